Source: an optimization exercise on an open RTL-to-GDS flow (aim: small area). Production flows keep margins and buffers that such runs may drop.
Where RTL was checked, it was by simulation tests only, not by an equivalence proof against the original.
Runs are listed by start time; runs that overlapped did not see each other's results, and the first one shown may already differ from the original design.
Some runs may be left out. An edit can pass the tests and still lose a function that they never use.
No functional check of the RTL was part of runs 1 and 2.
No driver is modelled on the clock port, so clocking that relies on it looks cheaper here than on a real chip.
Power figures rest on the tool's default switching activity, not on a simulated workload.

## config.mk

```make
export PLATFORM = sky130hd
export DESIGN_NAME = router_fifo
export DESIGN_NICKNAME = router_fifo
export VERILOG_FILES = /design/flow/design.v
export SDC_FILE = /design/flow/constraint.sdc
export NUM_CORES = 4
export LEC_CHECK = 0
export CAP_MARGIN = 20
export CORE_MARGIN = 2
export CORE_UTILIZATION = 40
export SLEW_MARGIN = 20
```

## constraint.sdc

```tcl
create_clock -name core_clock -period 5.0 [get_ports {clk}]
set_input_delay 1.0000 -clock core_clock [delete_from_list [all_inputs] [get_ports {clk}]]
set_output_delay 1.0000 -clock core_clock [all_outputs]
set_load 0.01 [all_outputs]
```

## design.v

```verilog
module router_fifo(clk,rstn,din,rd_enb,wr_enb,d_out,lfd_state,sft_rst,full,empty);
parameter width=9,depth=16; 
input [width-2:0]din;
input lfd_state;
input clk,rstn,rd_enb,sft_rst,wr_enb;
output reg [width-2:0]d_out;
output full,empty;
reg [4:0]wr_pntr,rd_pntr;
reg [6:0]count;
reg [width-1:0]mem[depth-1:0];
integer i;
reg temp;
assign full=((wr_pntr[4]!=rd_pntr[4])&&(wr_pntr[3:0]==rd_pntr[3:0]));
assign empty=(wr_pntr==rd_pntr);
always@(posedge clk)
begin
if(!rstn)
begin
temp<=0;
end
else
temp<=lfd_state;
end
always@(posedge clk)
begin
if(!rstn)
begin
for(i=0;i<16;i=i+1)
mem[i]<=0;
wr_pntr<=0;
end
else if(sft_rst)
begin
for(i=0;i<16;i=i+1)
mem[i]<=0;
wr_pntr<=0;
end
else if(wr_enb&&!full)
begin
{mem[wr_pntr[3:0]][8],mem[wr_pntr[3:0]][7:0]}<={temp,din};
wr_pntr<=wr_pntr+1'b1;
end
end
always@(posedge clk)
begin
if(!rstn)
begin
d_out<=0;
rd_pntr<=0;
end
else if(sft_rst)
begin
d_out<=8'b0;
end
else if(count==0)
begin
d_out<=8'b0;
end
else if(rd_enb&&!empty)
begin
d_out<=mem[rd_pntr[3:0]][7:0];
rd_pntr<=rd_pntr+1'b1;
end
else
d_out<=8'b0;
end
always@(posedge clk)
begin
if(!rstn)
count<=0;
else if(sft_rst)
count<=0;
else if(mem[rd_pntr[3:0]][8]==1)
begin
count<=mem[rd_pntr[3:0]][7:2]+1'b1;
end
else if(rd_enb&&!empty)
count<=count-1'b1;
else
count<=count;
end
endmodule
```

## run.sh

```bash
#!/bin/bash
# synth_recipe.tcl (not shown) runs the flow's synth.tcl, then flattens the netlist and writes it again
# the make line also repeats each setting of config.mk as NAME=value (left out here)
make -C /OpenROAD-flow-scripts/flow DESIGN_CONFIG=/design/flow/config.mk WORK_HOME=/design/flow/orfs CLKGATE_MAP_FILE= SYNTH_SCRIPT=/design/flow/synth_recipe.tcl finish
```

==> results of run 1 <==
[cell type report]
class | instances | area, um2 | share of cell area, %
Clock inverter | 13 | 166.4 | 1.811
Multi-Input combinational cell | 348 | 2939 | 31.99
Timing Repair Buffer | 38 | 342.8 | 3.732
Sequential cell | 174 | 4926 | 53.62
Tap cell | 270 | 337.8 | 3.677
Inverter | 12 | 45.04 | 0.4903
Clock buffer | 18 | 429.2 | 4.672
[cell usage in the layout (no fill, tap or decap), types with 3 or more instances in the layout]
cell,Yosys,layout
o21ai_0,12,12
mux4_2,22,22
clkbuf_16,0,17
mux4_1,14,14
mux2i_1,17,17
edfxtp_1,144,144
and2_1,150,150
nor2b_1,3,3
xor2_1,6,6
o211ai_1,4,4
bufinv_16,0,3
nand2_1,6,6
inv_1,10,10
dfxtp_1,30,29
nand4_1,6,6
nand2b_1,7,7
clkinv_4,0,4
clkdlybuf4s50_1,0,23
nor2_1,35,35
ha_1,7,7
nand3_1,4,4
buf_4,2,15
and3_1,3,3
clkinv_1,2,3
xnor2_1,15,15
a221oi_1,3,3
o21ai_1,3,3
nor3_2,5,5
[registers in the layout, indices dropped and copies added, names as in the netlist, named ones only]
signal / count
count: 7
rd_pntr: 5
temp: 1
mem: 144
d_out: 8
wr_pntr: 5
[worst paths after layout]
check / cells after the start / slack [ns] / endpoint / start
worst max-delay path: 5 / 1.45 / mem[2][7] / rstn
worst min-delay path: 2 / 0.54 / wr_pntr[4] / wr_pntr[4]
worst max register to register: 8 / 1.94 / count[2] / register
worst min register to register: 2 / 0.54 / wr_pntr[4] / wr_pntr[4]
[power groups by stage]
stage	logic, mW	registers, mW	clock network, mW
2_1_floorplan	0.101	1.66	0
3_3_place_gp	0.163	1.67	0
3_5_place_dp	0.166	1.67	0
4_1_cts	0.167	1.64	1.36
6_report	0.164	1.64	1.34
5_1_grt	0.178	1.64	1.42
[metrics by stage]
step / utilization, % / hold WS [ns] / instance area (um2) / setup slack (ns) / power [mW]
2_1_floorplan: - / 0.4984 / 8093 / 2.396 / 1.759
3_3_place_gp: 42.87 / 0.5114 / 8591 / 1.193 / 1.830
3_5_place_dp: 42.87 / 0.5319 / 8591 / 1.044 / 1.837
4_1_cts: 45.84 / 0.5485 / 9186 / 1.484 / 3.165
5_1_grt: 45.84 / 0.5855 / 9186 / 1.217 / 3.240
6_report: 45.84 / 0.5430 / 9186 / 1.448 / 3.141
[worst max-delay path, stage by stage]
cell             delay [ns]
clkdlybuf4s50_1        0.68
nor2b_1                0.64
nand3_1                0.41
nor3_2                 0.46
nand2b_1               0.43
[layer usage]
metal	GRT usage (%)	share of wire [%]	up-vias
met4	6.602	2.5	0
met1	24.41	43	2305
li1	-	-	2116
met5	0	0	-
met2	30.45	50	114
met3	4.281	5.2	24
[cells by family after synthesis]
group | after synthesis | synth area share, %
adders and majority gates | 7 | 1.082
buffers and inverters | 39 | 2.829
xor gates and xnor gates | 21 | 2.273
muxes | 56 | 13.27
AOI/OAI and AO/OA | 39 | 3.370
and+or+nand+nor | 225 | 16.33
DFF | 174 | 60.85
[synthesized netlist by cell type, drive strengths merged]
cell | n | share of area (%)
and2 | 150 | 12
edfxtp | 144 | 53
mux4 | 36 | 11
nor2 | 35 | 1.6
dfxtp | 30 | 7.4
mux2i | 18 | 2.3
o21ai | 15 | 0.93
xnor2 | 15 | 1.6
clkbuf | 14 | 0.70
buf | 13 | 1.6
inv | 10 | 0.46
ha | 7 | 1.1
nand2b | 7 | 0.54
nand2 | 6 | 0.28
nand4 | 6 | 0.46
nor3 | 6 | 0.68
xor2 | 6 | 0.65
a221oi | 4 | 0.51
nand3 | 4 | 0.25
o211ai | 4 | 0.37
and3 | 3 | 0.23
nor2b | 3 | 0.23
o21a | 3 | 0.29
a211oi | 2 | 0.19
a21oi | 2 | 0.12
a22oi | 2 | 0.19
clkinv | 2 | 0.093
mux2 | 2 | 0.32
a31o | 1 | 0.11
a31oi | 1 | 0.077
nand3b | 1 | 0.093
nor4 | 1 | 0.077
o2111ai | 1 | 0.11
o21ba | 1 | 0.12
o311a | 1 | 0.12
o311ai | 1 | 0.11
o32a | 1 | 0.12
or2 | 1 | 0.077
or3 | 1 | 0.077
or3b | 1 | 0.11
==> impl_metrics.tcl, run 1 <==
set metrics [dict create \
    hold_viol_final 0 \
    fp-row-count 52 \
    antenna_found_initial 0 \
    cts_hold_buf 0 \
    clock_latency_ns 0.43 \
    via_per_inst 5.222 \
    dp_hpwl_um 12810 \
    grt_max_degree 26 \
    htree_num_levels 4 \
    cp_max_fo 13 \
    place.gp.congestion 0.8675 \
    place_inst 842 \
    clock_power_share_pct 42.6 \
    dr.pass1.iters 4 \
    p_seq_share_pct 52.2 \
    status "finished clean" \
    netlist_area_um2 8093 \
    swShare_pct 21.45 \
    max_freq_mhz 281.6 \
    switching_power_uw 673.7 \
    cts_setup_buffers 0 \
    clkSlewWorstSetupHoldPaths_ns 0.06 \
    timing.setup.tns_ns 0 \
    post-route-period-util_pct 71.03 \
    cts_buffers 17 \
    end_kind "register" \
    finalMaxSlewViolations 0 \
    cp-start-kind "input port" \
    wirelength_um 18770 \
    clockBufferDepth 2 \
    cts_tree "done" \
    grt_pass1_vias 4805 \
    die_area_um2 21390 \
    die_x_um 146.2 \
    yosys_register_bits 174 \
    num_vias 4559 \
    period_needed_ns 3.552 \
    postSynthAreaPerCell_um2 14.43 \
    dr.first_iter.drc_count 459 \
    worst_slew_pin_slew_ns 0.8951 \
    crit_type "in -> reg" \
    port_buffers 23 \
    die_y_um 146.2 \
    powerDensity_nw_per_um2 342.0 \
    pwr-share-comb_pct 5.2 \
    nets 612 \
    grt_pass1_wl_um 28810 \
    initial_utilization_pct 40.38 \
    relSlewSlack_pct 40.25 \
    ys_warn_count 1 \
    yosysSeqAreaShare_pct 60.85 \
    syn_to_final_growth_pct 13.51 \
    synth_cell_types 53 \
    grt-ovfl-total 0 \
    layout-drive-gt1-share_pct 13.10 \
    track_usage_pct 18.57 \
    syn_inst 561 \
    insertedDiodeCount 0 \
    final_cells 873 \
    ios 24 \
    drcViolationCount 0 \
    drtAntennaViolNets 0 \
    setup_violations 0 \
    p_leak_nw 3.427 \
    rsz0062_at_grt "no" \
    internal_power_mw 2.468 \
    hold_path_class "reg -> reg" \
    clock-root-buffer "clkbuf_16" \
    clkSinkCount 174 \
    crit_required_ns 5.08 \
    cts_resized 0 \
    clock_skew_ns 0.009856 \
    max_cap_viol_count 0 \
    fillers 1798 \
    vdd_drop_max_mv 0.2219 \
    coreArea_um2 20040 \
    synth_nets 582 \
    routedWlPerCell_um 21.49 \
    arrival_ns 3.63 \
]
==> run 2: changes to the inputs <==
==> design.v (replaced) <==
module router_fifo(clk,rstn,din,rd_enb,wr_enb,d_out,lfd_state,sft_rst,full,empty);
input [7:0] din;
input lfd_state;
input clk,rstn,rd_enb,sft_rst,wr_enb;
output reg [7:0] d_out;
output full,empty;
reg [4:0] wr_pntr, rd_pntr;
reg [6:0] cnt_m1;       
reg temp;
reg wrapped;            
reg [8:0] mem [0:15];   
wire clr = !rstn || sft_rst;
assign full  = (wr_pntr[4] != rd_pntr[4]) && (wr_pntr[3:0] == rd_pntr[3:0]);
assign empty = (wr_pntr == rd_pntr);
wire wr = wr_enb && !full;
wire rd = rd_enb && !empty;
wire valid = wrapped || (rd_pntr[3:0] < wr_pntr[3:0]);
wire [8:0] q = valid ? mem[rd_pntr[3:0]] : 9'd0;
wire cnt_zero = &cnt_m1;
always @(posedge clk)
  temp <= rstn && lfd_state;
always @(posedge clk)
  if (!clr && wr) mem[wr_pntr[3:0]] <= {temp, din};
always @(posedge clk)
  if (clr) begin
    wr_pntr <= 5'd0;
    wrapped <= 1'b0;
  end else if (wr) begin
    wr_pntr <= wr_pntr + 1'b1;
    if (&wr_pntr[3:0]) wrapped <= 1'b1;
  end
always @(posedge clk)
  if (!rstn) rd_pntr <= 5'd0;
  else if (!sft_rst && !cnt_zero && rd) rd_pntr <= rd_pntr + 1'b1;
always @(posedge clk)
  d_out <= (!clr && !cnt_zero && rd) ? q[7:0] : 8'd0;
always @(posedge clk)
  if (clr) cnt_m1 <= 7'h7f;
  else if (q[8]) cnt_m1 <= {1'b0, q[7:2]};
  else if (rd) cnt_m1 <= cnt_m1 - 1'b1;
endmodule
--- a/config.mk
+++ b/config.mk
@@ -7,5 +7,6 @@
 export LEC_CHECK = 0
 export CAP_MARGIN = 20
 export CORE_MARGIN = 2
-export CORE_UTILIZATION = 40
+export CORE_UTILIZATION = 60
+export CTS_BUF_LIST = sky130_fd_sc_hd__clkbuf_8
 export SLEW_MARGIN = 20
==> run 2 against run 1 <==
- setup slack got worse by 0.062 ns
- via count decreased by 19%
- critical endpoint is now full
- clock skew increased by 0.0050 ns
- clock power decreased by 36%
- worst hold slack got worse by 0.060 ns
- still clean
- fmax decreased by 1.7%
==> impl_metrics.tcl, run 2 <==
set metrics [dict create \
    hold_viol_final 0 \
    yosys_register_bits 175 \
    rsz0062_at_grt "no" \
    dp_hpwl_um 9369 \
    ys.flop_type "edfxtp_1" \
    clock-root-buffer "clkbuf_8" \
    antenna_found_initial 0 \
    synth_compound_area_share_pct 2.304 \
    synth_top_cells_by_area "edfxtp_1, mux4_2, dfxtp_1" \
    crit_type "reg -> out" \
    drtAntennaViolNets 0 \
    syn_inst 414 \
    synth_xor_area_share_pct 1.983 \
    place_inst 569 \
    grt_max_degree 40 \
    place.gp.congestion 0.8430 \
    crit_required_ns 4.00 \
    synthArstFlopShare_pct 0 \
    track_usage_pct 24.61 \
    vdd_drop_max_mv 0.2388 \
    die_area_um2 12550 \
    synth.top_cell.area_share_pct 61.74 \
    ff2ff_path_depth 8 \
    synth_top_area_cell "edfxtp_1" \
    holdPathEnd "wrapped" \
    powerDensity_nw_per_um2 326.2 \
    cp_max_fo 9 \
    port_buffers 23 \
    dr.first_iter.drc_count 312 \
    synth_top_family_by_area "multiplexers" \
    netlist_area_um2 7004 \
    arrival_ns 2.61 \
    clkSlewWorstSetupHoldPaths_ns 0.08 \
    synthSimpleGateAreaFrac_pct 9.039 \
    hold_path_class "reg -> reg" \
    clock_latency_ns 0.47 \
    layout_common_cells "edfxtp_1, mux4_2, dfxtp_1" \
    grt_pass1_vias 3657 \
    timing.setup.tns_ns 0 \
    cts_tree "done" \
    initial_utilization_pct 61.34 \
    regToRegStartpoint "wr_pntr[2]" \
    coreArea_um2 11420 \
    relSlewSlack_pct 37.75 \
    dr.pass1.iters 5 \
    grt-ovfl-total 0 \
    synth_fa_ha_area_share_pct 1.965 \
    worst_slew_pin_slew_ns 0.9303 \
    cp-start-kind "register" \
    synth_mux_area_share_pct 11.99 \
    timing.reg2reg.setup_slack_ns 1.76 \
    whs_path_depth 2 \
    post-route-period-util_pct 72.26 \
    postSynthAreaPerCell_um2 16.92 \
    cts_hold_buf 0 \
    finalMaxSlewViolations 0 \
    wirelength_um 14210 \
    htree_num_levels 4 \
    worstReg2RegEnd "mem[8][5]" \
    layout-drive-gt1-share_pct 17.03 \
    synth-edff-count 144 \
    final_core_util_pct 67.41 \
    cts_setup_buffers 0 \
    num_vias 3676 \
    final_cells 601 \
    clockBufferDepth 2 \
    ios 24 \
    largest_register_ffs 144 \
    yosys-top-cells-count "edfxtp_1, mux4_2, dfxtp_1, nand3_1, nand2_1" \
    grt_pass1_wl_um 21980 \
    routedWlPerCell_um 23.64 \
    cts_resized 0 \
    end_kind "output port" \
    min_from "wrapped" \
    insertedDiodeCount 0 \
    final_common_cell "edfxtp_1" \
    syn_to_final_growth_pct 9.896 \
    max_cap_viol_count 0 \
    die_x_um 112.0 \
    synth_cell_types 40 \
    die_y_um 112.0 \
    synth_nets 439 \
    period_needed_ns 3.613 \
    ys_warn_count 1 \
    fp-row-count 39 \
    clkSinkCount 175 \
    yosysSeqAreaShare_pct 70.60 \
    p_leak_nw 2.451 \
    drcViolationCount 0 \
    via_per_inst 6.116 \
    setup_violations 0 \
    clock_skew_ns 0.01488 \
    max_freq_mhz 276.8 \
    nets 470 \
    power_mw 2.511 \
    cts_buffers 17 \
    yosysMostFrequentCell "edfxtp_1" \
    status "finished clean" \
]
==> run 2: changes by cell type after synthesis, sizes merged, moves of 5 or more <==
cell,delta
clkbuf,-7
and2,-144
nand3,+21
nor2b,+16
a22oi,+5
nor2,-13
nand2b,-5
o21ai,-7
mux2i,-11
nand2,+18
xnor2,-5
==> run 2: worst max-delay path by stage <==
| stage | depth (start not counted) | start | end |
|---|---|---|---|
| floorplan | 9 | wr_pntr[3] | mem[3][0] |
| global placement | 5 | rstn | mem[8][3] |
| global route | 5 | wr_pntr[2] | full |
| detailed placement | 5 | rstn | mem[8][3] |
| finish | 5 | wr_pntr[2] | full |
| CTS | 5 | wr_pntr[2] | full |
==> run 2: cell type report <==
| type | count | area, um2 |
|---|---|---|
| Tap cell | 143 | 178.9 |
| Clock inverter | 15 | 111.4 |
| Inverter | 9 | 33.78 |
| Fill cell | 793 | 3721 |
| Clock buffer | 17 | 234.0 |
| Timing Repair Buffer | 30 | 282.8 |
| Multi-Input combinational cell | 212 | 1911 |
| Sequential cell | 175 | 4946 |
==> run 2: metrics by stage <==
step | hold WS [ns] | setup WS [ns] | instance area (um2)
2_1_floorplan | 0.4457 | 2.259 | 7004
3_3_place_gp | 0.4779 | 1.520 | 7352
3_5_place_dp | 0.4719 | 1.410 | 7352
4_1_cts | 0.4851 | 1.390 | 7697
5_1_grt | 0.5235 | 1.200 | 7697
6_report | 0.4832 | 1.387 | 7697
==> run 2: cells by family after synthesis <==
kind of cell | after synthesis
DFF | 175
muxes | 41
buffers and inverters | 27
adders and majority gates | 11
and+or+nand+nor | 120
AOI/OAI and AO/OA | 25
xor gates and xnor gates | 15
==> run 2: power by group <==
group	switching [mW]	internal [mW]	leakage [nW]
combinational	0.0437	0.0276	0.720
clock	0.506	0.348	0.182
sequential	0.00661	1.58	1.55
==> run 2: routing by layer <==
metal,up-vias,part of all wire [%],wire length [um],GRT usage (%)
li1,1656,-,-,-
met1,1845,46,6587,38.61
met2,154,45,6422,34.71
met3,21,6.1,873,4.644
met4,0,2.3,326,10.16
met5,-,0,0,0
==> run 2: critical path, cell delays in order, from the launching register on <==
cell and delay (ns):
dfxtp_1 0.58, inv_1 0.17, ha_1 0.33, nand4_1 0.22, nor2b_1 0.28, clkdlybuf4s50_1 0.58
==> run 3: changes to the inputs <==
--- a/design.v
+++ b/design.v
@@ -15,7 +15,15 @@
 wire wr = wr_enb && !full;
 wire rd = rd_enb && !empty;
 wire valid = wrapped || (rd_pntr[3:0] < wr_pntr[3:0]);
-wire [8:0] q = valid ? mem[rd_pntr[3:0]] : 9'd0;
+wire [3:0] sel_lo = 4'b1 << rd_pntr[1:0];
+wire [3:0] sel_hi = {4{valid}} & (4'b1 << rd_pntr[3:2]);
+reg  [8:0] q;
+integer k;
+always @* begin
+  q = 9'd0;
+  for (k = 0; k < 16; k = k + 1)
+    q = q | ({9{sel_hi[k/4] & sel_lo[k%4]}} & mem[k]);
+end
 wire cnt_zero = &cnt_m1;
 always @(posedge clk)
   temp <= rstn && lfd_state;
==> flow/run.sh (new file) <==
#!/bin/bash
# Standard ORFS layout with smaller port buffers, no CTS dummy loads and
# power/area recovery on non-critical gates. Full make output in flow.log.
set -euo pipefail
export BUFFER_PORTS_ARGS="-buffer_cell sky130_fd_sc_hd__buf_1"
export CTS_ARGS="-sink_clustering_enable -repair_clock_nets -buf_list sky130_fd_sc_hd__clkbuf_8 -dont_use_dummy_load -sink_clustering_size 30 -sink_clustering_max_diameter 80"
export RECOVER_POWER=100
bash standard.sh finish > flow.log 2>&1
==> standard.sh (new file) <==
#!/bin/bash
# synth_recipe.tcl (not shown) runs the flow's synth.tcl, then flattens the netlist and writes it again
# the make line also repeats each setting of config.mk as NAME=value (left out here)
make -C /OpenROAD-flow-scripts/flow DESIGN_CONFIG=/design/flow/config.mk WORK_HOME=/design/flow/orfs CLKGATE_MAP_FILE= SYNTH_SCRIPT=/design/flow/synth_recipe.tcl "${@:-finish}"
--- a/config.mk
+++ b/config.mk
@@ -8,5 +8,4 @@
 export CAP_MARGIN = 20
 export CORE_MARGIN = 2
 export CORE_UTILIZATION = 60
-export CTS_BUF_LIST = sky130_fd_sc_hd__clkbuf_8
 export SLEW_MARGIN = 20
removed: run.sh
==> run 3 against run 2 <==
- the layout now fails its checks (max-capacitance violations, max-slew violations)
- via count up 12%
- setup slack better by 0.029 ns
- sequential share of layout area up 2.9 points
- critical path type is now reg -> reg
- largest power group unchanged
==> impl_metrics.tcl, run 3 <==
set metrics [dict create \
    postSynthAreaPerCell_um2 14.63 \
    final_common_cell "edfxtp_1" \
    die_x_um 110.7 \
    hold_viol_final 0 \
    synthArstFlopShare_pct 0 \
    clockBufferDepth 2 \
    yosysSeqAreaShare_pct 71.18 \
    grt_pass1_wl_um 24070 \
    grt_max_degree 51 \
    worst_slew_pin_slew_ns 1.520 \
    ff2ff_path_depth 8 \
    synth_top_area_cell "edfxtp_1" \
    cp_max_fo 43 \
    nets 519 \
    netlist_area_um2 6834 \
    synth_nets 495 \
    port_buffers 23 \
    whs_path_depth 2 \
    hold_path_class "reg -> reg" \
    clock-root-buffer "clkbuf_8" \
    max_cap_viol_count 1 \
    layout_common_cells "edfxtp_1, nor2_1, a22oi_1" \
    dr.pass1.iters 6 \
    htree_num_levels 4 \
    layout-drive-gt1-share_pct 6.339 \
    cts_hold_buf 0 \
    drcViolationCount 0 \
    track_usage_pct 27.19 \
    initial_utilization_pct 62.22 \
    synth_cell_types 50 \
    ys_warn_count 1 \
    insertedDiodeCount 0 \
    synth-edff-count 144 \
    post-route-period-util_pct 71.69 \
    clock_latency_ns 0.45 \
    die_area_um2 12260 \
    arrival_ns 3.62 \
    syn_to_final_growth_pct 6.042 \
    grt_pass1_vias 3959 \
    rsz0062_at_grt "no" \
    die_y_um 110.7 \
    num_vias 4124 \
    timing.reg2reg.setup_slack_ns 1.42 \
    fp-row-count 38 \
    setup_violations 0 \
    so_faults "max-capacitance violations, max-slew violations" \
    coreArea_um2 10980 \
    clock_skew_ns 0.02716 \
    cts_setup_buffers 0 \
    vdd_drop_max_mv 0.2283 \
    synth_top_cells_by_area "edfxtp_1, dfxtp_1, a22oi_1" \
    drtAntennaViolNets 0 \
    routedWlPerCell_um 25.30 \
    crit_type "reg -> reg" \
    power_mw 2.322 \
    ios 24 \
    whs_ns 0.4770 \
    relSlewSlack_pct -1.330 \
    grt-ovfl-total 0 \
    powerDensity_nw_per_um2 320.4 \
    finalMaxSlewViolations 36 \
    end_kind "register" \
    cts_resized 0 \
    syn_inst 467 \
    yosys_register_bits 171 \
    yosysMostFrequentCell "edfxtp_1" \
    max_freq_mhz 279.0 \
    worstReg2RegEnd "mem[0][2]" \
    critPathCapture "mem[0][2]" \
    largest_register_ffs 144 \
    p_leak_nw 2.251 \
    dp_hpwl_um 10270 \
    crit_required_ns 5.04 \
    period_needed_ns 3.584 \
    cts_tree "done" \
    antenna_found_initial 0 \
    cp-start-kind "register" \
    place.gp.congestion 0.8990 \
    ys.flop_type "edfxtp_1" \
    crit_path_start "rd_pntr[2]" \
    wirelength_um 15910 \
    timing.setup.tns_ns 0 \
    yosys-top-cells-count "edfxtp_1, a22oi_1, nor2_1, a21oi_1, dfxtp_1" \
    cts_buffers 17 \
    clkSlewWorstSetupHoldPaths_ns 0.07 \
    regToRegStartpoint "rd_pntr[2]" \
    synth.top_cell.area_share_pct 63.27 \
    dr.first_iter.drc_count 528 \
    via_per_inst 6.556 \
    status "complete, but fails checks" \
    final_core_util_pct 65.98 \
    clkSinkCount 171 \
]
## run 3: changes by cell type after synthesis, moves of 4 or more
cell,before,now
buf_2,6,18
nor2b_1,17,9
a21oi_1,4,28
dfxtp_1,31,27
a221oi_1,0,12
o21ai_0,7,2
nand3_1,25,8
mux4_2,33,2
nor2_1,22,31
a222oi_1,0,8
a22o_1,1,7
a22oi_1,7,31
## run 3: where the power goes
| part | internal [mW] | switching (mW) |
|---|---|---|
| Combinational | 0.0167 | 0.0470 |
| Sequential | 1.55 | 0.00562 |
| Clock | 0.300 | 0.405 |
## run 3: worst min-delay path by stage
stage,start,to,slack (ns)
final,wrapped,wrapped,0.48
after global routing,wrapped,wrapped,0.52
after CTS,wrapped,wrapped,0.48
after detailed placement,wrapped,wrapped,0.47
after global placement,wrapped,wrapped,0.46
after floorplan,wrapped,wrapped,0.45
## run 3: cell type report
type | instances | area, um2
sequential | 171 | 4866
fill | 791 | 3736
multi-input combinational | 258 | 1792
clock buffer | 17 | 234.0
tap | 140 | 175.2
timing repair buffer | 31 | 135.1
inverter | 12 | 45.04
## run 3: metal layers
layer	part of all wire, %	up-vias	GRT usage [%]
met3	9.4	21	8.748
met1	44	2028	40.09
met2	45	229	38.85
met4	2.0	0	9.000
li1	-	1846	-
met5	0	-	0
## run 3: through the flow
stage / setup slack [ns] / instances / area (um2)
finish: 1.416 / 629 / 7247
detailed placement: 1.723 / 612 / 7044
global route: 1.180 / 629 / 7247
global placement: 1.829 / 612 / 7044
floorplan: 2.122 / 467 / 6834
CTS: 1.690 / 629 / 7278
## run 3: kinds of logic (layout without fill, tap and decap cells)
kind of cell | after synthesis | after routing | share of synthesized area, %
flip-flops | 171 | 171 | 71.18
AO/OA/AOI/OAI | 113 | 113 | 12.16
AND/OR/NAND/NOR | 103 | 103 | 7.323
buffers and inverters | 38 | 60 | 2.417
XOR/XNOR | 15 | 15 | 2.032
adder cells (fa/ha/maj) | 14 | 14 | 2.563
multiplexers | 13 | 13 | 2.325
## run 3: critical path: stages, from the launching register on
cell and delay (ns):
dfxtp_1 0.31, buf_4 0.39, ha_1 0.33, nand4_1 0.14, nor2b_1 0.08, nor2b_1 0.39, nor2b_1 0.33, nand2_1 0.19
nor3_1 1.01
==> run 4: changes to the inputs <==
==> flow/run.sh (replaced) <==
#!/bin/bash
# Standard ORFS layout with smaller port buffers, no CTS dummy loads and
# power/area recovery on non-critical gates. Full make output in flow.log.
set -euo pipefail
export BUFFER_PORTS_ARGS="-buffer_cell sky130_fd_sc_hd__buf_1"
export CTS_ARGS="-sink_clustering_enable -repair_clock_nets -buf_list sky130_fd_sc_hd__clkbuf_8 -dont_use_dummy_load"
export RECOVER_POWER=100
bash standard.sh finish > flow.log 2>&1
==> run 4 against run 3 <==
- the layout still fails its checks (max-capacitance violations, max-slew violations)
- sequential share of layout area unchanged
- non-clock buffer count unchanged
- combinational power about the same
- fmax unchanged
- synthesized cell count unchanged
- flip-flop and latch count unchanged
- worst hold slack unchanged
- first-iteration DRC count unchanged
- routed wire length unchanged
- final area unchanged
- critical path depth unchanged
- sequential power about the same
- highest routed layer unchanged
==> impl_metrics.tcl, run 4 <==
set metrics [dict create \
    status "complete, but fails checks" \
    so_faults "max-capacitance violations, max-slew violations" \
    wirelength_um 15910 \
    arrival_ns 3.62 \
    rsz0062_at_grt "no" \
    die_x_um 110.7 \
    max_freq_mhz 279.0 \
    yosys-top-cells-count "edfxtp_1, a22oi_1, nor2_1, a21oi_1, dfxtp_1" \
    grt_pass1_wl_um 24070 \
    syn_inst 467 \
    synth.top_cell.area_share_pct 63.27 \
    drcViolationCount 0 \
    cp_slowest_cell "nor3_1" \
    end_kind "register" \
    powerDensity_nw_per_um2 320.4 \
    cpMostUsedCell "nor2b_1" \
    holdPathEnd "wrapped" \
    crit_type "reg -> reg" \
    grt_max_degree 51 \
    synth_top_cells_by_area "edfxtp_1, dfxtp_1, a22oi_1" \
    dr.pass1.iters 6 \
    netlist_area_um2 6834 \
    dp_hpwl_um 10270 \
    p_leak_nw 2.251 \
    synth_mux_area_share_pct 2.325 \
    largest_register_ffs 144 \
    timing.reg2reg.setup_slack_ns 1.42 \
    finalMaxSlewViolations 36 \
    clock_latency_ns 0.45 \
    yosysMostFrequentCell "edfxtp_1" \
    htree_num_levels 4 \
    place.gp.congestion 0.8990 \
    hold_path_class "reg -> reg" \
    fp-row-count 38 \
    period_needed_ns 3.584 \
    antenna_found_initial 0 \
    critPathTopFamily "simple AND/OR/NAND/NOR gates" \
    clkSinkCount 171 \
    synth-edff-count 144 \
    layout_common_cells "edfxtp_1, nor2_1, a22oi_1" \
    max_stage_delay_ns 1.01 \
    clkSlewWorstSetupHoldPaths_ns 0.07 \
    min_from "wrapped" \
    ios 24 \
    initial_utilization_pct 62.22 \
    regToRegStartpoint "rd_pntr[2]" \
    insertedDiodeCount 0 \
    ys.flop_type "edfxtp_1" \
    setup_violations 0 \
    ff2ff_path_depth 8 \
    synth_top_area_cell "edfxtp_1" \
    synth_xor_area_share_pct 2.032 \
    crit_required_ns 5.04 \
    postSynthAreaPerCell_um2 14.63 \
    layout-drive-gt1-share_pct 6.339 \
    track_usage_pct 27.19 \
    port_buffers 23 \
    fillers 791 \
    routedWlPerCell_um 25.30 \
    grt_pass1_vias 3959 \
    final_common_cell "edfxtp_1" \
    yosys_register_bits 171 \
    vdd_drop_max_mv 0.2283 \
    worstReg2RegEnd "mem[0][2]" \
    path_buf_inv 1 \
    coreArea_um2 10980 \
    clock-root-buffer "clkbuf_8" \
    synth_top_family_by_area "compound AO/OA/AOI/OAI gates" \
    cp_max_fo 43 \
    cts_resized 0 \
    clock_skew_ns 0.02716 \
    nets 519 \
    relSlewSlack_pct -1.330 \
    yosysSeqAreaShare_pct 71.18 \
    design_area_um2 7247 \
    synth_fa_ha_area_share_pct 2.563 \
    cp-start-kind "register" \
    synth_cell_types 50 \
    dr.first_iter.drc_count 528 \
    grt-ovfl-total 0 \
    drtAntennaViolNets 0 \
    syn_to_final_growth_pct 6.042 \
    worst_slew_pin_slew_ns 1.520 \
    post-route-period-util_pct 71.69 \
    max_cap_viol_count 1 \
    whs_path_depth 2 \
    synthSimpleGateAreaFrac_pct 7.323 \
    place_area_um2 7044 \
    path_cells "buf_4 > ha_1 > nand4_1 > nor2b_1 > nor2b_1 > nor2b_1 > nand2_1 > nor3_1" \
    synth_compound_area_share_pct 12.16 \
    clockBufferDepth 2 \
    cts_hold_buf 0 \
    ys_warn_count 1 \
    num_vias 4124 \
    cts_setup_buffers 0 \
    die_y_um 110.7 \
    synthArstFlopShare_pct 0 \
    synth_nets 495 \
    cts_tree "done" \
    hold_viol_final 0 \
    cts_buffers 17 \
    die_area_um2 12260 \
    timing.setup.tns_ns 0 \
    via_per_inst 6.556 \
]
run 4: worst max path at each step:
stage                          start          to  slack, ns  cells after the start
after floorplan           wr_pntr[2]   mem[2][0]       2.12                     10
after global routing      rd_pntr[2]   mem[0][2]       1.18                      8
final                     rd_pntr[2]   mem[0][2]       1.42                      8
after CTS                 rd_pntr[2]  mem[12][5]       1.69                      8
after global placement    rd_pntr[2]  mem[12][6]       1.83                      8
after detailed placement  rd_pntr[2]  mem[13][4]       1.72                      8
run 4: layout make-up:
type | count | area [um2] | area share, %
clock buffer | 17 | 234.0 | 3.229
inverter | 12 | 45.04 | 0.6215
multi-input combinational | 258 | 1792 | 24.72
tap | 140 | 175.2 | 2.417
sequential | 171 | 4866 | 67.14
timing repair buffer | 31 | 135.1 | 1.865
run 4: logic make-up (layout without fill, tap and decap cells):
| logic type | Yosys count | after routing |
|---|---|---|
| AO/OA/AOI/OAI | 113 | 113 |
| XOR/XNOR | 15 | 15 |
| adder cells (fa/ha/maj) | 14 | 14 |
| buffers and inverters | 38 | 60 |
| flip-flops | 171 | 171 |
| multiplexers | 13 | 13 |
| AND/OR/NAND/NOR | 103 | 103 |
run 4: routing by layer:
metal | global-route usage (%) | vias up | wire length [um]
met5 | 0 | - | 0
met4 | 9.000 | 0 | 318
met3 | 8.748 | 21 | 1498
met2 | 38.85 | 229 | 7095
met1 | 40.09 | 2028 | 7000
li1 | - | 1846 | -
run 4: metrics by stage:
stage / worst slack [ns] / util, % / total power, mW / hold slack (ns) / instances
after floorplan: 2.122 / - / 1.613 / 0.4495 / 467
after global placement: 1.829 / 64.14 / 1.648 / 0.4585 / 612
after detailed placement: 1.723 / 64.14 / 1.649 / 0.4715 / 612
after CTS: 1.690 / 66.27 / 2.337 / 0.4813 / 629
after global routing: 1.180 / 65.98 / 2.395 / 0.5180 / 629
final: 1.416 / 65.98 / 2.322 / 0.4770 / 629
run 4: report_power, final:
group / switching, mW / total (mW) / internal [mW]
combinational: 0.0470 / 0.0636 / 0.0167
clock: 0.405 / 0.705 / 0.300
sequential: 0.00562 / 1.55 / 1.55
total: 0.457 / 2.32 / 1.86
run 4: worst reg2reg max path: stages, from the launching register on:
cell and delay [ns]:
dfxtp_1 0.31, buf_4 0.39, ha_1 0.34, nand4_1 0.14
nor2b_1 0.08, nor2b_1 0.39, nor2b_1 0.33, nand2_1 0.19
nor3_1 1.01
==> run 5: changes to the inputs <==
==> flow/run.sh (replaced) <==
#!/bin/bash
# Own layout flow:
#  1. the standard synthesis (standard.sh synth), unchanged;
#  2. its combinational logic re-mapped for area with ABC (remap.sh), every
#     flip-flop kept as the standard synthesis made it, and the result proven
#     equivalent to the standard netlist (if any step fails, the standard
#     netlist is kept);
#  3. the standard ORFS layout (standard.sh finish), with buf_1 port buffers
#     and no CTS dummy loads.
# Each tool's output goes to its own log file in this folder.
set -uo pipefail
W=$(pwd)
F=$W/flow
if [[ -x $FLOW_HOME/../tools/install/yosys/bin/yosys ]]; then
  export YOSYS=$FLOW_HOME/../tools/install/yosys/bin/yosys
fi
export BUFFER_PORTS_ARGS="-buffer_cell sky130_fd_sc_hd__buf_1"
export CTS_ARGS="-sink_clustering_enable -repair_clock_nets -buf_list sky130_fd_sc_hd__clkbuf_8 -dont_use_dummy_load"
bash standard.sh synth > synth.log 2>&1 || exit 1
RES=$W/orfs/results/sky130hd/router_fifo/base
cp $RES/1_2_yosys.v $W/standard_netlist.v
if bash $F/remap.sh $W/standard_netlist.v $W/remapped.v $F/area.abc $W/remap > remap.log 2>&1; then
  echo "remapped netlist used" >> remap.log
  cp $W/remapped.v $RES/1_2_yosys.v
  rm -f $RES/1_synth.odb $RES/1_synth.sdc
  bash standard.sh synth > synth_remapped.log 2>&1 || exit 1
else
  echo "remap failed: standard netlist kept" >> remap.log
fi
bash standard.sh finish > layout.log 2>&1
==> flow/area.abc (new file) <==
strash
&get -n
&st
&deepsyn -T 20
&dch -f
&nf -R 1000 -a
&put
topo
==> flow/dontuse.txt (new file) <==
sky130_fd_sc_hd__lpflow_bleeder_1
sky130_fd_sc_hd__lpflow_clkbufkapwr_1
sky130_fd_sc_hd__lpflow_clkbufkapwr_16
sky130_fd_sc_hd__lpflow_clkbufkapwr_2
sky130_fd_sc_hd__lpflow_clkbufkapwr_4
sky130_fd_sc_hd__lpflow_clkbufkapwr_8
sky130_fd_sc_hd__lpflow_clkinvkapwr_1
sky130_fd_sc_hd__lpflow_clkinvkapwr_16
sky130_fd_sc_hd__lpflow_clkinvkapwr_2
sky130_fd_sc_hd__lpflow_clkinvkapwr_4
sky130_fd_sc_hd__lpflow_clkinvkapwr_8
sky130_fd_sc_hd__lpflow_decapkapwr_12
sky130_fd_sc_hd__lpflow_decapkapwr_3
sky130_fd_sc_hd__lpflow_decapkapwr_4
sky130_fd_sc_hd__lpflow_decapkapwr_6
sky130_fd_sc_hd__lpflow_decapkapwr_8
sky130_fd_sc_hd__lpflow_inputiso0n_1
sky130_fd_sc_hd__lpflow_inputiso0p_1
sky130_fd_sc_hd__lpflow_inputiso1n_1
sky130_fd_sc_hd__lpflow_inputiso1p_1
sky130_fd_sc_hd__lpflow_inputisolatch_1
sky130_fd_sc_hd__lpflow_isobufsrc_1
sky130_fd_sc_hd__lpflow_isobufsrc_16
sky130_fd_sc_hd__lpflow_isobufsrc_2
sky130_fd_sc_hd__lpflow_isobufsrc_4
sky130_fd_sc_hd__lpflow_isobufsrc_8
sky130_fd_sc_hd__lpflow_isobufsrckapwr_16
sky130_fd_sc_hd__lpflow_lsbuf_lh_hl_isowell_tap_1
sky130_fd_sc_hd__lpflow_lsbuf_lh_hl_isowell_tap_2
sky130_fd_sc_hd__lpflow_lsbuf_lh_hl_isowell_tap_4
sky130_fd_sc_hd__lpflow_lsbuf_lh_isowell_4
sky130_fd_sc_hd__lpflow_lsbuf_lh_isowell_tap_1
sky130_fd_sc_hd__lpflow_lsbuf_lh_isowell_tap_2
sky130_fd_sc_hd__lpflow_lsbuf_lh_isowell_tap_4
sky130_fd_sc_hd__probe_p_8
sky130_fd_sc_hd__probec_p_8
==> flow/genmodels.py (new file) <==
# Writes comb.v (Verilog models of the combinational cells, from the liberty
# functions) and seq.v (blackboxes of the sequential cells).
import re, sys
lib = open(sys.argv[1]).read()
comb, seq = [], []
def expr(f):
    f = f.strip().strip('"')
    f = f.replace('!', '~')
    f = re.sub(r'(?<=[\w)])\s+(?=[\w(~])', ' & ', f)  # implicit AND
    f = f.replace('*', '&').replace('+', '|')
    return f
for c in re.split(r'\n\s*cell\s*\(', lib)[1:]:
    name = re.match(r'\s*"?(\w+)"?', c).group(1)
    pins = re.findall(r'pin\s*\(\s*"?(\w+)"?\s*\)\s*\{(.*?)\n\s{8}\}', c, re.S)
    pins = []
    for m in re.finditer(r'\bpin\s*\(\s*"?(\w+)"?\s*\)', c):
        body = c[m.end():m.end()+20000]
        d = re.search(r'direction\s*:\s*"?(\w+)"?', body).group(1)
        fn = re.search(r'\bfunction\s*:\s*"([^"]*)"', body[:body.find('timing') if 'timing' in body else 3000])
        pins.append((m.group(1), d, fn.group(1) if fn else None))
    seen=set(); pins=[p for p in pins if not (p[0] in seen or seen.add(p[0]))]
    if not pins: continue
    is_seq = re.search(r'\b(ff|latch|statetable)\s*\(', c) is not None
    ports = ', '.join(p for p, _, _ in pins)
    decl = ''.join(f'  {"input" if d=="input" else "output" if d=="output" else "inout"} {p};\n' for p, d, _ in pins)
    if is_seq or any(d == 'output' and fn is None for p, d, fn in pins):
        seq.append(f'(* blackbox *)\nmodule {name}({ports});\n{decl}endmodule\n')
    else:
        body = ''.join(f'  assign {p} = {expr(fn)};\n' for p, d, fn in pins if d == 'output')
        comb.append(f'module {name}({ports});\n{decl}{body}endmodule\n')
open('comb.v', 'w').write('\n'.join(comb))
open('seq.v', 'w').write('\n'.join(seq))
print(len(comb), 'comb', len(seq), 'seq')

# Functional models of the plain and enable flip-flops, for the equivalence check.
ff = []
for n in re.findall(r'\n\s*cell\s*\(\s*"?(sky130_fd_sc_hd__e?dfxtp_\d)"?', lib):
    if n.split('__')[1].startswith('e'):
        ff.append(f'module {n}(CLK, D, DE, Q);\n  input CLK, D, DE;\n  output reg Q;\n  always @(posedge CLK) if (DE) Q <= D;\nendmodule\n')
    else:
        ff.append(f'module {n}(CLK, D, Q);\n  input CLK, D;\n  output reg Q;\n  always @(posedge CLK) Q <= D;\nendmodule\n')
open('ff.v', 'w').write('\n'.join(ff))
==> flow/remap.sh (new file) <==
#!/bin/bash
# remap.sh IN.v OUT.v ABC_SCRIPT WORKDIR
# Re-maps the combinational logic of the standard synthesis netlist IN.v with
# ABC_SCRIPT, keeping every flip-flop instance (name, cell type, connections),
# then proves OUT.v equivalent to IN.v. Exits non-zero if anything fails.
set -euo pipefail
H=$(dirname $(realpath $0))
IN=$(realpath $1); OUT=$2; S=$(realpath $3); W=$4
mkdir -p $W; W=$(realpath $W)
LIB=${LIB:-$FLOW_HOME/platforms/sky130hd/lib/sky130_fd_sc_hd__tt_025C_1v80.lib}
YOSYS=${YOSYS:-yosys}
(cd $W && python3 $H/genmodels.py $LIB)
DU=""
for c in $(cat $H/dontuse.txt); do DU="$DU -dont_use $c"; done
for p in 'sky130_fd_sc_hd__lpflow_*' 'sky130_fd_sc_hd__clkdlybuf*' 'sky130_fd_sc_hd__dlygate*' \
         'sky130_fd_sc_hd__dlymetal*' 'sky130_fd_sc_hd__clkbuf_*' 'sky130_fd_sc_hd__clkinv*' \
         'sky130_fd_sc_hd__probe*' 'sky130_fd_sc_hd__buf_*'; do DU="$DU -dont_use $p"; done
cat > $W/flat.ys <<EOF
read_verilog -lib $W/seq.v
read_verilog $W/comb.v
read_verilog $IN
hierarchy -top router_fifo
flatten
rename -hide w:*.*
proc
techmap
opt -fast
opt_clean
write_verilog -noattr $W/gates.v
EOF
cat > $W/map.ys <<EOF
read_liberty -lib $LIB
read_verilog $W/gates.v
hierarchy -top router_fifo
techmap
opt -fast
abc -liberty $LIB $DU -script $S
opt_clean
hilomap -singleton -hicell sky130_fd_sc_hd__conb_1 HI -locell sky130_fd_sc_hd__conb_1 LO
insbuf -buf sky130_fd_sc_hd__buf_1 A X
splitnets
opt_clean
check -assert -mapped
tee -o $W/remap_stat.txt stat -liberty $LIB
write_verilog -noattr -nohex -nodec $W/remap.v
EOF
cat > $W/equiv.ys <<EOF
read_verilog $W/ff.v
read_verilog $W/comb.v
read_verilog $IN
rename router_fifo gold
read_verilog $W/remap.v
rename router_fifo gate
hierarchy -check
flatten gold gate
proc
opt_clean
rename -hide gold/w:_* gold/w:*.* gate/w:_* gate/w:*.*
equiv_make gold gate eq
hierarchy -top eq
equiv_simple -undef
equiv_induct -undef
equiv_status -assert
EOF
$YOSYS -q -l $W/flat.log $W/flat.ys
$YOSYS -q -l $W/map.log $W/map.ys
$YOSYS -q -l $W/equiv.log $W/equiv.ys
# same flip-flops, by instance name and cell type
ffs() { grep -oE '^\s*sky130_fd_sc_hd__e?dfxtp_[0-9]+\s+\S+' $1 | awk '{print $1, $2}' | sort; }
cmp <(ffs $IN) <(ffs $W/remap.v)
[ "$(ffs $IN | wc -l)" -gt 0 ]
cp $W/remap.v $OUT
==> run 5 against run 4 <==
- now clean on timing, DRC and antenna
- total power is 0.85% lower
- routed wire length decreased by 4.3%
- sequential share of layout area increased by 4.1 points
- core utilization up 0.73 points
- sequential power barely moved
- synthesized area decreased by 8.4%
- clock skew shrank 0.010 ns
- non-clock buffer count grew 2
- clock power hardly changed
- flip-flop and latch count stayed put
- setup slack better by 0.51 ns
- largest cell class unchanged
==> impl_metrics.tcl, run 5 <==
set metrics [dict create \
    status "finished clean" \
    final_core_util_pct 66.71 \
    dr.first_iter.drc_count 503 \
    syn_inst 429 \
    clock-root-buffer "clkbuf_8" \
    cts_buffers 17 \
    largest_register_ffs 144 \
    clockBufferDepth 2 \
    antenna_found_initial 0 \
    die_area_um2 11260 \
    cts_resized 0 \
    wirelength_um 15220 \
    end_kind "register" \
    arrival_ns 3.14 \
    layout-drive-gt1-share_pct 5.846 \
    post-route-period-util_pct 61.53 \
    clkSlewWorstSetupHoldPaths_ns 0.07 \
    cpMostUsedCell "nor2_1" \
    powerDensity_nw_per_um2 337.3 \
    initial_utilization_pct 61.16 \
    clock_skew_ns 0.01712 \
    rsz0062_at_grt "no" \
    nets 495 \
    drcViolationCount 0 \
    via_per_inst 6.537 \
    worst_slew_pin_slew_ns 0.9567 \
    layout_common_cells "edfxtp_1, nor2_1, a21oi_1" \
    finalMaxSlewViolations 0 \
    critPathTopFamily "simple AND/OR/NAND/NOR gates" \
    max_freq_mhz 325.1 \
    postSynthAreaPerCell_um2 14.59 \
    die_x_um 106.1 \
    cts_setup_buffers 0 \
    max_cap_viol_count 0 \
    grt_pass1_vias 3722 \
    place_inst 598 \
    setup_violations 0 \
    final_cells 615 \
    insertedDiodeCount 0 \
    path_cells "inv_1 > o22ai_1 > a21oi_1 > o2111ai_1 > o21ai_0 > nor2_1 > nand3_1 > nor2_1" \
    dp_hpwl_um 9831 \
    fp-row-count 37 \
    die_y_um 106.1 \
    grt-ovfl-total 0 \
    dp_slack_ns 2.016 \
    num_vias 4020 \
    vdd_drop_max_mv 0.2332 \
    final_common_cell "edfxtp_1" \
    grt_pass1_wl_um 22660 \
    syn_to_final_growth_pct 9.078 \
    hold_viol_final 0 \
    cp-start-kind "register" \
    dr.pass1.iters 5 \
    drtAntennaViolNets 0 \
    cp_slowest_cell "nor2_1" \
    hold_path_class "reg -> reg" \
    crit_required_ns 5.06 \
    place.gp.congestion 0.9566 \
    relSlewSlack_pct 35.99 \
    synth_nets 443 \
    p_leak_nw 2.100 \
    clock_latency_ns 0.45 \
    ios 24 \
    cts_tree "done" \
    whs_ns 0.4575 \
    max_stage_delay_ns 0.81 \
    track_usage_pct 28.95 \
    htree_num_levels 4 \
    port_buffers 23 \
    cp_max_fo 12 \
    crit_type "reg -> reg" \
    ys_warn_count 1 \
    routedWlPerCell_um 24.75 \
    path_buf_inv 1 \
    clkSinkCount 171 \
    timing.setup.tns_ns 0 \
    cts_hold_buf 0 \
    netlist_area_um2 6257 \
    grt_max_degree 20 \
    period_needed_ns 3.076 \
    worst_slack_ns 1.924 \
    coreArea_um2 10230 \
]
## run 5: cell types whose count changed in the layout (fill, tap and decap cells not counted), sizes merged, moves of 10 or more
cell	previous run	this run
o21ai	5	33
o22ai	0	25
a22oi	31	16
buf	19	33
ha	14	0
clkbuf	29	17
nor2	31	43
a221oi	12	2
## run 5: cell type report
cell class                      instances  area, um2
Timing Repair Buffer                   33      161.4
Clock buffer                           17      234.0
Sequential cell                       171       4865
Inverter                                8      30.03
Tap cell                              136      170.2
Fill cell                             768       3406
Multi-Input combinational cell        250       1365
## run 5: per-layer routing
layer  share of wire [%]  global-route usage [%]  up-vias  routed length (um)
met3                  11                   7.541       29                1725
met5                   0                       0        -                   0
met1                  41                   41.66     1981                6215
met4                 2.4                   11.09        0                 364
met2                  45                   42.99      225                6916
li1                    -                       -     1785                   -
## run 5: path summary, 6_finish.rpt
path | start | end | slack (ns) | cells after the start
max | rd_pntr[3] | mem[15][7] | 1.92 | 8
min | wrapped | wrapped | 0.46 | 1
max reg2reg | rd_pntr[3] | mem[15][7] | 1.92 | 8
min reg2reg | wrapped | wrapped | 0.46 | 1
## run 5: metrics by stage
step / total power, mW / cell area [um2]
detailed placement: 1.630 / 6591
global placement: 1.629 / 6591
finish: 2.302 / 6825
CTS: 2.317 / 6825
floorplan: 1.598 / 6257
global route: 2.366 / 6825
## run 5: worst register-to-register path: cells and delay by family, from the launching register on
kind	cells	cell delay (ns)
simple gates	3	1.36
buf+inv	1	0.19
compound gates	4	0.64
flops	1	0.52
## run 5: power by group
| group | internal [mW] | leakage (nW) | switching (mW) |
|---|---|---|---|
| Clock | 0.300 | 0.122 | 0.402 |
| Sequential | 1.55 | 1.52 | 0.00458 |
| Combinational | 0.0110 | 0.462 | 0.0369 |
| Total | 1.86 | 2.10 | 0.444 |
==> run 6: changes to the inputs <==
--- a/flow/run.sh
+++ b/flow/run.sh
@@ -5,8 +5,9 @@
 #     flip-flop kept as the standard synthesis made it, and the result proven
 #     equivalent to the standard netlist (if any step fails, the standard
 #     netlist is kept);
-#  3. the standard ORFS layout (standard.sh finish), with buf_1 port buffers
-#     and no CTS dummy loads.
+#  3. the standard ORFS layout (standard.sh finish), with buf_1 port buffers,
+#     no CTS dummy loads, and clock buffers downsized after CTS where the
+#     flip-flop clock pins keep a slew under 110 ps (post_cts.tcl).
 # Each tool's output goes to its own log file in this folder.
 set -uo pipefail
 W=$(pwd)
@@ -15,6 +16,7 @@
   export YOSYS=$FLOW_HOME/../tools/install/yosys/bin/yosys
 fi
 export BUFFER_PORTS_ARGS="-buffer_cell sky130_fd_sc_hd__buf_1"
+export POST_CTS_TCL=$F/post_cts.tcl
 export CTS_ARGS="-sink_clustering_enable -repair_clock_nets -buf_list sky130_fd_sc_hd__clkbuf_8 -dont_use_dummy_load"
 bash standard.sh synth > synth.log 2>&1 || exit 1
 RES=$W/orfs/results/sky130hd/router_fifo/base
==> flow/area.abc (replaced) <==
strash
&get -n
&st
&deepsyn -T 60
&dch -f
&nf -R 1000 -a
&put
topo
==> flow/clkdown.tcl (new file) <==
# Downsize clock-tree buffers while every flip-flop clock pin keeps a slew
# under clk_slew_target (placement parasitics). Run after CTS.
proc clk_worst_slew {} {
  set worst 0
  foreach pin [all_registers -clock_pins] {
    foreach e {rise fall} {
      foreach a {min max} {
        set s [sta::time_ui_sta [get_property $pin slew_${a}_$e]]
        if {$s > $worst} { set worst $s }
      }
    }
  }
  return $worst
}
proc clk_downsize {target sizes} {
  set block [ord::get_db_block]
  estimate_parasitics -placement
  puts "clkdown: start worst clock pin slew [format %.1f [expr [clk_worst_slew]*1e12]] ps"
  # leaves first (they drive the flip-flops), the root last
  set insts {}
  foreach inst [$block getInsts] {
    if {[string match "sky130_fd_sc_hd__clkbuf_*" [[$inst getMaster] getName]] && [string match "clkbuf_*" [$inst getName]]} {
      lappend insts $inst
    }
  }
  set insts [lsort -command {apply {{a b} {expr {[string length [$b getName]] - [string length [$a getName]]}}}} $insts]
  foreach inst $insts {
    set name [$inst getName]
    set orig [[$inst getMaster] getName]
    foreach cand $sizes {
      if {$cand eq $orig} { break }
      replace_cell $name $cand
      estimate_parasitics -placement
      set w [clk_worst_slew]
      if {$w <= $target} {
        puts "clkdown: $name $orig -> $cand (worst [format %.1f [expr $w*1e12]] ps)"
        set orig $cand
        break
      }
      replace_cell $name $orig
    }
  }
  estimate_parasitics -placement
  puts "clkdown: end worst clock pin slew [format %.1f [expr [clk_worst_slew]*1e12]] ps"
}
==> flow/post_cts.tcl (new file) <==
# ORFS POST_CTS_TCL hook: downsize clock buffers while every flip-flop clock
# pin stays under 110 ps of slew.
source [file join [file dirname [info script]] clkdown.tcl]
set_propagated_clock [all_clocks]
clk_downsize 110e-12 {sky130_fd_sc_hd__clkbuf_1 sky130_fd_sc_hd__clkbuf_2 sky130_fd_sc_hd__clkbuf_4 sky130_fd_sc_hd__clkbuf_8}
--- a/config.mk
+++ b/config.mk
@@ -8,4 +8,5 @@
 export CAP_MARGIN = 20
 export CORE_MARGIN = 2
 export CORE_UTILIZATION = 60
+export GPL_TIMING_DRIVEN = 0
 export SLEW_MARGIN = 20
==> run 6 against run 5 <==
- die area is the same
- still clean
- combinational power shrank 14%
- clock skew grew 0.021 ns
- cell count shrank 0.81%
- routed wire length shrank 9.3%
- critical path type is now reg -> out
- fmax shrank 9.6%
- non-clock buffer count shrank 3
- worst hold slack gained 0.023 ns
- final area shrank 0.35%
- synthesized cell count shrank 0.70%
- total power shrank 4.6%
==> impl_metrics.tcl, run 6 <==
set metrics [dict create \
    multiInputGateArea_um2 1398 \
    drcViolationCount 0 \
    final_cells 610 \
    max_freq_mhz 293.9 \
    nets 489 \
    postSynthAreaPerCell_um2 14.69 \
    fillers 771 \
    syn_to_final_growth_pct 8.698 \
    worst_slack_ns 1.598 \
    status "finished clean" \
    timing.reg2reg.setup_slack_ns 1.77 \
    timing.setup.tns_ns 0 \
    grt_pass1_wl_um 21070 \
    antenna_found_initial 1 \
    netlist_area_um2 6257 \
    final_core_util_pct 66.48 \
    p_leak_nw 2.146 \
    place.gp.congestion 0.8384 \
    rsz0062_at_grt "no" \
    place_inst 592 \
    period_needed_ns 3.402 \
    coreArea_um2 10230 \
    via_per_inst 6.316 \
    drtAntennaViolNets 0 \
    vdd_drop_max_mv 0.2311 \
    setup_violations 0 \
    dp_slack_ns 1.461 \
    port_buffers 23 \
    max_cap_viol_count 0 \
    wirelength_um 13810 \
    power_mw 2.197 \
    routedWlPerCell_um 22.64 \
    num_vias 3853 \
    layout_common_cells "edfxtp_1, nor2_1, nand2_1" \
    ys_warn_count 1 \
    relSlewSlack_pct 20.75 \
    synth_nets 440 \
    clock_latency_ns 0.55 \
    end_kind "output port" \
    die_x_um 106.1 \
    fp-row-count 37 \
    crit_required_ns 4.00 \
    whs_ns 0.4805 \
    worst_slew_pin_slew_ns 1.184 \
    arrival_ns 2.40 \
    worstReg2RegEnd "mem[5][5]" \
    clkSlewWorstSetupHoldPaths_ns 0.11 \
    hold_path_class "reg -> reg" \
    initial_utilization_pct 61.16 \
    crit_type "reg -> out" \
    die_y_um 106.1 \
    dr.first_iter.drc_count 366 \
    post-route-period-util_pct 68.05 \
    hold_viol_final 0 \
    dp_hpwl_um 8766 \
    ff2ff_path_depth 9 \
    clkSinkCount 171 \
    grt_max_degree 21 \
    final_common_cell "edfxtp_1" \
    clock_skew_ns 0.03781 \
    ios 24 \
    grt_pass1_vias 3734 \
    design_area_um2 6802 \
    cp-start-kind "register" \
    dr.pass1.iters 5 \
    finalMaxSlewViolations 0 \
    layout-drive-gt1-share_pct 7.188 \
    powerDensity_nw_per_um2 323.0 \
    cts_tree "done" \
    grt-ovfl-total 0 \
    regToRegStartpoint "rd_pntr[3]" \
    cp_max_fo 9 \
    largest_register_ffs 144 \
    syn_inst 426 \
    die_area_um2 11260 \
    critPathCapture "empty" \
    crit_path_start "rd_pntr[1]" \
    place_area_um2 6623 \
    track_usage_pct 26.16 \
    regArea_um2 4865 \
]
==> run 6: changes by cell type in the layout (fill, tap and decap cells not counted), moves of 8 or more <==
cell / delta
a21oi_1: -11
a22oi_1: -11
o22ai_1: -8
clkbuf_8: -10
a222oi_1: +10
o21ai_0: -11
buf_4: -8
clkbuf_4: +10
==> run 6: power breakdown <==
part	internal (mW)	switching, mW
Clock	0.214	0.392
Combinational	0.0104	0.0309
Sequential	1.55	0.00387
Total	1.77	0.426
==> run 6: worst min-delay path by stage <==
stage | slack [ns] | end | cells after the start | startpoint
detailed placement | 0.45 | wrapped | 1 | wrapped
global placement | 0.44 | wrapped | 1 | wrapped
global route | 0.49 | rd_pntr[4] | 1 | rd_pntr[4]
finish | 0.48 | wrapped | 1 | wrapped
floorplan | 0.43 | wrapped | 1 | wrapped
==> run 6: layout make-up <==
type                    instances  share of cell area (%)
flip-flops and latches        171                   71.52
multi-input cells             247                   20.55
clock buffers                  17                   2.520
well taps                     136                   2.502
repair buffers                 30                   2.428
inverters                       8                  0.4415
diodes                          1                 0.03679
==> run 6: routing by layer <==
layer / wire (um) / GRT usage [%]
met1: 5753 / 35.15
met2: 6966 / 42.03
met3: 823 / 5.702
met4: 267 / 10.53
met5: 0 / 0
==> run 6: critical path, cell delays in order (launching register included) <==
cell and delay (ns):
dfxtp_1 0.52, inv_1 0.13, a222oi_1 0.32, o21ai_0 0.21
or3_1 0.46, inv_1 0.07, buf_1 0.14
==> run 7: changes to the inputs <==
--- a/config.mk
+++ b/config.mk
@@ -5,8 +5,8 @@
 export SDC_FILE = /design/flow/constraint.sdc
 export NUM_CORES = 4
 export LEC_CHECK = 0
-export CAP_MARGIN = 20
+export CAP_MARGIN = 0
 export CORE_MARGIN = 2
 export CORE_UTILIZATION = 60
 export GPL_TIMING_DRIVEN = 0
-export SLEW_MARGIN = 20
+export SLEW_MARGIN = 0
==> run 7 against run 6 <==
- still clean
- core utilization is 0.62 points lower
- register-to-register slack worse by 0.02 ns
- clock-buffer cell count stayed put
- first-iteration DRC count is 12% higher
- die area is 0.42% lower
- sequential share of layout area is 1.0 points higher
- via count is 0.18% higher
- critical path depth is 3 higher
- largest power group unchanged
==> impl_metrics.tcl, run 7 <==
set metrics [dict create \
    status "finished clean" \
    die_area_um2 11210 \
    post-route-period-util_pct 65.00 \
    die_x_um 105.9 \
    timing.setup.tns_ns 0 \
    ff2ff_path_depth 9 \
    clkSlewWorstSetupHoldPaths_ns 0.09 \
    regArea_um2 4865 \
    drcViolationCount 0 \
    path_cells "inv_1 > o22ai_1 > a31oi_1 > nand3_1 > nor3_1 > nand2b_1 > nor2_1 > nand3_1 > nor2_1" \
    worstReg2RegEnd "mem[15][6]" \
    setup_violations 0 \
    coreArea_um2 10180 \
    path_buf_inv 1 \
    regToRegStartpoint "wr_pntr[2]" \
    min_from "wrapped" \
    fp-row-count 37 \
    track_usage_pct 25.92 \
    synth_nets 441 \
    drtAntennaViolNets 0 \
    end_kind "register" \
    nets 484 \
    dr.first_iter.drc_count 409 \
    ios 24 \
    hold_path_class "reg -> reg" \
    final_common_cell "edfxtp_1" \
    ys_warn_count 1 \
    syn_to_final_growth_pct 7.672 \
    cp-start-kind "register" \
    max_cap_viol_count 0 \
    cts_tree "done" \
    fillers 787 \
    timing.reg2reg.setup_slack_ns 1.75 \
    multiInputGateArea_um2 1359 \
    worst_slew_pin_slew_ns 1.410 \
    holdPathEnd "wrapped" \
    layout-drive-gt1-share_pct 4.701 \
    place.gp.congestion 0.8391 \
    rsz0062_at_grt "no" \
    wirelength_um 13620 \
    arrival_ns 3.29 \
    routedWlPerCell_um 22.55 \
    netlist_area_um2 6230 \
    syn_inst 427 \
    die_y_um 105.9 \
    postSynthAreaPerCell_um2 14.59 \
    grt_pass1_wl_um 20470 \
    cp_max_fo 12 \
    crit_required_ns 5.04 \
    initial_utilization_pct 61.17 \
    critPathTopFamily "simple AND/OR/NAND/NOR gates" \
    p_leak_nw 2.065 \
    num_vias 3860 \
    grt_pass1_vias 3618 \
    crit_type "reg -> reg" \
    clock_latency_ns 0.44 \
    finalMaxSlewViolations 0 \
    antenna_found_initial 0 \
    max_freq_mhz 307.7 \
    grt_max_degree 22 \
    insertedDiodeCount 0 \
    via_per_inst 6.391 \
    dr.pass1.iters 7 \
    port_buffers 23 \
    max_stage_delay_ns 0.97 \
    grt-ovfl-total 0 \
    hold_viol_final 0 \
    cp_slowest_cell "nor2_1" \
    relSlewSlack_pct 5.836 \
    layout_common_cells "edfxtp_1, nor2_1, o21ai_0" \
    powerDensity_nw_per_um2 333.7 \
    period_needed_ns 3.250 \
    vdd_drop_max_mv 0.2447 \
    largest_register_ffs 144 \
    clkSinkCount 171 \
    final_core_util_pct 65.86 \
    whs_path_depth 1 \
    dp_hpwl_um 8320 \
    clock_skew_ns 0.02822 \
]
==> run 7: worst reg2reg max path, cell delays in order, from the launching register on <==
cell and delay (ns):
dfxtp_1 0.57, inv_1 0.14, o22ai_1 0.15, a31oi_1 0.08
nand3_1 0.14, nor3_1 0.08, nand2b_1 0.21, nor2_1 0.28
nand3_1 0.23, nor2_1 0.97
==> run 7: area by class of cell <==
type / count / share of cell area, %
flip-flops and latches: 171 / 72.52
multi-input cells: 249 / 20.26
clock buffers: 17 / 2.835
well taps: 136 / 2.537
repair buffers: 24 / 1.455
inverters: 7 / 0.3917
==> run 7: worst max-delay path by stage <==
stage | from | end | slack (ns) | depth (start not counted)
global route | wr_pntr[2] | mem[15][6] | 1.50 | 9
finish | wr_pntr[2] | mem[15][6] | 1.75 | 9
global placement | rstn | mem[2][6] | 1.04 | 4
floorplan | rstn | mem[1][0] | 2.23 | 3
detailed placement | rstn | mem[15][5] | 1.31 | 4
==> run 7: per-layer routing <==
| layer | GRT usage, % | vias to the layer above | wire length, um |
|---|---|---|---|
| li1 | - | 1770 | - |
| met1 | 36.96 | 1893 | 6014 |
| met2 | 38.94 | 177 | 6270 |
| met3 | 6.315 | 20 | 1071 |
| met4 | 10.71 | 0 | 263 |
| met5 | 0 | - | 0 |
==> run 7: where the power goes <==
group	total (mW)	internal, mW	switching (mW)
registers	1.55	1.55	0.00378
clock network	0.644	0.242	0.401
logic	0.0449	0.0101	0.0349
==> run 7: stage by stage <==
step	hold slack, ns	std cells	setup slack, ns	area, um2	power, mW
after detailed placement	0.4444	586	1.308	6506	1.627
after global placement	0.4402	586	1.035	6486	1.625
after floorplan	0.4280	427	2.232	6230	1.599
after global routing	0.4859	604	1.497	6708	2.300
final	0.4689	604	1.750	6708	2.238
==> run 8: changes to the inputs <==
--- a/design.v
+++ b/design.v
@@ -15,8 +15,9 @@
 wire wr = wr_enb && !full;
 wire rd = rd_enb && !empty;
 wire valid = wrapped || (rd_pntr[3:0] < wr_pntr[3:0]);
-wire [3:0] sel_lo = 4'b1 << rd_pntr[1:0];
-wire [3:0] sel_hi = {4{valid}} & (4'b1 << rd_pntr[3:2]);
+wire [3:0] ra = wr_pntr[3:0] + ~rd_pntr[3:0];   
+wire [3:0] sel_lo = 4'b1 << ra[1:0];
+wire [3:0] sel_hi = {4{valid}} & (4'b1 << ra[3:2]);
 reg  [8:0] q;
 integer k;
 always @* begin
@@ -27,8 +28,12 @@
 wire cnt_zero = &cnt_m1;
 always @(posedge clk)
   temp <= rstn && lfd_state;
+integer i;
 always @(posedge clk)
-  if (!clr && wr) mem[wr_pntr[3:0]] <= {temp, din};
+  if (!clr && wr) begin
+    for (i = 15; i > 0; i = i - 1) mem[i] <= mem[i-1];
+    mem[0] <= {temp, din};
+  end
 always @(posedge clk)
   if (clr) begin
     wr_pntr <= 5'd0;
--- a/flow/run.sh
+++ b/flow/run.sh
@@ -7,7 +7,9 @@
 #     netlist is kept);
 #  3. the standard ORFS layout (standard.sh finish), with buf_1 port buffers,
 #     no CTS dummy loads, and clock buffers downsized after CTS where the
-#     flip-flop clock pins keep a slew under 110 ps (post_cts.tcl).
+#     flip-flop clock pins keep a slew under 110 ps (post_cts.tcl), and,
+#     before repair_design, drivers of nets with a slew over 1.2 ns upsized
+#     where that fixes the slew (presize.tcl), so fewer buffers are added.
 # Each tool's output goes to its own log file in this folder.
 set -uo pipefail
 W=$(pwd)
@@ -16,6 +18,7 @@
   export YOSYS=$FLOW_HOME/../tools/install/yosys/bin/yosys
 fi
 export BUFFER_PORTS_ARGS="-buffer_cell sky130_fd_sc_hd__buf_1"
+export PRE_RESIZE_TCL=$F/presize.tcl
 export POST_CTS_TCL=$F/post_cts.tcl
 export CTS_ARGS="-sink_clustering_enable -repair_clock_nets -buf_list sky130_fd_sc_hd__clkbuf_8 -dont_use_dummy_load"
 bash standard.sh synth > synth.log 2>&1 || exit 1
==> flow/presize.tcl (new file) <==
proc ps_load_slew {drv_inst_name out_pin} {
  set worst 0
  set net [get_nets -of_objects [get_pins $drv_inst_name/$out_pin]]
  foreach p [get_pins -of_objects $net -filter "direction == input"] {
    foreach e {rise fall} {
      set s [sta::time_ui_sta [get_property $p slew_max_$e]]
      if {$s > $worst} { set worst $s }
    }
  }
  foreach e {rise fall} {
    set s [sta::time_ui_sta [get_property [get_pins $drv_inst_name/$out_pin] slew_max_$e]]
    if {$s > $worst} { set worst $s }
  }
  return $worst
}
proc presize {limit} {
  set block [ord::get_db_block]
  set db [ord::get_db]
  estimate_parasitics -placement
  set n 0
  foreach inst [$block getInsts] {
    set m [$inst getMaster]
    set mname [$m getName]
    if {![regexp {^(sky130_fd_sc_hd__[a-z0-9]+)_([0-9]+)$} $mname -> base size]} { continue }
    if {[string match "*df*" $base] || [string match "*clk*" $base] || [string match "*tap*" $base]} { continue }
    set outs {}
    foreach mt [$m getMTerms] {
      if {[$mt getIoType] eq "OUTPUT" && [$mt getSigType] eq "SIGNAL"} { lappend outs [$mt getName] }
    }
    if {[llength $outs] != 1} { continue }
    set out [lindex $outs 0]
    set iname [$inst getName]
    if {[ps_load_slew $iname $out] <= $limit} { continue }
    # bigger variants of the same cell, smallest first
    set cands {}
    foreach lib [$db getLibs] {
      foreach cm [$lib getMasters] {
        if {[regexp "^${base}_(\[0-9\]+)\$" [$cm getName] -> s] && $s > $size} {
          lappend cands [list [expr {[$cm getWidth]}] [$cm getName]]
        }
      }
    }
    set done 0
    foreach c [lsort -integer -index 0 $cands] {
      replace_cell $iname [lindex $c 1]
      estimate_parasitics -placement
      if {[ps_load_slew $iname $out] <= $limit} {
        puts "presize: $iname $mname -> [lindex $c 1]"
        incr n; set done 1; break
      }
    }
    if {!$done} { replace_cell $iname $mname; estimate_parasitics -placement }
  }
  puts "presize: $n drivers upsized"
}

presize 1.2e-9
==> run 8 against run 7 <==
- still clean
- synthesized area shrank 1.4%
- setup slack worse by 0.48 ns
- global-route usage decreased by 3.1 points
- routed wire length fell by 14%
- sequential share of layout area grew 0.23 points
- critical path depth grew 5
- flip-flop and latch count unchanged
- critical endpoint is now cnt_m1[1]
- largest cell class unchanged
- highest routed layer unchanged
==> impl_metrics.tcl, run 8 <==
set metrics [dict create \
    postSynthAreaPerCell_um2 17.11 \
    layout_common_cells "edfxtp_1, a222oi_1, dfxtp_1" \
    die_area_um2 11060 \
    status "finished clean" \
    worstReg2RegEnd "cnt_m1[1]" \
    netlist_area_um2 6141 \
    track_usage_pct 22.85 \
    grt_pass1_vias 3386 \
    final_cells 536 \
    final_common_cell "edfxtp_1" \
    post-route-period-util_pct 74.56 \
    worst_slew_pin_slew_ns 1.120 \
    setup_violations 0 \
    nets 419 \
    power_mw 2.290 \
    end_kind "register" \
    grt_pass1_wl_um 18390 \
    coreArea_um2 9864 \
    via_per_inst 6.470 \
    dr.first_iter.drc_count 472 \
    rsz0062_at_grt "no" \
    insertedDiodeCount 0 \
    cts_tree "done" \
    initial_utilization_pct 62.25 \
    clkSlewWorstSetupHoldPaths_ns 0.09 \
    ios 24 \
    hold_viol_final 0 \
    layout-drive-gt1-share_pct 7.444 \
    max_cap_viol_count 0 \
    ff2ff_path_depth 14 \
    port_buffers 23 \
    drtAntennaViolNets 0 \
    synth_nets 373 \
    crit_path_start "rd_pntr[1]" \
    place_inst 519 \
    regToRegStartpoint "rd_pntr[1]" \
    dp_slack_ns 1.296 \
    finalMaxSlewViolations 0 \
    period_needed_ns 3.728 \
    dr.pass1.iters 8 \
    relSlewSlack_pct 24.79 \
    timing.reg2reg.setup_slack_ns 1.27 \
    ys_warn_count 2 \
    wirelength_um 11660 \
    critPathCapture "cnt_m1[1]" \
    die_y_um 105.2 \
    max_freq_mhz 268.3 \
    place.gp.congestion 0.7505 \
    syn_to_final_growth_pct 8.883 \
    p_leak_nw 2.112 \
    clock_latency_ns 0.44 \
    cp-start-kind "register" \
    fp-row-count 36 \
    cp_max_fo 17 \
    routedWlPerCell_um 21.74 \
    largest_register_ffs 144 \
    dp_hpwl_um 6916 \
    num_vias 3468 \
    powerDensity_nw_per_um2 342.4 \
    vdd_drop_max_mv 0.2618 \
    grt_max_degree 36 \
    worst_slack_ns 1.272 \
    grt-ovfl-total 0 \
    clock_skew_ns 0.03279 \
    clkSinkCount 171 \
    crit_type "reg -> reg" \
    arrival_ns 4.10 \
    die_x_um 105.2 \
    crit_required_ns 5.38 \
    antenna_found_initial 0 \
    drcViolationCount 0 \
    timing.setup.tns_ns 0 \
    syn_inst 359 \
    hold_path_class "reg -> reg" \
]
-- run 8: per-stage QoR --
step | util [%] | hold slack (ns) | cell area (um2)
after floorplan | - | 0.3855 | 6148
after global placement | 64.89 | 0.3927 | 6401
after detailed placement | 65.98 | 0.3913 | 6509
after global routing | 67.78 | 0.4218 | 6686
final | 67.78 | 0.4163 | 6686
-- run 8: routing by layer --
metal / track usage, % / part of all wire, % / wire, um / vias to the layer above
met4: 11.33 / 1.6 / 191 / 0
met1: 32.27 / 42 / 4930 / 1703
met5: 0 / 0 / 0 / -
met3: 6.862 / 9.3 / 1080 / 18
li1: - / - / - / 1585
met2: 32.61 / 47 / 5452 / 162
-- run 8: critical path, cell delays in order, from the launching register on --
cell and delay (ns):
dfxtp_1 0.36, xor2_1 0.21, nor3b_1 0.27, a21oi_1 0.11, nor2_1 0.10, a21oi_1 0.08, o21ai_0 0.22, nand2_1 0.21
nor2_2 0.82, a22o_1 0.27, a221oi_1 0.05, and3_1 0.26, a21oi_1 0.18, or2_0 0.33, o32a_1 0.20
-- run 8: final cells by class --
class	count	area, um2
Clock buffer	17	177.7
Fill cell	689	3178
Inverter	6	22.52
Multi-Input combinational cell	182	1281
Sequential cell	171	4865
Tap cell	133	166.4
Timing Repair Buffer	27	173.9
-- run 8: power breakdown --
group	leakage, nW	switching, mW	internal [mW]
combinational	0.451	0.0583	0.0323
clock	0.0989	0.388	0.226
sequential	1.56	0.0168	1.57
-- run 8: worst min path at each step --
| stage | startpoint | end | slack [ns] | depth (start not counted) |
|---|---|---|---|---|
| floorplan | temp | mem[0][8] | 0.39 | 0 |
| global placement | temp | mem[0][8] | 0.39 | 0 |
| detailed placement | temp | mem[0][8] | 0.39 | 0 |
| global route | temp | mem[0][8] | 0.42 | 0 |
| finish | temp | mem[0][8] | 0.42 | 0 |
==> run 9: changes to the inputs <==
--- a/config.mk
+++ b/config.mk
@@ -5,8 +5,8 @@
 export SDC_FILE = /design/flow/constraint.sdc
 export NUM_CORES = 4
 export LEC_CHECK = 0
-export CAP_MARGIN = 0
+export CAP_MARGIN = 20
 export CORE_MARGIN = 2
 export CORE_UTILIZATION = 60
 export GPL_TIMING_DRIVEN = 0
-export SLEW_MARGIN = 0
+export SLEW_MARGIN = 20
==> run 9 against run 8 <==
- clock power down 2%
- combinational power up 4.3%
- synthesized cell count unchanged
- routed wire length up 1.3%
- worst hold slack worse by 0.0044 ns
- core utilization up 0.37 points
- flip-flop and latch count unchanged
- sequential share of layout area down 0.39 points
- largest power group unchanged
==> impl_metrics.tcl, run 9 <==
set metrics [dict create \
    period_needed_ns 3.820 \
    global_route.usage.met1_pct 33.32 \
    setup_violations 0 \
    die_x_um 105.2 \
    cp_max_fo 17 \
    timing.setup.tns_ns 0 \
    clock_skew_ns 0.04127 \
    dr.pass1.iters 6 \
    hold_path_class "reg -> reg" \
    die_y_um 105.2 \
    fillers 679 \
    num_vias 3520 \
    fp-row-count 36 \
    max_stage_delay_ns 0.85 \
    track_usage_pct 23.05 \
    vdd_drop_max_mv 0.2485 \
    grt_pass1_vias 3424 \
    cp_slowest_cell "nor2_2" \
    postSynthAreaPerCell_um2 17.11 \
    netlist_area_um2 6141 \
    end_kind "register" \
    layout_common_cells "edfxtp_1, a222oi_1, dfxtp_1" \
    synth_nets 373 \
    nets 420 \
    coreArea_um2 9864 \
    ios 24 \
    powerDensity_nw_per_um2 339.5 \
    cp-start-kind "register" \
    path_cells "xor2_1 > nor3b_1 > a21oi_1 > nor2_1 > a21oi_1 > o21ai_0 > nand2_1 > nor2_2 > a22o_1 > a221oi_1 > and3_1 > a21oi_1 > or2_0 > o32a_1" \
    rsz0062_at_grt "no" \
    initial_utilization_pct 62.25 \
    worst_slew_pin_slew_ns 1.143 \
    cts_tree "done" \
    insertedDiodeCount 0 \
    dr.first_iter.drc_count 542 \
    dp_hpwl_um 6960 \
    crit_required_ns 5.51 \
    p_leak_nw 2.126 \
    path_buf_inv 0 \
    grt-ovfl-total 0 \
    grt_max_degree 31 \
    status "finished clean" \
    post-route-period-util_pct 76.40 \
    cpMostUsedCell "a21oi_1" \
    critPathTopFamily "simple AND/OR/NAND/NOR gates" \
    final_common_cell "edfxtp_1" \
    use_met3_pct 7.923 \
    whs_ns 0.4119 \
    place.gp.congestion 0.7505 \
    clkSlewWorstSetupHoldPaths_ns 0.11 \
    finalMaxSlewViolations 0 \
    syn_to_final_growth_pct 9.474 \
    relSlewSlack_pct 23.22 \
    layout-drive-gt1-share_pct 7.921 \
    grt_pass1_wl_um 18670 \
    syn_inst 359 \
    via_per_inst 6.555 \
    clock_latency_ns 0.57 \
    routedWlPerCell_um 21.99 \
    power_mw 2.282 \
    hold_viol_final 0 \
    arrival_ns 4.33 \
    max_cap_viol_count 0 \
    ys_warn_count 2 \
    crit_type "reg -> reg" \
    drcViolationCount 0 \
    wirelength_um 11810 \
    clkSinkCount 171 \
    antenna_found_initial 0 \
    busiest_layer "met1" \
    max_freq_mhz 261.8 \
    port_buffers 23 \
    largest_register_ffs 144 \
    gr-usage-met2_pct 31.77 \
    drtAntennaViolNets 0 \
    die_area_um2 11060 \
]
run 9: final timing paths:
check / depth (start not counted) / startpoint / endpoint / slack (ns)
setup / recovery: 14 / rd_pntr[1] / cnt_m1[1] / 1.18
hold / removal: 0 / mem[2][4] / mem[3][4] / 0.41
setup reg to reg: 14 / rd_pntr[1] / cnt_m1[1] / 1.18
hold reg to reg: 0 / mem[2][4] / mem[3][4] / 0.41
run 9: cell type report:
class	instances	area, um2	share of cell area [%]
clock buffer	17	171.4	2.550
sequential	171	4865	72.36
timing repair buffer	28	209.0	3.108
tap	133	166.4	2.475
multi-input combinational	182	1289	19.17
inverter	6	22.52	0.3350
run 9: worst register-to-register path, delay by kind of cell (launching register included):
kind            cells  cell delay (ns)
compound gates      7             1.16
xor+xnor            1             0.22
simple gates        6             2.04
flops               1             0.37
run 9: report_power, final:
part           internal (mW)  switching [mW]
registers               1.57          0.0168
clock network          0.214           0.389
logic                 0.0344          0.0600
run 9: stage by stage:
| step | setup slack, ns | cell area (um2) | utilization (%) | cells |
|---|---|---|---|---|
| 2_1_floorplan | 1.098 | 6148 | - | 359 |
| 3_3_place_gp | 0.1107 | 6401 | 64.89 | 515 |
| 3_5_place_dp | 1.315 | 6544 | 66.34 | 520 |
| 5_1_grt | 0.8995 | 6723 | 68.15 | 537 |
| 6_report | 1.180 | 6723 | 68.15 | 537 |
run 9: metal layers:
layer	vias up	routed length (um)
met1	1728	5092
met3	18	1090
li1	1591	-
met4	0	231
met5	-	0
met2	183	5396
==> run 10: changes to the inputs <==
--- a/design.v
+++ b/design.v
@@ -15,9 +15,8 @@
 wire wr = wr_enb && !full;
 wire rd = rd_enb && !empty;
 wire valid = wrapped || (rd_pntr[3:0] < wr_pntr[3:0]);
-wire [3:0] ra = wr_pntr[3:0] + ~rd_pntr[3:0];   
-wire [3:0] sel_lo = 4'b1 << ra[1:0];
-wire [3:0] sel_hi = {4{valid}} & (4'b1 << ra[3:2]);
+wire [3:0] sel_lo = 4'b1 << rd_pntr[1:0];
+wire [3:0] sel_hi = {4{valid}} & (4'b1 << rd_pntr[3:2]);
 reg  [8:0] q;
 integer k;
 always @* begin
@@ -28,12 +27,8 @@
 wire cnt_zero = &cnt_m1;
 always @(posedge clk)
   temp <= rstn && lfd_state;
-integer i;
 always @(posedge clk)
-  if (!clr && wr) begin
-    for (i = 15; i > 0; i = i - 1) mem[i] <= mem[i-1];
-    mem[0] <= {temp, din};
-  end
+  if (!clr && wr) mem[wr_pntr[3:0]] <= {temp, din};
 always @(posedge clk)
   if (clr) begin
     wr_pntr <= 5'd0;
==> run 10 against run 9 <==
- still clean on timing, DRC and antenna
- routed wire length up 15%
- cell count up 13%
- worst hold slack better by 0.063 ns
- fmax up 22%
- critical path type unchanged
==> impl_metrics.tcl, run 10 <==
set metrics [dict create \
    rsz0062_at_grt "no" \
    layout-drive-gt1-share_pct 5.342 \
    worst_slew_pin_slew_ns 1.082 \
    die_y_um 105.9 \
    die_x_um 105.9 \
    path_cells "inv_1 > o22ai_1 > a31oi_1 > nand3_1 > nor3_1 > nand2b_1 > nor2_1 > nand3_1 > nor2_1" \
    clock_skew_ns 0.03262 \
    dp_hpwl_um 8386 \
    cp_max_fo 9 \
    antenna_found_initial 1 \
    postSynthAreaPerCell_um2 14.59 \
    dr.pass1.iters 7 \
    final_common_cell "edfxtp_1" \
    clkSlewWorstSetupHoldPaths_ns 0.11 \
    dr.first_iter.drc_count 456 \
    crit_type "reg -> reg" \
    drtAntennaViolNets 0 \
    coreArea_um2 10180 \
    drcViolationCount 0 \
    status "finished clean" \
    powerDensity_nw_per_um2 327.9 \
    layout_common_cells "edfxtp_1, nor2_1, o21ai_0" \
    fp-row-count 37 \
    initial_utilization_pct 61.17 \
    grt-ovfl-total 0 \
    wirelength_um 13580 \
    ios 24 \
    arrival_ns 3.29 \
    die_area_um2 11210 \
    max_freq_mhz 319.6 \
    via_per_inst 6.476 \
    clkSinkCount 171 \
    max_stage_delay_ns 0.83 \
    p_leak_nw 2.057 \
    finalMaxSlewViolations 0 \
    timing.setup.tns_ns 0 \
    end_kind "register" \
    setup_violations 0 \
    netlist_area_um2 6230 \
    routedWlPerCell_um 22.44 \
    port_buffers 23 \
    grt_pass1_wl_um 20360 \
    ys_warn_count 1 \
    hold_viol_final 0 \
    final_core_util_pct 65.71 \
    largest_register_ffs 144 \
    relSlewSlack_pct 27.81 \
    synth_nets 441 \
    cp_slowest_cell "nor2_1" \
    num_vias 3918 \
    place.gp.congestion 0.8391 \
    grt_pass1_vias 3601 \
    hold_path_class "reg -> reg" \
    track_usage_pct 25.67 \
    max_cap_viol_count 0 \
    crit_required_ns 5.16 \
    nets 484 \
    cts_tree "done" \
    syn_to_final_growth_pct 7.431 \
    clock_latency_ns 0.56 \
    vdd_drop_max_mv 0.2012 \
    cp-start-kind "register" \
    post-route-period-util_pct 62.58 \
    syn_inst 427 \
    grt_max_degree 22 \
    period_needed_ns 3.129 \
]
==> run 10: path summary, 6_finish.rpt <==
path	startpoint	end	slack, ns	depth (start not counted)
worst max register to register	wr_pntr[2]	mem[13][3]	1.87	9
worst min register to register	wrapped	wrapped	0.47	1
worst max-delay path	wr_pntr[2]	mem[13][3]	1.87	9
worst min-delay path	wrapped	wrapped	0.47	1
==> run 10: final cells by class <==
cell class,instances,area [um2]
diodes,1,2.502
clock buffers,17,165.2
fillers,777,3492
inverters,7,26.28
multi-input cells,249,1366
flip-flops and latches,171,4865
well taps,136,170.2
repair buffers,24,97.59
==> run 10: power breakdown <==
group	internal (mW)	total (mW)	switching, mW
registers	1.55	1.55	0.00397
clock network	0.206	0.600	0.394
logic	0.00998	0.0446	0.0346
==> run 10: worst max-delay path: cells and delay by family (launching register included) <==
family / cells / cell delay (ns)
simple gates: 6 / 1.80
flops: 1 / 0.57
buf+inv: 1 / 0.14
compound gates: 2 / 0.23
==> run 10: layer usage <==
| layer | GRT usage, % | vias to the layer above | share of wire, % |
|---|---|---|---|
| met4 | 7.049 | 0 | 0.82 |
| met2 | 38.57 | 177 | 47 |
| li1 | - | 1770 | - |
| met5 | 0 | - | 0 |
| met1 | 38.14 | 1962 | 42 |
| met3 | 6.438 | 9 | 9.6 |
==> run 10: metrics by stage <==
stage / setup WS (ns) / instances / power, mW / cell area, um2 / hold slack (ns)
floorplan: 2.232 / 427 / 1.599 / 6230 / 0.4280
global route: 1.593 / 605 / 2.249 / 6693 / 0.4901
finish: 1.871 / 605 / 2.194 / 6693 / 0.4749
global placement: 1.035 / 586 / 1.625 / 6486 / 0.4402
detailed placement: 1.395 / 587 / 1.626 / 6525 / 0.4454
==> run 11: changes to the inputs <==
--- a/design.v
+++ b/design.v
@@ -15,8 +15,9 @@
 wire wr = wr_enb && !full;
 wire rd = rd_enb && !empty;
 wire valid = wrapped || (rd_pntr[3:0] < wr_pntr[3:0]);
-wire [3:0] sel_lo = 4'b1 << rd_pntr[1:0];
-wire [3:0] sel_hi = {4{valid}} & (4'b1 << rd_pntr[3:2]);
+wire [3:0] ra = wr_pntr[3:0] + ~rd_pntr[3:0];   
+wire [3:0] sel_lo = 4'b1 << ra[1:0];
+wire [3:0] sel_hi = {4{valid}} & (4'b1 << ra[3:2]);
 reg  [8:0] q;
 integer k;
 always @* begin
@@ -27,8 +28,12 @@
 wire cnt_zero = &cnt_m1;
 always @(posedge clk)
   temp <= rstn && lfd_state;
+integer i;
 always @(posedge clk)
-  if (!clr && wr) mem[wr_pntr[3:0]] <= {temp, din};
+  if (!clr && wr) begin
+    for (i = 15; i > 0; i = i - 1) mem[i] <= mem[i-1];
+    mem[0] <= {temp, din};
+  end
 always @(posedge clk)
   if (clr) begin
     wr_pntr <= 5'd0;
--- a/flow/run.sh
+++ b/flow/run.sh
@@ -8,8 +8,10 @@
 #  3. the standard ORFS layout (standard.sh finish), with buf_1 port buffers,
 #     no CTS dummy loads, and clock buffers downsized after CTS where the
 #     flip-flop clock pins keep a slew under 110 ps (post_cts.tcl), and,
-#     before repair_design, drivers of nets with a slew over 1.2 ns upsized
-#     where that fixes the slew (presize.tcl), so fewer buffers are added.
+#     before repair_design (presize.tcl), nets with 30 or more loads split
+#     into clusters driven by buf_2 (prebuf.tcl) and drivers of nets with a
+#     slew over 1.2 ns upsized where that fixes it, so that repair_design
+#     adds fewer and smaller buffers.
 # Each tool's output goes to its own log file in this folder.
 set -uo pipefail
 W=$(pwd)
==> flow/prebuf.tcl (new file) <==
# Before repair_design: split every high-fanout signal net into clusters of
# at most $maxfo loads (k-means on location), each driven by one small buffer
# placed at its centroid. repair_design would otherwise drive such a net with
# a few very large buffers.
proc pb_kmeans {pts k iters} {
  set n [llength $pts]
  set sorted [lsort -real -index 0 $pts]
  set cents {}
  for {set i 0} {$i < $k} {incr i} { lappend cents [lindex $sorted [expr {int(($i + 0.5) * $n / $k)}]] }
  set asg {}
  for {set it 0} {$it < $iters} {incr it} {
    set asg {}
    foreach p $pts {
      set best 0; set bd 1e30
      for {set i 0} {$i < $k} {incr i} {
        set c [lindex $cents $i]
        set d [expr {abs([lindex $p 0]-[lindex $c 0]) + abs([lindex $p 1]-[lindex $c 1])}]
        if {$d < $bd} { set bd $d; set best $i }
      }
      lappend asg $best
    }
    set sx {}; set sy {}; set sn {}
    for {set i 0} {$i < $k} {incr i} { lappend sx 0.0; lappend sy 0.0; lappend sn 0 }
    foreach p $pts a $asg {
      lset sx $a [expr {[lindex $sx $a] + [lindex $p 0]}]
      lset sy $a [expr {[lindex $sy $a] + [lindex $p 1]}]
      lset sn $a [expr {[lindex $sn $a] + 1}]
    }
    for {set i 0} {$i < $k} {incr i} {
      if {[lindex $sn $i] > 0} {
        lset cents $i [list [expr {[lindex $sx $i] / [lindex $sn $i]}] [expr {[lindex $sy $i] / [lindex $sn $i]}]]
      }
    }
  }
  return [list $asg $cents]
}
proc prebuf {minfo maxfo bufcell} {
  set block [ord::get_db_block]
  set bm [[ord::get_db] findMaster $bufcell]
  set nb 0
  foreach net [$block getNets] {
    if {[$net getSigType] ne "SIGNAL"} { continue }
    if {[llength [$net getBTerms]] > 0} { continue }
    set loads {}
    set drv ""
    foreach it [$net getITerms] {
      if {[$it isOutputSignal]} { set drv $it } elseif {[$it isInputSignal]} { lappend loads $it }
    }
    set n [llength $loads]
    if {$drv eq "" || $n < $minfo} { continue }
    set k [expr {($n + $maxfo - 1) / $maxfo}]
    set pts {}
    foreach it $loads {
      set bb [[$it getInst] getBBox]
      lappend pts [list [expr {([$bb xMin] + [$bb xMax]) / 2.0}] [expr {([$bb yMin] + [$bb yMax]) / 2.0}]]
    }
    lassign [pb_kmeans $pts $k 30] asg cents
    set name [$net getName]
    for {set i 0} {$i < $k} {incr i} {
      set c [lindex $cents $i]
      set bname "prebuf_${nb}"
      set onet [odb::dbNet_create $block "${bname}_net"]
      set b [odb::dbInst_create $block $bm $bname]
      [$b findITerm A] connect $net
      [$b findITerm X] connect $onet
      $b setLocation [expr {int([lindex $c 0])}] [expr {int([lindex $c 1])}]
      $b setPlacementStatus PLACED
      set cnt 0
      foreach it $loads a $asg {
        if {$a == $i} { $it disconnect; $it connect $onet; incr cnt }
      }
      puts "prebuf: net $name ($n loads): $bname drives $cnt"
      incr nb
    }
  }
  puts "prebuf: $nb buffers inserted"
  if {$nb > 0} { detailed_placement }
}
--- a/flow/presize.tcl
+++ b/flow/presize.tcl
@@ -54,4 +54,6 @@
   puts "presize: $n drivers upsized"
 }
 
+source [file join [file dirname [info script]] prebuf.tcl]
+prebuf 30 36 sky130_fd_sc_hd__buf_2
 presize 1.2e-9
==> run 11 against run 10 <==
- first-iteration DRC count grew 7.0%
- routed wire length down 14%
- clock power is 0.7% higher
- flip-flop and latch count stayed put
- total power is 3.7% higher
- cell count is 11% lower
- via count decreased by 12%
- clock skew rose by 0.0032 ns
- sequential power is 3% higher
- worst hold slack lost 0.057 ns
- combinational power increased by 91%
- sequential share of layout area rose by 0.80 points
- critical path type unchanged
- largest cell class unchanged
==> impl_metrics.tcl, run 11 <==
set metrics [dict create \
    status "finished clean" \
    coreArea_um2 9864 \
    place_area_um2 6441 \
    clkSinkCount 171 \
    track_usage_pct 22.50 \
    p_leak_nw 2.095 \
    worst_slack_ns 1.214 \
    setup_violations 0 \
    dp_slack_ns 1.266 \
    largest_register_ffs 144 \
    global_route.usage.met1_pct 31.74 \
    path_cells "xor2_1 > nor3b_1 > a21oi_1 > nor2_1 > a21oi_1 > o21ai_0 > nand2_1 > nor2_2 > a22o_1 > a221oi_1 > and3_1 > a21oi_1 > or2_0 > o22a_1" \
    final_core_util_pct 67.11 \
    layout-drive-gt1-share_pct 7.692 \
    internal_power_mw 1.811 \
    regToRegStartpoint "rd_pntr[1]" \
    min_from "mem[3][5]" \
    num_vias 3446 \
    layout_common_cells "edfxtp_1, a222oi_1, dfxtp_1" \
    finalMaxSlewViolations 0 \
    syn_inst 359 \
    crit_path_start "rd_pntr[1]" \
    cp-start-kind "register" \
    design_area_um2 6620 \
    ys_warn_count 2 \
    port_buffers 23 \
    grt_pass1_wl_um 18100 \
    busiest_layer "met2" \
    dr.pass1.iters 8 \
    arrival_ns 4.27 \
    wirelength_um 11620 \
    worst_slew_pin_slew_ns 1.159 \
    crit_required_ns 5.48 \
    via_per_inst 6.429 \
    max_cap_viol_count 0 \
    cp_slowest_cell "nor2_2" \
    post-route-period-util_pct 75.73 \
    crit_type "reg -> reg" \
    grt_pass1_vias 3297 \
    drcViolationCount 0 \
    die_y_um 105.2 \
    ff2ff_path_depth 14 \
    place.gp.congestion 0.7505 \
    hold_path_class "reg -> reg" \
    p_seq_share_pct 69.7 \
    dr.first_iter.drc_count 488 \
    timing.reg2reg.setup_slack_ns 1.21 \
    critPathTopFamily "simple AND/OR/NAND/NOR gates" \
    insertedDiodeCount 0 \
    switching_power_uw 463.7 \
    timing.setup.tns_ns 0 \
    clock_latency_ns 0.56 \
    max_freq_mhz 264.1 \
    grt-ovfl-total 0 \
    nets 419 \
    die_x_um 105.2 \
    clock_power_share_pct 26.5 \
    cpMostUsedCell "a21oi_1" \
    ios 24 \
    syn_to_final_growth_pct 7.804 \
    path_buf_inv 0 \
    cp_max_fo 17 \
    dp_hpwl_um 6796 \
    fp-row-count 36 \
    gr-usage-met2_pct 32.37 \
    routedWlPerCell_um 21.68 \
    final_common_cell "edfxtp_1" \
    cts_tree "done" \
    antenna_found_initial 0 \
    swShare_pct 20.39 \
    initial_utilization_pct 62.25 \
    whs_ns 0.4184 \
    period_needed_ns 3.786 \
    use_met3_pct 7.236 \
    clock_skew_ns 0.03581 \
    end_kind "register" \
    die_area_um2 11060 \
    worstReg2RegEnd "cnt_m1[3]" \
    grt_max_degree 49 \
    drtAntennaViolNets 0 \
    postSynthAreaPerCell_um2 17.11 \
    critPathCapture "cnt_m1[3]" \
    clkSlewWorstSetupHoldPaths_ns 0.10 \
    pwr-share-comb_pct 3.8 \
    relSlewSlack_pct 22.16 \
    synth_nets 373 \
    hold_viol_final 0 \
    powerDensity_nw_per_um2 343.6 \
    netlist_area_um2 6141 \
    max_stage_delay_ns 0.82 \
    cp.depth 14 \
    rsz0062_at_grt "no" \
    vdd_drop_max_mv 0.2321 \
]
==> run 11: power groups by stage <==
stage | Combinational [mW] | Sequential [mW] | Clock (mW)
after floorplan | 0.0564 | 1.61 | 0
after global placement | 0.0812 | 1.62 | 0
after detailed placement | 0.0854 | 1.62 | 0
after global routing | 0.0945 | 1.59 | 0.676
final | 0.0854 | 1.59 | 0.604
==> run 11: per-stage QoR <==
| stage | total power [mW] | std cells |
|---|---|---|
| 2_1_floorplan | 1.670 | 359 |
| 3_3_place_gp | 1.701 | 515 |
| 3_5_place_dp | 1.703 | 519 |
| 5_1_grt | 2.360 | 536 |
| 6_report | 2.275 | 536 |
==> run 11: per-layer routing <==
layer,wire [um],vias to the layer above
met5,0,-
met4,189,0
met3,837,16
met2,5343,134
met1,5251,1717
li1,-,1579
==> run 11: layout make-up, without the clock buffers <==
| type | instances | area (um2) |
|---|---|---|
| multi-input cells | 182 | 1289 |
| well taps | 133 | 166.4 |
| inverters | 6 | 22.52 |
| flip-flops and latches | 171 | 4865 |
| repair buffers | 23 | 86.33 |
| plain buffers | 4 | 20.02 |
| fillers | 685 | 3244 |
==> run 11: worst reg2reg max path, cell delays in order, from the launching register on <==
cell      delay [ns]
dfxtp_1         0.36
xor2_1          0.21
nor3b_1         0.28
a21oi_1         0.10
nor2_1          0.10
a21oi_1         0.09
o21ai_0         0.25
nand2_1         0.21
nor2_2          0.82
a22o_1          0.27
a221oi_1        0.05
and3_1          0.26
a21oi_1         0.17
or2_0           0.34
o22a_1          0.20
==> run 11: worst min-delay path by stage <==
| stage | to | slack, ns | depth (start not counted) |
|---|---|---|---|
| finish | mem[4][5] | 0.42 | 0 |
| global route | mem[0][8] | 0.42 | 0 |
| detailed placement | mem[0][8] | 0.39 | 0 |
| global placement | mem[0][8] | 0.39 | 0 |
| floorplan | mem[0][8] | 0.39 | 0 |
==> run 12: changes to the inputs <==
--- a/config.mk
+++ b/config.mk
@@ -7,6 +7,7 @@
 export LEC_CHECK = 0
 export CAP_MARGIN = 20
 export CORE_MARGIN = 2
-export CORE_UTILIZATION = 60
+export CORE_UTILIZATION = 75
 export GPL_TIMING_DRIVEN = 0
+export PLACE_DENSITY = 0.82
 export SLEW_MARGIN = 20
==> run 12 against run 11 <==
- total power is 0.36% higher
- clock skew is 0.0066 ns lower
- flip-flop and latch count stayed put
- still clean
- via count is 6.0% higher
==> impl_metrics.tcl, run 12 <==
set metrics [dict create \
    die_y_um 94.49 \
    hold_viol_final 0 \
    dr.first_iter.drc_count 497 \
    ys_warn_count 2 \
    arrival_ns 4.25 \
    layout_common_cells "edfxtp_1, a222oi_1, dfxtp_1" \
    clkSlewWorstSetupHoldPaths_ns 0.09 \
    vdd_drop_max_mv 0.3530 \
    post-route-period-util_pct 77.72 \
    regArea_um2 4865 \
    clock_skew_ns 0.02922 \
    setup_violations 0 \
    clock_power_share_pct 26.6 \
    synth_nets 373 \
    nets 419 \
    hold_path_class "reg -> reg" \
    die_area_um2 8927 \
    crit_required_ns 5.37 \
    place.gp.congestion 0.7864 \
    layout-drive-gt1-share_pct 8.189 \
    cp_max_fo 18 \
    netlist_area_um2 6141 \
    worst_slack_ns 1.114 \
    fillers 421 \
    powerDensity_nw_per_um2 346.0 \
    grt_pass1_vias 3558 \
    cp-start-kind "register" \
    num_vias 3652 \
    swShare_pct 20.48 \
    final_common_cell "edfxtp_1" \
    status "finished clean" \
    wirelength_um 12160 \
    via_per_inst 7.189 \
    worst_slew_pin_slew_ns 1.062 \
    max_cap_viol_count 0 \
    syn_inst 359 \
    die_x_um 94.49 \
    cts_tree "done" \
    postSynthAreaPerCell_um2 17.11 \
    multiInputGateArea_um2 1301 \
    syn_to_final_growth_pct 7.437 \
    pwr-share-comb_pct 3.9 \
    grt_pass1_wl_um 18640 \
    drtAntennaViolNets 0 \
    coreArea_um2 8093 \
    rsz0062_at_grt "no" \
    dp_hpwl_um 7152 \
    fp-row-count 33 \
    finalMaxSlewViolations 0 \
    clock_latency_ns 0.43 \
    grt-ovfl-total 0 \
    grt_max_degree 48 \
    timing.setup.tns_ns 0 \
    clkSinkCount 171 \
    relSlewSlack_pct 29.10 \
    p_leak_nw 2.103 \
    ios 24 \
    dp_slack_ns 1.263 \
    switching_power_uw 467.4 \
    antenna_found_initial 0 \
    insertedDiodeCount 0 \
    largest_register_ffs 144 \
    max_freq_mhz 257.3 \
    drcViolationCount 0 \
    internal_power_mw 1.815 \
    crit_type "reg -> reg" \
    initial_utilization_pct 75.88 \
    p_seq_share_pct 69.5 \
    routedWlPerCell_um 23.94 \
    period_needed_ns 3.886 \
    end_kind "register" \
    port_buffers 23 \
    dr.pass1.iters 7 \
    track_usage_pct 29.51 \
]
run 12: worst paths after layout:
path | from | to | slack (ns) | depth (start not counted)
worst min-delay path | temp | mem[0][8] | 0.41 | 0
worst min register to register | temp | mem[0][8] | 0.41 | 0
worst max-delay path | rd_pntr[1] | cnt_m1[5] | 1.11 | 14
worst max register to register | rd_pntr[1] | cnt_m1[5] | 1.11 | 14
run 12: power by group through the flow:
stage	logic (mW)	registers, mW	clock network [mW]
2_1_floorplan	0.0564	1.61	0
3_3_place_gp	0.0785	1.62	0
3_5_place_dp	0.0865	1.62	0
5_1_grt	0.0962	1.59	0.669
6_report	0.0886	1.59	0.607
run 12: through the flow:
step                      cell area, um2  util [%]  total power [mW]  instances  hold WS [ns]
after floorplan                     6148         -             1.670        359        0.3855
after global placement              6366     78.66             1.697        487        0.3910
final                               6598     81.52             2.283        508        0.4137
after global routing                6598     81.52             2.355        508        0.4324
after detailed placement            6419     79.31             1.705        491        0.3956
run 12: routing by layer:
layer / GRT usage (%) / vias up / wire [um]
met5: 0 / - / 0
met4: 13.77 / 0 / 313
met3: 12.13 / 30 / 1394
met2: 42.62 / 280 / 5797
met1: 39.94 / 1763 / 4657
li1: - / 1579 / -
run 12: critical path, stage by stage (launching register included):
cell and delay, ns:
dfxtp_1 0.35, xor2_1 0.21, nor3b_1 0.29, a21oi_1 0.13
nor2_1 0.11, a21oi_1 0.11, o21ai_0 0.27, nand2b_1 0.22
nor2_2 0.85, a22o_1 0.25, a221oi_1 0.05, and3_1 0.26
a21oi_1 0.16, or2_0 0.34, o22a_1 0.22
run 12: cell type report, without the clock buffers:
type,count,share of cell area (%)
Multi-Input combinational cell,182,19.72
Buffer,4,0.3034
Tap cell,105,1.991
Inverter,6,0.3414
Sequential cell,171,73.73
Timing Repair Buffer,23,1.309
==> run 13: changes to the inputs <==
--- a/flow/run.sh
+++ b/flow/run.sh
@@ -7,7 +7,7 @@
 #     netlist is kept);
 #  3. the standard ORFS layout (standard.sh finish), with buf_1 port buffers,
 #     no CTS dummy loads, and clock buffers downsized after CTS where the
-#     flip-flop clock pins keep a slew under 110 ps (post_cts.tcl), and,
+#     flip-flop clock pins keep a slew under 116 ps (post_cts.tcl), and,
 #     before repair_design (presize.tcl), nets with 30 or more loads split
 #     into clusters driven by buf_2 (prebuf.tcl) and drivers of nets with a
 #     slew over 1.2 ns upsized where that fixes it, so that repair_design
==> flow/post_cts.tcl (replaced) <==
# ORFS POST_CTS_TCL hook: downsize clock buffers while every flip-flop clock
# pin stays under 116 ps of slew.
source [file join [file dirname [info script]] clkdown.tcl]
set_propagated_clock [all_clocks]
clk_downsize 116e-12 {sky130_fd_sc_hd__clkbuf_1 sky130_fd_sc_hd__clkbuf_2 sky130_fd_sc_hd__clkbuf_4 sky130_fd_sc_hd__clkbuf_8}
--- a/config.mk
+++ b/config.mk
@@ -7,7 +7,6 @@
 export LEC_CHECK = 0
 export CAP_MARGIN = 20
 export CORE_MARGIN = 2
-export CORE_UTILIZATION = 75
+export CORE_UTILIZATION = 60
 export GPL_TIMING_DRIVEN = 0
-export PLACE_DENSITY = 0.82
 export SLEW_MARGIN = 20
==> run 13 against run 12 <==
- worst hold slack improved by 0.0043 ns
- largest power group unchanged
- total power down 0.99%
- still clean on timing, DRC and antenna
- setup slack improved by 0.11 ns
- core utilization is 15 points lower
- critical endpoint is now cnt_m1[1]
- critical path type unchanged
- synthesized area stayed put
- clock power shrank 3%
==> impl_metrics.tcl, run 13 <==
set metrics [dict create \
    status "finished clean" \
    powerDensity_nw_per_um2 342.1 \
    hold_path_class "reg -> reg" \
    crit_type "reg -> reg" \
    dp_hpwl_um 6796 \
    cp-start-kind "register" \
    fillers 685 \
    regToRegStartpoint "rd_pntr[1]" \
    die_y_um 105.2 \
    grt-ovfl-total 0 \
    hold_viol_final 0 \
    die_area_um2 11060 \
    place.gp.congestion 0.7505 \
    coreArea_um2 9864 \
    num_vias 3472 \
    clkSinkCount 171 \
    arrival_ns 4.16 \
    worstReg2RegEnd "cnt_m1[1]" \
    path_cells "xor2_1 > nor3b_1 > a21oi_1 > nor2_1 > a21oi_1 > o21ai_0 > nand2_1 > nor2_2 > a22o_1 > a221oi_1 > and3_1 > a21oi_1 > or2_0 > o32a_1" \
    cp_max_fo 17 \
    grt_max_degree 49 \
    vdd_drop_max_mv 0.2329 \
    grt_pass1_wl_um 18100 \
    power_mw 2.260 \
    postSynthAreaPerCell_um2 17.11 \
    finalMaxSlewViolations 0 \
    largest_register_ffs 144 \
    critPathCapture "cnt_m1[1]" \
    grt_pass1_vias 3293 \
    cp_slowest_cell "nor2_2" \
    dr.pass1.iters 5 \
    timing.reg2reg.setup_slack_ns 1.22 \
    die_x_um 105.2 \
    rsz0062_at_grt "no" \
    antenna_found_initial 0 \
    layout-drive-gt1-share_pct 7.692 \
    clkSlewWorstSetupHoldPaths_ns 0.10 \
    drcViolationCount 0 \
    p_seq_share_pct 70.2 \
    fp-row-count 36 \
    nets 419 \
    pwr-share-comb_pct 3.8 \
    final_core_util_pct 66.98 \
    clock_power_share_pct 26.1 \
    layout_common_cells "edfxtp_1, a222oi_1, dfxtp_1" \
    ff2ff_path_depth 14 \
    port_buffers 23 \
    design_area_um2 6608 \
    synth_nets 373 \
    routedWlPerCell_um 21.73 \
    max_freq_mhz 264.8 \
    post-route-period-util_pct 75.53 \
    timing.setup.tns_ns 0 \
    crit_path_start "rd_pntr[1]" \
    insertedDiodeCount 0 \
    syn_to_final_growth_pct 7.600 \
    period_needed_ns 3.776 \
    max_stage_delay_ns 0.83 \
    cpMostUsedCell "a21oi_1" \
    ys_warn_count 2 \
    wirelength_um 11650 \
    end_kind "register" \
    initial_utilization_pct 62.25 \
    netlist_area_um2 6141 \
    clock_latency_ns 0.44 \
    syn_inst 359 \
    relSlewSlack_pct 20.64 \
    setup_violations 0 \
    dr.first_iter.drc_count 511 \
    max_cap_viol_count 0 \
    track_usage_pct 22.50 \
    drtAntennaViolNets 0 \
    via_per_inst 6.478 \
    swShare_pct 20.46 \
    p_leak_nw 2.090 \
    ios 24 \
    final_common_cell "edfxtp_1" \
    worst_slew_pin_slew_ns 1.181 \
    place_area_um2 6441 \
    switching_power_uw 462.4 \
    crit_required_ns 5.38 \
    cts_tree "done" \
    clock_skew_ns 0.03413 \
    internal_power_mw 1.798 \
]
## run 13: power groups by stage
stage | logic (mW) | clock network [mW] | registers (mW)
after global routing | 0.0945 | 0.657 | 1.59
after global placement | 0.0812 | 0 | 1.62
after floorplan | 0.0564 | 0 | 1.61
after detailed placement | 0.0854 | 0 | 1.62
final | 0.0854 | 0.589 | 1.59
## run 13: through the flow
stage | cells | hold slack [ns] | setup WS (ns)
finish | 536 | 0.4179 | 1.224
global route | 536 | 0.4223 | 0.8989
detailed placement | 519 | 0.3913 | 1.266
global placement | 515 | 0.3927 | 0.1107
floorplan | 359 | 0.3855 | 1.098
## run 13: worst min-delay path by stage
stage / start / to / slack (ns) / depth (start not counted)
floorplan: temp / mem[0][8] / 0.39 / 0
global placement: temp / mem[0][8] / 0.39 / 0
detailed placement: temp / mem[0][8] / 0.39 / 0
global route: temp / mem[0][8] / 0.42 / 0
finish: temp / mem[0][8] / 0.42 / 0
## run 13: critical path: cells and delay by family, from the launching register on
kind            cells  cell delay, ns
flops               1            0.36
compound gates      7            1.14
xor+xnor            1            0.21
simple gates        6            2.01
## run 13: routing by layer
metal	part of all wire, %	vias to the layer above	global-route usage [%]
met5	0	-	0
met4	2.4	0	11.05
met3	6.8	22	6.488
met2	45	135	32.37
met1	45	1733	31.74
li1	-	1582	-
## run 13: area by class of cell, without the clock buffers
type	count	area, um2	share of cell area [%]
well taps	133	166.4	2.518
inverters	6	22.52	0.3408
flip-flops and latches	171	4865	73.62
repair buffers	23	86.33	1.307
multi-input cells	182	1289	19.50
plain buffers	4	20.02	0.3030
==> run 14: changes to the inputs <==
--- a/config.mk
+++ b/config.mk
@@ -7,6 +7,6 @@
 export LEC_CHECK = 0
 export CAP_MARGIN = 20
 export CORE_MARGIN = 2
-export CORE_UTILIZATION = 60
+export CORE_UTILIZATION = 50
 export GPL_TIMING_DRIVEN = 0
 export SLEW_MARGIN = 20
==> run 14 against run 13 <==
- still clean on timing, DRC and antenna
- final area up 0.34%
- core utilization fell by 12 points
- critical path depth did not move
- total power fell by 0.14%
- via count hardly changed
- clock skew shrank 0.0054 ns
- synthesized area is the same
- setup slack worse by 0.14 ns
- critical endpoint is now cnt_m1[4]
- highest routed layer unchanged
==> impl_metrics.tcl, run 14 <==
set metrics [dict create \
    dr.pass1.iters 5 \
    ys_warn_count 2 \
    clock_skew_ns 0.02874 \
    internal_power_mw 1.782 \
    cp_max_fo 17 \
    nets 419 \
    hold_path_class "reg -> reg" \
    routedWlPerCell_um 22.48 \
    timing.setup.tns_ns 0 \
    synth_nets 373 \
    setup_violations 0 \
    period_needed_ns 3.921 \
    final_common_cell "edfxtp_1" \
    syn_inst 359 \
    worst_slew_pin_slew_ns 1.128 \
    dp_hpwl_um 7001 \
    post-route-period-util_pct 78.42 \
    p_leak_nw 2.093 \
    powerDensity_nw_per_um2 340.4 \
    clock_power_share_pct 25.9 \
    relSlewSlack_pct 24.71 \
    end_kind "register" \
    vdd_drop_max_mv 0.1556 \
    insertedDiodeCount 0 \
    grt_pass1_vias 3399 \
    coreArea_um2 12010 \
    fp-row-count 40 \
    clkSinkCount 171 \
    design_area_um2 6630 \
    hold_viol_final 0 \
    path_buf_inv 0 \
    swShare_pct 21.07 \
    layout_common_cells "edfxtp_1, a222oi_1, dfxtp_1" \
    netlist_area_um2 6141 \
    grt_pass1_wl_um 19000 \
    cp-start-kind "register" \
    arrival_ns 4.31 \
    fillers 995 \
    max_cap_viol_count 0 \
    die_area_um2 13180 \
    wirelength_um 12370 \
    cpMostUsedCell "a21oi_1" \
    worst_slack_ns 1.079 \
    clock_latency_ns 0.44 \
    grt_max_degree 43 \
    crit_type "reg -> reg" \
    clkSlewWorstSetupHoldPaths_ns 0.11 \
    rsz0062_at_grt "no" \
    die_y_um 114.8 \
    port_buffers 23 \
    drcViolationCount 0 \
    cp_slowest_cell "nor2_2" \
    drtAntennaViolNets 0 \
    track_usage_pct 19.94 \
    finalMaxSlewViolations 0 \
    grt-ovfl-total 0 \
    layout-drive-gt1-share_pct 8.189 \
    initial_utilization_pct 51.13 \
    ios 24 \
    critPathTopFamily "simple AND/OR/NAND/NOR gates" \
    die_x_um 114.8 \
    crit_required_ns 5.38 \
    max_freq_mhz 255.0 \
    largest_register_ffs 144 \
    dp_slack_ns 1.189 \
    dr.first_iter.drc_count 492 \
    postSynthAreaPerCell_um2 17.11 \
    syn_to_final_growth_pct 7.967 \
    switching_power_uw 475.5 \
    num_vias 3475 \
    place.gp.congestion 0.7497 \
    status "finished clean" \
    max_stage_delay_ns 0.90 \
    p_seq_share_pct 70.3 \
    cts_tree "done" \
    antenna_found_initial 0 \
    via_per_inst 6.318 \
    path_cells "xor2_1 > nor3b_1 > a21oi_1 > nor2_1 > a21oi_1 > o21ai_0 > nand2_1 > nor2_2 > a22o_1 > a221oi_1 > and3_1 > a21oi_1 > or2_0 > o32a_1" \
    place_area_um2 6479 \
    pwr-share-comb_pct 3.9 \
]
## run 14: worst reg2reg max path, cell delays in order, from the launching register on
cell and delay (ns):
dfxtp_1 0.41, xor2_1 0.15, nor3b_1 0.26, a21oi_1 0.11
nor2_1 0.10, a21oi_1 0.11, o21ai_0 0.29, nand2_1 0.22
nor2_2 0.90, a22o_1 0.29, a221oi_1 0.05, and3_1 0.25
a21oi_1 0.17, or2_0 0.36, o32a_1 0.21
## run 14: final cells by class, without the clock buffers
type / count / area (um2) / area share, %
multi-input cells: 182 / 1306 / 19.70
plain buffers: 4 / 20.02 / 0.3019
inverters: 6 / 22.52 / 0.3397
well taps: 147 / 183.9 / 2.774
flip-flops and latches: 171 / 4865 / 73.37
repair buffers: 23 / 86.33 / 1.302
## run 14: worst paths after layout
| check | endpoint | start | cells past startpoint | slack, ns |
|---|---|---|---|---|
| worst min register to register | mem[2][5] | mem[1][5] | 0 | 0.43 |
| worst max-delay path | cnt_m1[4] | wr_pntr[1] | 14 | 1.08 |
| worst min-delay path | mem[2][5] | mem[1][5] | 0 | 0.43 |
| worst max register to register | cnt_m1[4] | wr_pntr[1] | 14 | 1.08 |
## run 14: power by group through the flow
stage          Combinational (mW)  Clock (mW)  Sequential, mW
3_5_place_dp               0.0870           0            1.62
3_3_place_gp               0.0824           0            1.62
6_report                   0.0871       0.584            1.59
2_1_floorplan              0.0564           0            1.61
5_1_grt                    0.0951       0.659            1.59
## run 14: stage by stage
stage	util (%)	instances	hold WS (ns)	total power, mW
after floorplan	-	359	0.3855	1.670
after global placement	53.44	529	0.3912	1.702
after detailed placement	53.94	533	0.4040	1.705
after global routing	55.20	550	0.4372	2.344
final	55.20	550	0.4332	2.257
## run 14: per-layer routing
layer / track usage [%] / routed length, um
met1: 28.55 / 5670
met2: 29.35 / 5779
met3: 6.695 / 780
met4: 6.104 / 136
met5: 0 / 0
==> run 15: changes to the inputs <==
--- a/flow/genmodels.py
+++ b/flow/genmodels.py
@@ -11,14 +11,14 @@
     return f
 for c in re.split(r'\n\s*cell\s*\(', lib)[1:]:
     name = re.match(r'\s*"?(\w+)"?', c).group(1)
-    pins = re.findall(r'pin\s*\(\s*"?(\w+)"?\s*\)\s*\{(.*?)\n\s{8}\}', c, re.S)
     pins = []
     for m in re.finditer(r'\bpin\s*\(\s*"?(\w+)"?\s*\)', c):
         body = c[m.end():m.end()+20000]
         d = re.search(r'direction\s*:\s*"?(\w+)"?', body).group(1)
         fn = re.search(r'\bfunction\s*:\s*"([^"]*)"', body[:body.find('timing') if 'timing' in body else 3000])
         pins.append((m.group(1), d, fn.group(1) if fn else None))
-    seen=set(); pins=[p for p in pins if not (p[0] in seen or seen.add(p[0]))]
+    seen = set()  # some cells list a pin twice
+    pins = [p for p in pins if not (p[0] in seen or seen.add(p[0]))]
     if not pins: continue
     is_seq = re.search(r'\b(ff|latch|statetable)\s*\(', c) is not None
     ports = ', '.join(p for p, _, _ in pins)
--- a/config.mk
+++ b/config.mk
@@ -5,8 +5,8 @@
 export SDC_FILE = /design/flow/constraint.sdc
 export NUM_CORES = 4
 export LEC_CHECK = 0
-export CAP_MARGIN = 20
+export CAP_MARGIN = 0
 export CORE_MARGIN = 2
-export CORE_UTILIZATION = 50
+export CORE_UTILIZATION = 60
 export GPL_TIMING_DRIVEN = 0
-export SLEW_MARGIN = 20
+export SLEW_MARGIN = 0
==> run 15 against run 14 <==
- clock power rose by 0.9%
- worst hold slack got worse by 0.015 ns
- clock skew rose by 0.0066 ns
- first-iteration DRC count rose by 4.3%
- routed wire length fell by 6.0%
- fmax rose by 5.3%
- sequential power barely moved
- final area fell by 0.45%
- synthesized area did not move
- core utilization rose by 12 points
- largest cell class unchanged
==> impl_metrics.tcl, run 15 <==
set metrics [dict create \
    cpMostUsedCell "a21oi_1" \
    insertedDiodeCount 0 \
    relSlewSlack_pct 18.25 \
    powerDensity_nw_per_um2 342.4 \
    grt_pass1_wl_um 18100 \
    max_freq_mhz 268.5 \
    syn_to_final_growth_pct 7.478 \
    largest_register_ffs 144 \
    die_area_um2 11060 \
    place.gp.congestion 0.7505 \
    dr.pass1.iters 6 \
    design_area_um2 6600 \
    nets 419 \
    antenna_found_initial 0 \
    coreArea_um2 9864 \
    whs_path_depth 0 \
    grt_max_degree 49 \
    via_per_inst 6.414 \
    ff2ff_path_depth 14 \
    fillers 688 \
    clkSlewWorstSetupHoldPaths_ns 0.10 \
    max_stage_delay_ns 0.84 \
    max_cap_viol_count 0 \
    layout_common_cells "edfxtp_1, a222oi_1, dfxtp_1" \
    period_needed_ns 3.724 \
    end_kind "register" \
    postSynthAreaPerCell_um2 17.11 \
    fp-row-count 36 \
    worstReg2RegEnd "cnt_m1[0]" \
    rsz0062_at_grt "no" \
    cts_tree "done" \
    hold_viol_final 0 \
    timing.reg2reg.setup_slack_ns 1.28 \
    syn_inst 359 \
    track_usage_pct 22.50 \
    whs_ns 0.4179 \
    clock_latency_ns 0.44 \
    status "finished clean" \
    wirelength_um 11620 \
    clkSinkCount 171 \
    holdPathEnd "mem[0][8]" \
    clock_skew_ns 0.03538 \
    netlist_area_um2 6141 \
    drtAntennaViolNets 0 \
    regToRegStartpoint "rd_pntr[1]" \
    place_area_um2 6441 \
    finalMaxSlewViolations 0 \
    grt-ovfl-total 0 \
    final_common_cell "edfxtp_1" \
    crit_required_ns 5.38 \
    num_vias 3438 \
    worst_slew_pin_slew_ns 1.222 \
    layout-drive-gt1-share_pct 7.444 \
    die_y_um 105.2 \
    arrival_ns 4.10 \
    p_leak_nw 2.088 \
    vdd_drop_max_mv 0.2320 \
    grt_pass1_vias 3293 \
    post-route-period-util_pct 74.48 \
    routedWlPerCell_um 21.68 \
    synth_nets 373 \
    path_cells "xor2_1 > nor3b_1 > a21oi_1 > nor2_1 > a21oi_1 > o21ai_0 > nand2b_1 > nor2_2 > a22o_1 > a221oi_1 > and3_1 > a21oi_1 > or2_0 > o22a_1" \
    hold_path_class "reg -> reg" \
    power_mw 2.260 \
    die_x_um 105.2 \
    cp_max_fo 18 \
    ys_warn_count 2 \
    cp_slowest_cell "nor2_2" \
    setup_violations 0 \
    min_from "temp" \
    dr.first_iter.drc_count 513 \
    drcViolationCount 0 \
    initial_utilization_pct 62.25 \
    timing.setup.tns_ns 0 \
    port_buffers 23 \
    ios 24 \
    crit_type "reg -> reg" \
    dp_hpwl_um 6796 \
    cp-start-kind "register" \
]
-- run 15: where the power goes --
group | internal, mW | switching [mW] | leakage, nW
Combinational | 0.0278 | 0.0576 | 0.434
Clock | 0.201 | 0.388 | 0.0912
Sequential | 1.57 | 0.0165 | 1.56
-- run 15: how the worst max path moves through the flow --
stage | startpoint | end | slack [ns]
floorplan | sft_rst | mem[0][0] | 1.10
global route | rd_pntr[1] | cnt_m1[1] | 0.92
detailed placement | rd_pntr[1] | cnt_m1[1] | 1.27
finish | rd_pntr[1] | cnt_m1[0] | 1.28
global placement | rstn | mem[0][1] | 0.11
-- run 15: layer usage --
layer  part of all wire (%)  global-route usage, %  wire length, um  vias up
met3                    7.5                  6.488              875       23
met2                     45                  32.37             5285      141
met1                     45                  31.74             5173     1691
met5                      0                      0                0        -
li1                       -                      -                -     1583
met4                    2.5                  11.05              288        0
-- run 15: critical path: cells and delay by family, from the launching register on --
kind | cells | cell delay, ns
simple gates | 6 | 2.00
compound gates | 7 | 1.08
flops | 1 | 0.36
xor+xnor | 1 | 0.21
-- run 15: metrics by stage --
| stage | cells | worst slack [ns] | util, % |
|---|---|---|---|
| floorplan | 359 | 1.098 | - |
| global placement | 515 | 0.1107 | 64.89 |
| detailed placement | 519 | 1.266 | 65.30 |
| global route | 536 | 0.9225 | 66.91 |
| finish | 536 | 1.276 | 66.91 |
-- run 15: cell type report, without the clock buffers --
| type | instances | area (um2) | share of cell area, % |
|---|---|---|---|
| buffer | 4 | 20.02 | 0.3033 |
| sequential | 171 | 4865 | 73.71 |
| multi-input combinational | 182 | 1281 | 19.41 |
| tap | 133 | 166.4 | 2.521 |
| timing repair buffer | 23 | 86.33 | 1.308 |
| inverter | 6 | 22.52 | 0.3412 |

[re-timing with driven ports]
In the flow no input, the clock included, has a driving cell. The finished layouts below were timed again as built, in two steps.
Step 1 sets driving cells, clkbuf_16 on the clock port and buf_2 on the other inputs (assumed; they add their load-dependent delay and slew).
Step 2 moves the port delays by t, midway between the first and last clock arrival at a register: inputs arrive t later, outputs are due t later. That takes back most of the time a late clock gives input paths.
a / b / c = ideal / step 1 / step 2; a / b = the first two.
run	shift t [ns]	setup slack, ns	hold WS [ns]	slew at the worst register clock pin (ns)	worst slew at a driven data input, ns
run 1	0.468	1.448 / 1.462 / 0.994	0.543 / 0.543 / 0.543	0.07 / 0.07	0.03
run 2	0.492	1.387 / 1.354 / 1.428	0.483 / 0.483 / 0.483	0.10 / 0.10	0.03
run 3	0.475	1.416 / 1.416 / 1.416	0.477 / 0.477 / 0.477	0.08 / 0.08	0.04
run 4	0.475	1.416 / 1.416 / 1.416	0.477 / 0.477 / 0.477	0.08 / 0.08	0.04
run 5	0.472	1.924 / 1.924 / 1.924	0.458 / 0.458 / 0.458	0.08 / 0.08	0.03
run 6	0.570	1.598 / 1.560 / 1.488	0.481 / 0.481 / 0.481	0.11 / 0.11	0.03
run 7	0.473	1.750 / 1.750 / 1.320	0.469 / 0.469 / 0.469	0.11 / 0.11	0.03
run 8	0.457	1.272 / 1.272 / 1.272	0.416 / 0.416 / 0.416	0.11 / 0.11	0.03
run 9	0.579	1.180 / 1.180 / 1.180	0.412 / 0.412 / 0.412	0.11 / 0.11	0.03
run 10	0.581	1.871 / 1.871 / 1.305	0.475 / 0.475 / 0.475	0.11 / 0.11	0.03
run 11	0.578	1.214 / 1.214 / 1.214	0.418 / 0.418 / 0.418	0.11 / 0.11	0.03
run 12	0.449	1.114 / 1.114 / 1.114	0.414 / 0.414 / 0.414	0.11 / 0.11	0.03
run 13	0.457	1.224 / 1.224 / 1.224	0.418 / 0.418 / 0.418	0.11 / 0.11	0.03
run 14	0.458	1.079 / 1.079 / 1.079	0.433 / 0.433 / 0.433	0.11 / 0.11	0.04
run 15	0.459	1.276 / 1.276 / 1.276	0.418 / 0.418 / 0.418	0.11 / 0.11	0.03
For run 10, which loses most, drivers alone change the setup slack by 0.000 ns; drivers and shift together by -0.566 ns.
